Source: an optimization exercise on an open RTL-to-GDS flow (aim: small area). Production flows keep margins and buffers that such runs may drop.
At most, simulation tests tie the RTL to the original design; equivalence was not proved.
Order is by start time. A run may have started before the one above it ended, and the first run may already hold edits.
Some runs may be left out. An edit can pass the tests and still lose a function that they never use.
Only the layout flow was run in run 4; the RTL was not checked for function there.
Power figures rest on the tool's default switching activity, not on a simulated workload.

`flow/constraint.sdc`:
```
create_clock -name core_clock -period 5.0 [get_ports {HCLK}]
set_input_delay 1.0000 -clock core_clock [delete_from_list [all_inputs] [get_ports {HCLK}]]
set_output_delay 1.0000 -clock core_clock [all_outputs]
set_load 0.01 [all_outputs]
```
`flow/run.sh`:
```
#!/bin/bash
# synth_recipe.tcl (not shown) runs the flow's synth.tcl, then flattens the netlist and writes it again
# the make line also repeats each setting of config.mk as NAME=value (left out here)
make -C /OpenROAD-flow-scripts/flow DESIGN_CONFIG=/design/flow/config.mk WORK_HOME=/design/flow/orfs CLKGATE_MAP_FILE= SYNTH_SCRIPT=/design/flow/synth_recipe.tcl finish
```
`flow/design.v`:
```
`timescale 1ns / 1ps
module AHB_master#(
    parameter ADDR_WIDTH=32,
    parameter DATA_WIDTH=32)
(
    input wire HRESETn,
    input wire HCLK,
    input wire HREADY,
    input wire HRESP,                         
    input wire [DATA_WIDTH-1:0] HRDATA,
    output reg [ADDR_WIDTH-1:0] HADDR,
    output reg HWRITE,
    output reg [2:0] HSIZE,
    output reg [2:0] HBURST,
    output reg [3:0] HPROT,
    output reg [1:0] HTRANS,
    output reg HMASTLOCK,
    output reg [DATA_WIDTH-1:0] HWDATA,
    input wire cmd_valid,
    input wire cmd_write,
    input wire [ADDR_WIDTH-1:0] cmd_addr,
    input wire [DATA_WIDTH-1:0] cmd_wdata,
    input wire [7:0] cmd_len, 
    input wire [2:0] cmd_size,
    output reg cmd_ready,
    output reg resp_valid,
    output reg [DATA_WIDTH-1:0] resp_rdata,
    output reg resp_err
);
    localparam HTRANS_IDLE   = 2'b00;
    localparam HTRANS_BUSY   = 2'b01;
    localparam HTRANS_NONSEQ = 2'b10;
    localparam HTRANS_SEQ    = 2'b11;
    localparam S_IDLE = 3'd0;
    localparam S_ADDR = 3'd1;
    localparam S_DATA = 3'd2;
    reg [2:0] state, next_state;
    reg [7:0] beat_count;
    reg [ADDR_WIDTH-1:0] addr_reg;
    reg [DATA_WIDTH-1:0] wdata_reg;
    reg write_reg;
    reg [2:0] size_reg;
    always @(posedge HCLK or negedge HRESETn) begin
        if (!HRESETn) begin
            HADDR       <= {ADDR_WIDTH{1'b0}};
            HWRITE      <= 1'b0;
            HSIZE       <= 3'd2;
            HBURST      <= 3'd0;
            HPROT       <= 4'b0011;  
            HTRANS      <= HTRANS_IDLE;
            HMASTLOCK   <= 1'b0;
            HWDATA      <= {DATA_WIDTH{1'b0}};
            cmd_ready   <= 1'b1;
            resp_valid  <= 1'b0;
            resp_rdata  <= {DATA_WIDTH{1'b0}};
            resp_err    <= 1'b0;
            state       <= S_IDLE;
            beat_count  <= 8'd0;
            addr_reg    <= {ADDR_WIDTH{1'b0}};
            wdata_reg   <= {DATA_WIDTH{1'b0}};
            write_reg   <= 1'b0;
            size_reg    <= 3'd2;
        end else begin
            state <= next_state;
            case (state)
                S_IDLE: begin
                    HTRANS <= HTRANS_IDLE;
                    resp_valid <= 1'b0;
                    if (cmd_valid && cmd_ready) begin
                        addr_reg   <= cmd_addr;
                        wdata_reg  <= cmd_wdata;
                        write_reg  <= cmd_write;
                        size_reg   <= cmd_size;
                        beat_count <= (cmd_len == 0) ? 8'd1 : cmd_len;
                        HADDR      <= cmd_addr;
                        HSIZE      <= cmd_size;
                        HBURST     <= (cmd_len > 1) ? 3'b001 : 3'b000;  
                        HWRITE     <= cmd_write;
                        HPROT      <= 4'b0011;
                        HMASTLOCK  <= 1'b0;
                        HTRANS     <= HTRANS_NONSEQ;
                        cmd_ready  <= 1'b0;  
                    end else begin
                        cmd_ready  <= 1'b1;
                    end
                end
                S_ADDR: begin
                    if (HREADY) begin
                        if (write_reg)
                            HWDATA <= wdata_reg;
                    end
                end
                S_DATA: begin
                    if (HREADY) begin
                        if (write_reg) begin
                            if (beat_count > 1) begin
                                beat_count <= beat_count - 1;
                                addr_reg   <= addr_reg + (1 << size_reg);
                                HADDR      <= addr_reg + (1 << size_reg);
                                HTRANS     <= HTRANS_SEQ;
                                HWDATA     <= wdata_reg;  
                            end else begin
                                HTRANS     <= HTRANS_IDLE;
                                cmd_ready  <= 1'b1;
                                resp_valid <= 1'b1;
                                resp_err   <= HRESP;  
                            end
                        end else begin
                            resp_rdata <= HRDATA;
                            if (beat_count > 1) begin
                                beat_count <= beat_count - 1;
                                addr_reg   <= addr_reg + (1 << size_reg);
                                HADDR      <= addr_reg + (1 << size_reg);
                                HTRANS     <= HTRANS_SEQ;
                            end else begin
                                HTRANS     <= HTRANS_IDLE;
                                cmd_ready  <= 1'b1;
                                resp_valid <= 1'b1;
                                resp_err   <= HRESP;
                            end
                        end
                    end else begin
                        HTRANS <= HTRANS_BUSY;  
                    end
                end
                default: ;
            endcase
            if (resp_valid && cmd_valid == 0)
                resp_valid <= 1'b0;
        end
    end
    always @(*) begin
        next_state = state;
        case (state)
            S_IDLE: begin
                if (cmd_valid && cmd_ready)
                    next_state = S_ADDR;
            end
            S_ADDR: begin
                if (HREADY)
                    next_state = S_DATA;
            end
            S_DATA: begin
                if (HREADY && (beat_count == 1))
                    next_state = S_IDLE;
            end
            default: next_state = S_IDLE;
        endcase
    end
endmodule
```
`flow/config.mk`:
```
export PLATFORM = sky130hd
export DESIGN_NAME = AHB_master
export DESIGN_NICKNAME = AHB_master
export VERILOG_FILES = /design/flow/design.v
export SDC_FILE = /design/flow/constraint.sdc
export NUM_CORES = 4
export LEC_CHECK = 0
export CAP_MARGIN = 20
export CORE_MARGIN = 2
export CORE_UTILIZATION = 40
export SLEW_MARGIN = 20
```
==> results of run 1 <==
per-stage QoR:
step / instances / utilization [%] / setup slack (ps)
floorplan: 679 / - / 2292
CTS: 1116 / 57.56 / 1952
finish: 1117 / 57.58 / 1914
detailed placement: 1084 / 54.17 / 1515
global placement: 1084 / 54.17 / 1595
global route: 1116 / 57.56 / 1755
placed cells by master (no fill, tap or decap), types with 8 or more instances in the layout:
cell / netlist / layout
o22ai_1: 11 / 11
nand2_1: 151 / 150
o21ai_0: 20 / 20
dfrtp_1: 146 / 146
mux2_2: 35 / 35
and3_1: 15 / 14
buf_4: 9 / 8
a211oi_1: 8 / 8
clkbuf_16: 0 / 17
nor2_1: 35 / 34
o211ai_1: 9 / 9
mux2_4: 30 / 30
nand4_1: 8 / 8
ha_1: 10 / 10
a21oi_1: 31 / 31
nor3_1: 9 / 9
clkdlybuf4s50_1: 0 / 217
nand3_1: 13 / 13
critical path: stages:
cell	delay [ps]
clkdlybuf4s50_1	610
nand2_1	140
a21oi_4	330
a21boi_4	530
buf_4	290
nand4_1	130
o211ai_1	170
o311ai_0	160
synthesized netlist by cell type, drive strengths merged (3+ instances only):
| cell type | instances |
|---|---|
| a211oi | 8 |
| a21o | 5 |
| a21oi | 32 |
| a2bb2oi | 3 |
| a311oi | 5 |
| a31oi | 7 |
| and3 | 15 |
| buf | 34 |
| clkbuf | 12 |
| dfrtp | 146 |
| ha | 10 |
| inv | 6 |
| mux2 | 66 |
| nand2 | 151 |
| nand3 | 13 |
| nand4 | 8 |
| nor2 | 37 |
| nor3 | 9 |
| nor3b | 3 |
| nor4 | 4 |
| o211ai | 9 |
| o21a | 3 |
| o21ai | 24 |
| o22ai | 11 |
| or3 | 6 |
| xor2 | 3 |
layer usage:
layer  vias up  share of wire, %
li1       2783                 -
met4         0               1.8
met5         -                 0
met3        23               6.3
met1      2904                45
met2       218                47
worst min-delay path by stage:
stage | endpoint | slack, ps | cells past startpoint
after floorplan | wdata_reg[0]$_DFFE_PN0P_ | 440 | 2
after global placement | wdata_reg[16]$_DFFE_PN0P_ | 460 | 2
after detailed placement | wdata_reg[0]$_DFFE_PN0P_ | 460 | 2
after CTS | wdata_reg[0]$_DFFE_PN0P_ | 480 | 2
after global routing | wdata_reg[1]$_DFFE_PN0P_ | 500 | 2
final | wdata_reg[5]$_DFFE_PN0P_ | 480 | 2
layout make-up:
| cell class | instances | area, sq um |
|---|---|---|
| antenna | 1 | 2.502 |
| clock inverter | 12 | 121.4 |
| clock buffer | 20 | 466.7 |
| timing repair buffer | 226 | 2243 |
| fill | 1436 | 7363 |
| sequential | 148 | 3706 |
| tap | 225 | 281.5 |
| inverter | 6 | 22.52 |
| multi-input combinational | 479 | 3149 |
power by group:
part / switching [mW] / internal (mW) / total (mW)
clock network: 0.535 / 0.733 / 1.27
logic: 1.39 / 1.54 / 2.94
registers: 0.477 / 1.78 / 2.26
total: 2.41 / 4.06 / 6.46
cell families after synthesis:
logic type,Yosys count
compound gates,126
xor+xnor,5
fa+ha+maj,11
buf+inv,52
flops,148
mux,67
other cells,2
simple gates,263
==> results.cfg, run 1 <==
[logic_synthesis]
syn-cell-area_sq_um = 7117
yosysTopAreaCellShare_pct = 51.34
synth_ff_type = dfrtp_1
yosysSeqAreaShare_pct = 52.07
synthXorXnorAreaFrac_pct = 0.6153
synth_fa_ha_area_share_pct = 2.039
synth_top_family_by_area = simple AND/OR/NAND/NOR gates
synth_largest_area_cell = dfrtp_1
async_reset_ff_share_pct = 100.0
synth_edf_count = 0
yosys.area_share.simple_pct = 16.75
synth.area.mux_share_pct = 12.17
ys_seq_elements = 148
synth_area_leaders = dfrtp_1 (51%), nand2_1 (8.0%), mux2_4 (6.3%)
yosysWarnings = 1
synth_area_per_cell_sq_um = 10.56
synth_compound_area_share_pct = 11.94
yosys.cell_types.count = 67
synthCells = 674

[sta]
grt_setup_unrepaired = false
fmax_mhz = 324.1
drv_slew = 0
worst_pin_slew_ps = 1091
setup_violations = 0
final.setup.tns_ps = 0
period_share_pct = 61.72
min_period_ps = 3086
slew_headroom_pct = 27.29
finalClockSkew_ps = 13.85
finalHoldViolations = 0
fin_hold_ws_ps = 477.7

[grt]
grtUsageMet2_pct = 32.31
grt_antenna_before_repair = 0
grt_pass1_vias = 5771
grt-ovfl-total = 0
grt_max_degree = 58
grt.busiest_layer = met2
grt_util_met1_pct = 30.25
use_met3_pct = 4.857
grt_first_pass_wirelength_mm = 30.90
grtUsageTotal_pct = 21.32

[cts]
numCtsBuffers = 17
clk_latency_ps = 420
clock-root-buffer = clkbuf_16
clockBufferDepth = 2
ctsHtreeMaxLevel = 4
clock_sinks = 148
cts_tree = yes
clkTransAtPathRegs_ps = 70
ctsResizeCount = 0
hold_buffers = 0
post_cts_buffers = 0

[finish]
drive_gt1_share_pct = 13.92
fin_area_sq_um = 9993
area_delta_synth_final_pct = 40.42
fin_nets = 1002

[drt]
route.vias.total = 5928
drt_iter0_drc = 414
dr.pass1.iters = 5
wire_per_inst_um = 18.24
drc = 0
routed_wl_mm = 20.38
antenna_left = 0
via_per_inst = 5.307

[worst_setup_path]
cp.required_ps = 5260
r2r_slack_ps = 1990
rr_endpoint = HADDR[28]$_DFFE_PN0P_
crit_end = HADDR[31]$_DFFE_PN0P_
regToRegStartpoint = HSIZE[1]$_DFFE_PN1P_
crit_type = in2reg
start_kind = primary input
reg2regPathDepth = 9
path_max_fanout = 16
cp.arrival_ps = 3350
cp-end-kind = flip-flop
crit_path_start = HREADY

[status]
outcome = finished clean

[floorplanning]
ios = 226
core-area_sq_um = 17360
die_w_um = 137.4
die-area_sq_um = 18870
rows = 48
die-height_um = 137.4
start_util_pct = 41.00

[pwr]
power_density_nw_per_um2 = 646.6
p_total_mw = 6.461
peakVddDrop_v = 0.0003250
leakage_nw = 4.351

[place]
hpwl_mm = 14.26
gp_routability_congestion = 0.8201
dpl_cell_area_sq_um = 9403
portBuffers = 218

[hold_path]
hold_class = reg2reg
min_from = wdata_reg[5]$_DFFE_PN0P_

[flow_run]
cap_violations = 0
==> run 2: changes to the inputs <==
==> flow/design.v (replaced) <==
`timescale 1ns / 1ps
module AHB_master#(
    parameter ADDR_WIDTH=32,
    parameter DATA_WIDTH=32)
(
    input wire HRESETn,
    input wire HCLK,
    input wire HREADY,
    input wire HRESP,                         
    input wire [DATA_WIDTH-1:0] HRDATA,
    output reg [ADDR_WIDTH-1:0] HADDR,
    output reg HWRITE,
    output reg [2:0] HSIZE,
    output wire [2:0] HBURST,
    output wire [3:0] HPROT,
    output reg [1:0] HTRANS,
    output wire HMASTLOCK,
    output reg [DATA_WIDTH-1:0] HWDATA,
    input wire cmd_valid,
    input wire cmd_write,
    input wire [ADDR_WIDTH-1:0] cmd_addr,
    input wire [DATA_WIDTH-1:0] cmd_wdata,
    input wire [7:0] cmd_len,
    input wire [2:0] cmd_size,
    output wire cmd_ready,
    output wire resp_valid,
    output reg [DATA_WIDTH-1:0] resp_rdata,
    output reg resp_err
);
    reg ph;                          
    reg burst;                       
    reg [7:0] beat_count;            
    reg [DATA_WIDTH-1:0] wdata_reg;  
    wire idle    = ~(HTRANS[1] | HTRANS[0]);
    wire accept  = idle & cmd_valid;
    wire data_st = ~idle & ph;
    wire last    = ~|beat_count[7:1];
    wire step    = data_st & HREADY & ~last;
    assign cmd_ready  = idle;
    assign resp_valid = idle & ph;
    assign HBURST     = {2'b00, burst};
    assign HPROT      = 4'b0011;
    assign HMASTLOCK  = 1'b0;
    always @(posedge HCLK or negedge HRESETn) begin
        if (!HRESETn) begin
            HADDR      <= {ADDR_WIDTH{1'b0}};
            HWRITE     <= 1'b0;
            HSIZE      <= 3'd2;
            burst      <= 1'b0;
            HTRANS     <= 2'b00;
            HWDATA     <= {DATA_WIDTH{1'b0}};
            resp_rdata <= {DATA_WIDTH{1'b0}};
            resp_err   <= 1'b0;
            ph         <= 1'b0;
        end else begin
            ph        <= ~idle & (ph | HREADY);
            HTRANS[1] <= idle ? cmd_valid : (~ph | (HREADY & ~last));
            HTRANS[0] <= data_st & ~(HREADY & last);
            if (accept) begin
                HADDR  <= cmd_addr;
                HSIZE  <= cmd_size;
                HWRITE <= cmd_write;
                burst  <= |cmd_len[7:1];
            end else if (step) begin
                HADDR  <= HADDR + ({{(ADDR_WIDTH-8){1'b0}}, 8'd1} << HSIZE);
            end
            if (HREADY & HWRITE)
                HWDATA <= wdata_reg;
            if (data_st & HREADY & ~HWRITE)
                resp_rdata <= HRDATA;
            if (data_st & HREADY & last)
                resp_err <= HRESP;
        end
    end
    always @(posedge HCLK) begin
        if (accept) begin
            wdata_reg  <= cmd_wdata;
            beat_count <= cmd_len;
        end else if (step) begin
            beat_count <= beat_count - 8'd1;
        end
    end
endmodule
--- a/flow/config.mk
+++ b/flow/config.mk
@@ -6,4 +6,5 @@
 export NUM_CORES = 4
 export LEC_CHECK = 0
+export ABC_AREA = 1
 export CAP_MARGIN = 20
 export CORE_MARGIN = 2
==> run 2 against run 1 <==
Clock-buffer cell count is 1 lower; wire length is 6.7% lower; worst setup slack better by 180 ps; core utilization is 0.32 points higher; clock power is 4% higher; synthesized cell count is 8.5% higher; global-route usage is 1.0 points lower; worst hold slack worse by 8.7 ps; die area is 0.17% lower.
==> results.cfg, run 2 <==
[floorplanning]
start_util_pct = 40.93
ios = 226
die_w_um = 137.3
die-area_sq_um = 18840
core-area_sq_um = 17360
die-height_um = 137.3
rows = 48

[sta]
finalHoldViolations = 0
drv_slew = 0
fmax_mhz = 344.6
min_period_ps = 2902
grt_setup_unrepaired = false
final.setup.tns_ps = 0
finalClockSkew_ps = 10.22
setup_violations = 0
worst_pin_slew_ps = 932.8
period_share_pct = 58.04
layout_setup_ws_ps = 2098
slew_headroom_pct = 37.67

[pwr]
power_density_nw_per_um2 = 603.6
swShare_pct = 35.32
leakage_nw = 4.345
p_int_mw = 3.923
switching_power_mw = 2.142
comb_power_share_pct = 43.6
clkPwrFrac_pct = 21.8
p_seq_share_pct = 34.7
peakVddDrop_v = 0.0002845

[hold_path]
min_path_cells = 1
hold_class = reg2reg
min_to = HWDATA[21]$_DFFE_PN0P_
min_from = wdata_reg[21]$_DFFE_PP_

[drt]
route.vias.total = 5819
drc = 0
wire_per_inst_um = 16.01
routed_wl_mm = 19.02
antenna_left = 0
drt_iter0_drc = 326
dr.pass1.iters = 5
via_per_inst = 4.898

[cts]
hold_buffers = 0
ctsHtreeMaxLevel = 4
clockBufferDepth = 2
clk_latency_ps = 420
numCtsBuffers = 17
ctsResizeCount = 0
clock_sinks = 145
cts_tree = yes
clkTransAtPathRegs_ps = 60
post_cts_buffers = 0
clock-root-buffer = clkbuf_16

[logic_synthesis]
ys_top_cells_by_count = nand2_1 (182), dfrtp_1 (104), mux2_2 (65), nor2_1 (61), inv_1 (59)
yosys.cell_types.count = 40
syn-cell-area_sq_um = 7104
async_reset_ff_share_pct = 72.41
yosysWarnings = 1
synth_ff_type = dfrtp_1
synthCells = 731
synth_largest_area_cell = dfrtp_1
yosysSeqAreaShare_pct = 53.91
yosysTopAreaCellShare_pct = 36.63
synth_area_per_cell_sq_um = 9.719
synth.most_common_cell = nand2_1
ys_seq_elements = 145
synth_edf_count = 40
synth_area_leaders = dfrtp_1 (37%), edfxtp_1 (17%), mux2_2 (10%)

[grt]
grt_max_degree = 75
grtUsageTotal_pct = 20.28
grt_first_pass_wirelength_mm = 29.24
grt_pass1_vias = 5690
grt_antenna_before_repair = 1
grt-ovfl-total = 0

[worst_setup_path]
cp.required_ps = 4000
regToRegStartpoint = HSIZE[1]$_DFFE_PN1P_
cp.arrival_ps = 1900
r2r_slack_ps = 2600
path_max_fanout = 9
reg2regPathDepth = 13
start_kind = flip-flop
crit_type = reg2out
cp-end-kind = primary output
rr_endpoint = HADDR[19]$_DFFE_PN0P_

[status]
outcome = finished clean

[place]
hpwl_mm = 13.75
pre_cts_slack_ps = 1759
gp_routability_congestion = 0.9199
portBuffers = 218

[finish]
area_delta_synth_final_pct = 41.44
fin_nets = 1073
final_common_cell = clkdlybuf4s50_1
antennaDiodeCount = 0
final_cell_mix = clkdlybuf4s50_1 (217), nand2_1 (182), dfrtp_1 (104), mux2_2 (65), nor2_1 (61)
drive_gt1_share_pct = 14.12

[flow_run]
cap_violations = 0
==> run 2: cell types whose count changed after synthesis, sizes merged, moves of 8 or more <==
cell	delta
nand2	+34
nor2	+39
a21oi	-11
nand3	+44
dfrtp	-42
clkbuf	-12
inv	+56
and3	-15
a211oi	-8
edfxtp	+40
nor3	+8
o22ai	-11
==> run 2: final cells by class <==
class / instances / area [sq um]
fill: 1479 / 7308
sequential: 145 / 3830
multi-input combinational: 499 / 2841
timing repair buffer: 225 / 2252
clock buffer: 19 / 432.9
tap: 225 / 281.5
inverter: 62 / 232.7
clock inverter: 13 / 177.7
==> run 2: metrics by stage <==
step / utilization, % / cell area (sq um) / std cells / hold WS (ps) / total power [mW]
6_report: 57.89 / 10050 / 1188 / 469.0 / 6.065
5_1_grt: 57.89 / 10050 / 1188 / 485.5 / 6.473
4_1_cts: 57.74 / 10020 / 1187 / 474.6 / 6.123
3_5_place_dp: 54.22 / 9410 / 1155 / 465.2 / 4.777
3_3_place_gp: 54.22 / 9410 / 1155 / 457.7 / 4.714
2_1_floorplan: - / 7123 / 736 / 455.3 / 3.505
==> run 2: worst max path at each step <==
| stage | start | endpoint | slack (ps) | cells after the start |
|---|---|---|---|---|
| 2_1_floorplan | cmd_valid | beat_count[0]$_DFFE_PP_ | 2700 | 5 |
| 3_3_place_gp | cmd_valid | beat_count[4]$_DFFE_PP_ | 1790 | 5 |
| 3_5_place_dp | cmd_valid | beat_count[4]$_DFFE_PP_ | 1760 | 5 |
| 4_1_cts | HTRANS[0]$_DFF_PN0_ | resp_valid | 2080 | 4 |
| 5_1_grt | HTRANS[0]$_DFF_PN0_ | resp_valid | 2000 | 4 |
| 6_report | HTRANS[0]$_DFF_PN0_ | resp_valid | 2100 | 4 |
==> run 2: cells by family after synthesis <==
family	after synthesis	synth area share (%)
DFF	145	53.91
AOI/OAI and AO/OA	60	5.037
adders and majority gates	10	1.867
muxes	65	10.30
buffers and inverters	92	6.358
xor gates and xnor gates	9	1.110
and+or+nand+nor	348	21.31
other	2	0.1057
==> run 2: power by group through the flow <==
stage          logic, mW  registers [mW]  clock network (mW)
2_1_floorplan       1.28            2.22                   0
3_3_place_gp        2.62            2.10                   0
3_5_place_dp        2.66            2.12                   0
4_1_cts             2.67            2.11                1.35
5_1_grt             2.90            2.18                1.40
6_report            2.64            2.10                1.32
==> run 2: routing by layer <==
metal  routed length, um  up-vias  GRT usage, %
met1                8264     2742         26.21
met5                  10        -             0
li1                    -     2845             -
met3                1379       21         4.857
met4                 285        2         6.586
met2                9077      209         33.58
==> run 2: critical path, stage by stage, from the launching register on <==
cell             delay, ps
dfrtp_1                410
nor2_4                 270
inv_2                  100
nor2_1                 110
clkdlybuf4s50_1        600
==> run 3: changes to the inputs <==
--- a/flow/config.mk
+++ b/flow/config.mk
@@ -6,5 +6,4 @@
 export NUM_CORES = 4
 export LEC_CHECK = 0
-export ABC_AREA = 1
 export CAP_MARGIN = 20
 export CORE_MARGIN = 2
==> run 3 against run 2 <==
Global-route usage grew 0.60 points; final area shrank 3.5%; synthesized cell count shrank 21%; non-clock buffer count shrank 1; worst hold slack gained 8.4 ps; clock skew shrank 3.2 ps; combinational power shrank 11%; area after synthesis shrank 4.7%; power shrank 6.2%; clock-buffer cell count shrank 2; clock power is essentially flat; sequential share of layout area grew 1.4 points; largest power group unchanged.
==> results.cfg, run 3 <==
[hold_path]
min_from = wdata_reg[25]$_DFFE_PP_
min_to = HWDATA[25]$_DFFE_PN0P_
hold_class = reg2reg
min_path_cells = 1

[place]
gp_routability_congestion = 0.9087
portBuffers = 218
dp_cells = 986
dpl_cell_area_sq_um = 9095
hpwl_mm = 13.55

[worst_setup_path]
max_stage_delay_ps = 880
r2r_slack_ps = 1860
path_max_fanout = 49
start_kind = primary input
rr_endpoint = HADDR[27]$_DFFE_PN0P_
cp.required_ps = 5300
path_cells = clkdlybuf4s50_1 -> or3b_2 -> clkinv_2 -> buf_4 -> nand2_1 -> o21ai_0 -> a31oi_1 -> nand3_1
crit_type = in2reg
cp.arrival_ps = 4020
regToRegStartpoint = HTRANS[1]$_DFF_PN0_
crit_slowest_cell = or3b_2
reg2regPathDepth = 7
cp-end-kind = flip-flop

[logic_synthesis]
synthCells = 574
synth_area_leaders = dfrtp_1 (38%), edfxtp_1 (18%), mux2_2 (11%)
synth_largest_area_cell = dfrtp_1
synth.most_common_cell = dfrtp_1
synth_area_per_cell_sq_um = 11.80
synth_edf_count = 40
yosys.cell_types.count = 60
syn-cell-area_sq_um = 6771
ys_top_cells_by_count = dfrtp_1 (104), nand2_1 (67), mux2_2 (66), edfxtp_1 (40), nor2_1 (36)
async_reset_ff_share_pct = 72.41
synth_ff_type = dfrtp_1
yosysSeqAreaShare_pct = 56.56
ys_seq_elements = 145
yosysTopAreaCellShare_pct = 38.43
yosysWarnings = 1

[finish]
final_cell_count_no_fill = 1019
layout.area.seq_sq_um = 3830
fin_area_sq_um = 9701
fillCellCount = 1402
drive_gt1_share_pct = 15.91
area_delta_synth_final_pct = 43.26
final_cell_mix = clkdlybuf4s50_1 (217), dfrtp_1 (104), nand2_1 (67), mux2_2 (66), edfxtp_1 (40)
final_common_cell = clkdlybuf4s50_1
fin_nets = 908
multi_input_area_sq_um = 2719

[cts]
ctsResizeCount = 0
ctsHtreeMaxLevel = 4
numCtsBuffers = 17
clkTransAtPathRegs_ps = 60
hold_buffers = 0
clock_sinks = 145
clk_latency_ps = 420
cts_tree = yes
clock-root-buffer = clkbuf_16
post_cts_buffers = 0
clockBufferDepth = 2

[sta]
worst_pin_slew_ps = 1052
finalHoldViolations = 0
drv_slew = 0
finalClockSkew_ps = 7.027
fmax_mhz = 268.8
final.setup.tns_ps = 0
setup_violations = 0
min_period_ps = 3721
period_share_pct = 74.41
slew_headroom_pct = 29.85
fin_hold_ws_ps = 477.4
grt_setup_unrepaired = false

[grt]
grt_antenna_before_repair = 2
grt_max_degree = 77
grt-ovfl-total = 0
grt_first_pass_wirelength_mm = 28.90
grt_pass1_vias = 5274
grtUsageTotal_pct = 20.87

[pwr]
peakVddDrop_v = 0.0002899
power_density_nw_per_um2 = 586.5
leakage_nw = 3.883

[floorplanning]
die-area_sq_um = 17990
die_w_um = 134.1
ios = 226
rows = 47
die-height_um = 134.1
core-area_sq_um = 16580
start_util_pct = 40.83

[status]
outcome = finished clean

[drt]
routed_wl_mm = 18.69
route.vias.total = 5337
antenna_left = 0
drt_iter0_drc = 228
wire_per_inst_um = 18.34
drc = 0
dr.pass1.iters = 6
via_per_inst = 5.237

[flow_run]
cap_violations = 0
[run 3: changes by cell type after synthesis, moves of 6 or more]
cell	before	now
and2_1	1	8
nor2_1	61	36
nor2_2	11	0
nor3b_1	0	6
a31oi_1	7	14
clkbuf_1	0	7
nand4_1	2	13
xnor2_1	3	9
nand2_1	182	67
nand3_1	57	26
o211ai_1	0	7
and3_1	0	6
inv_1	59	11
[run 3: area by class of cell]
class                   instances  share of cell area [%]
inverters                      12                  0.4772
clock buffers                  17                   4.385
repair buffers                224                   22.97
flip-flops and latches        145                   39.48
multi-input cells             385                   28.03
diodes                          1                 0.02580
well taps                     220                   2.838
clock inverters                15                   1.793
[run 3: layer usage]
| layer | track usage, % | up-vias | wire, um | share of wire [%] |
|---|---|---|---|---|
| met2 | 32.93 | 235 | 8708 | 47 |
| met4 | 6.316 | 2 | 245 | 1.3 |
| met1 | 28.39 | 2584 | 8269 | 44 |
| met3 | 5.556 | 23 | 1458 | 7.8 |
| li1 | - | 2493 | - | - |
| met5 | 0 | - | 8 | 0.043 |
[run 3: metrics by stage]
| step | worst slack, ps | util, % | total power, mW |
|---|---|---|---|
| global route | 969.4 | 58.48 | 6.021 |
| CTS | 1228 | 58.46 | 5.745 |
| finish | 1279 | 58.50 | 5.690 |
| detailed placement | 795.9 | 54.84 | 4.438 |
| floorplan | 2299 | - | 3.249 |
| global placement | 924.7 | 54.84 | 4.375 |
[run 3: cell families after synthesis]
kind of cell / after synthesis / share of synthesized area (%)
AO/OA/AOI/OAI: 87 / 9.978
XOR/XNOR: 17 / 2.199
adder cells (fa/ha/maj): 10 / 1.959
buffers and inverters: 49 / 3.603
flip-flops: 145 / 56.56
multiplexers: 67 / 11.12
other: 2 / 0.1109
AND/OR/NAND/NOR: 197 / 14.47
[run 3: how the worst max path moves through the flow]
stage	from	endpoint	slack [ps]	depth (start not counted)
finish	cmd_valid	HADDR[27]$_DFFE_PN0P_	1280	8
global route	cmd_valid	HADDR[29]$_DFFE_PN0P_	970	8
CTS	cmd_valid	HADDR[27]$_DFFE_PN0P_	1230	8
detailed placement	cmd_valid	HADDR[27]$_DFFE_PN0P_	800	8
global placement	cmd_valid	HADDR[28]$_DFFE_PN0P_	920	6
floorplan	HSIZE[1]$_DFFE_PN1P_	HADDR[18]$_DFFE_PN0P_	2300	10
[run 3: report_power, final]
| part | internal, mW | switching, mW | total, mW |
|---|---|---|---|
| Clock | 0.754 | 0.535 | 1.29 |
| Combinational | 1.30 | 1.06 | 2.36 |
| Sequential | 1.70 | 0.349 | 2.05 |
| Total | 3.75 | 1.94 | 5.69 |
[run 3: worst max-delay path, delay by kind of cell]
family                 cells  cell delay, ps
buffers and inverters      3            1700
and+or+nand+nor            3            1080
AOI/OAI and AO/OA          2             220
==> run 4: changes to the inputs <==
--- a/flow/design.v
+++ b/flow/design.v
@@ -37,4 +37,16 @@
     wire last    = ~|beat_count[7:1];
     wire step    = data_st & HREADY & ~last;
+    wire [7:0] inc = step ? (8'd1 << HSIZE) : 8'd0;
+    wire [32:0] cy;
+    assign cy[0] = inc[0];
+    genvar gi;
+    generate for (gi = 1; gi < 32; gi = gi + 1) begin : g_cy
+        if (gi < 8) begin : g_lo
+            assign cy[gi] = inc[gi] | (cy[gi-1] & HADDR[gi-1]);
+        end else begin : g_hi
+            assign cy[gi] = cy[gi-1] & HADDR[gi-1];
+        end
+    end endgenerate
+    assign cy[32] = 1'b0;
     assign cmd_ready  = idle;
     assign resp_valid = idle & ph;
@@ -62,6 +74,6 @@
                 HWRITE <= cmd_write;
                 burst  <= |cmd_len[7:1];
-            end else if (step) begin
-                HADDR  <= HADDR + ({{(ADDR_WIDTH-8){1'b0}}, 8'd1} << HSIZE);
+            end else begin
+                HADDR  <= HADDR ^ cy[31:0];
             end
             if (HREADY & HWRITE)
--- a/flow/config.mk
+++ b/flow/config.mk
@@ -9,3 +9,4 @@
 export CORE_MARGIN = 2
 export CORE_UTILIZATION = 40
+export CTS_BUF_LIST = sky130_fd_sc_hd__clkbuf_4
 export SLEW_MARGIN = 20
==> run 4 against run 3 <==
Final cell count shrank 12%; global-route usage shrank 2.8 points; clock-buffer cell count grew 4; die area shrank 12%; the layout now fails its checks (negative setup slack); critical endpoint is now HADDR[31]$_DFF_PN0_; first-iteration DRC count shrank 23%; via count shrank 21%.
==> results.cfg, run 4 <==
[cts]
clockBufferDepth = 2
hold_buffers = 0
clock-root-buffer = clkbuf_4
numCtsBuffers = 17
clock_sinks = 145
cts_tree = yes
clk_latency_ps = 550
ctsHtreeMaxLevel = 4
clkTransAtPathRegs_ps = 120

[sta]
finalHoldViolations = 0
layout_setup_ws_ps = -2537
drv_slew = 0
fin_hold_ws_ps = 478.8
min_period_ps = 7537
worst_pin_slew_ps = 1011
slew_headroom_pct = 32.60
setup_violations = 18
period_share_pct = 150.7
grt_setup_unrepaired = true
fmax_mhz = 132.7
finalClockSkew_ps = 16.81

[grt]
grt_pass1_vias = 4408
grt-ovfl-total = 0
grt_antenna_before_repair = 0
grt_first_pass_wirelength_mm = 22.29
grt_max_degree = 77
grtUsageTotal_pct = 18.07

[worst_setup_path]
cp.required_ps = 5430
r2r_slack_ps = -2530
cp_common_cell = ha_4
start_kind = primary input
cp.arrival_ps = 7970
cp-end-kind = flip-flop
crit_slowest_cell = dlygate4sd2_1
max_stage_delay_ps = 250
path_max_fanout = 2
crit_type = in2reg

[floorplanning]
rows = 44
die-area_sq_um = 15800
start_util_pct = 40.91
core-area_sq_um = 14480
die_w_um = 125.7
die-height_um = 125.7
ios = 226

[pwr]
swShare_pct = 31.80
clkPwrFrac_pct = 15.8
leakage_nw = 3.827
p_seq_share_pct = 39.3
comb_power_share_pct = 44.9
p_total_mw = 5.205
peakVddDrop_v = 0.0002356
p_int_mw = 3.550
power_density_nw_per_um2 = 565.4
switching_power_mw = 1.655

[finish]
fillCellCount = 1125
antennaDiodeCount = 0
final_cell_mix = clkdlybuf4s50_1 (216), nand2_1 (106), dfrtp_1 (104), mux2_2 (65), edfxtp_1 (40)
final_common_cell = clkdlybuf4s50_1
fin_nets = 840
area_delta_synth_final_pct = 55.43
drive_gt1_share_pct = 25.56

[drt]
drt_iter0_drc = 176
dr.pass1.iters = 6
antenna_left = 0
drc = 0
routed_wl_mm = 14.15
wire_per_inst_um = 15.87
via_per_inst = 4.726
route.vias.total = 4216

[logic_synthesis]
syn-cell-area_sq_um = 5923
yosysSeqAreaShare_pct = 64.66
synth_ff_type = dfrtp_1
synth_area_leaders = dfrtp_1 (44%), edfxtp_1 (20%), mux2_2 (12%)
ys_top_cells_by_count = nand2_1 (110), dfrtp_1 (104), mux2_2 (65), edfxtp_1 (40), ha_1 (32)
synthCells = 442
synth_area_per_cell_sq_um = 13.40
synth.most_common_cell = nand2_1
async_reset_ff_share_pct = 72.41
yosysWarnings = 1
synth_edf_count = 40
yosys.cell_types.count = 38
synth_largest_area_cell = dfrtp_1
yosysTopAreaCellShare_pct = 43.94
ys_seq_elements = 145

[status]
outcome = finished with violations
violations = negative setup slack

[flow_run]
cap_violations = 0

[place]
hpwl_mm = 10.22
portBuffers = 218
gp_routability_congestion = 0.7869

[hold_path]
hold_class = reg2reg
==> run 4: cell types whose count changed after synthesis, sizes merged, moves of 15 or more <==
cell	change
a21oi	-16
nand2	+43
nor2	-25
nand3	-26
ha	+23
nor3	-15
==> run 4: final timing paths <==
| check | depth (start not counted) | start | endpoint |
|---|---|---|---|
| worst max-delay path | 44 | HREADY | HADDR[31]$_DFF_PN0_ |
| worst min-delay path | 1 | wdata_reg[19]$_DFFE_PP_ | HWDATA[19]$_DFFE_PN0P_ |
| worst max register to register | 44 | beat_count[5]$_DFFE_PP_ | HADDR[31]$_DFF_PN0_ |
| worst min register to register | 1 | wdata_reg[19]$_DFFE_PP_ | HWDATA[19]$_DFFE_PN0P_ |
| max in group asynchronous | 2 | HRESETn | HSIZE[1]$_DFFE_PN1P_ |
| min in group asynchronous | 1 | HRESETn | HWDATA[7]$_DFFE_PN0P_ |
==> run 4: per-stage QoR <==
step	instance area, sq um	setup slack [ps]	utilization (%)	setup TNS (ps)	cells
6_report	9206	-2537	63.58	-24640	892
5_1_grt	9206	-2795	63.58	-28980	892
4_1_cts	9110	-2553	62.92	-24940	891
3_5_place_dp	8768	-3373	60.56	-41230	858
3_3_place_gp	8768	-3277	60.56	-39390	858
2_1_floorplan	6255	-2758	-	-28330	447
==> run 4: layout make-up <==
| class | instances | area, sq um | share of cell area (%) |
|---|---|---|---|
| Clock buffer | 21 | 157.7 | 1.712 |
| Clock inverter | 11 | 162.7 | 1.767 |
| Inverter | 4 | 15.01 | 0.1631 |
| Multi-Input combinational cell | 274 | 2370 | 25.74 |
| Sequential cell | 145 | 3830 | 41.60 |
| Tap cell | 184 | 230.2 | 2.501 |
| Timing Repair Buffer | 253 | 2441 | 26.52 |
==> run 4: logic make-up after synthesis <==
| kind of cell | Yosys count | synth area share [%] |
|---|---|---|
| adder cells (fa/ha/maj) | 32 | 6.760 |
| XOR/XNOR | 3 | 0.4437 |
| other | 2 | 0.1268 |
| multiplexers | 65 | 12.36 |
| AO/OA/AOI/OAI | 27 | 3.105 |
| buffers and inverters | 28 | 2.725 |
| AND/OR/NAND/NOR | 140 | 9.823 |
| flip-flops | 145 | 64.66 |
==> run 4: power groups by stage <==
| stage | clock [mW] | combinational, mW | sequential (mW) |
|---|---|---|---|
| 3_5_place_dp | 0 | 2.31 | 2.07 |
| 4_1_cts | 0.849 | 2.33 | 2.04 |
| 5_1_grt | 0.895 | 2.54 | 2.11 |
| 2_1_floorplan | 0 | 0.783 | 2.25 |
| 3_3_place_gp | 0 | 2.28 | 2.04 |
| 6_report | 0.821 | 2.34 | 2.05 |
==> run 4: metal layers <==
layer	part of all wire, %	track usage (%)	up-vias
met4	2.1	7.059	0
li1	-	-	2022
met5	0	0	-
met2	48	30.11	147
met1	43	21.60	2025
met3	7.4	6.330	22
==> run 4: critical path: cells and delay by family <==
| family | cells | cell delay [ps] |
|---|---|---|
| fa+ha+maj | 31 | 4760 |
| buf+inv | 1 | 250 |
| xor+xnor | 1 | 110 |
| compound gates | 10 | 1640 |
| simple gates | 1 | 170 |
==> run 4: repair_timing <==
item | CTS | global route
gates cloned | 0 | 0
gates resized for setup | 5 | 11
pin swaps | 5 | 5
buffers inserted | 1 | 1
setup endpoints to repair | 19 | 20
==> run 5: changes to the inputs <==
--- a/flow/design.v
+++ b/flow/design.v
@@ -37,16 +37,29 @@
     wire last    = ~|beat_count[7:1];
     wire step    = data_st & HREADY & ~last;
-    wire [7:0] inc = step ? (8'd1 << HSIZE) : 8'd0;
-    wire [32:0] cy;
+    wire [7:0] onehot = 8'd1 << HSIZE;
+    wire [7:0] inc = step ? onehot : 8'd0;
+    wire [31:0] cy;
+    wire [8:0] tl;
+    assign tl[0] = 1'b0;
+    genvar gi;
+    generate for (gi = 0; gi < 8; gi = gi + 1) begin : g_tl
+        assign tl[gi+1] = (onehot[gi] | tl[gi]) & HADDR[gi];
+    end endgenerate
+    wire p1 = &HADDR[15:8];
+    wire p2 = &HADDR[23:16];
+    wire [3:1] cin;
+    assign cin[1] = step & tl[8];
+    assign cin[2] = step & tl[8] & p1;
+    assign cin[3] = step & tl[8] & p1 & p2;
     assign cy[0] = inc[0];
-    genvar gi;
     generate for (gi = 1; gi < 32; gi = gi + 1) begin : g_cy
         if (gi < 8) begin : g_lo
             assign cy[gi] = inc[gi] | (cy[gi-1] & HADDR[gi-1]);
+        end else if (gi % 8 == 0) begin : g_blk
+            assign cy[gi] = cin[gi/8];
         end else begin : g_hi
             assign cy[gi] = cy[gi-1] & HADDR[gi-1];
         end
     end endgenerate
-    assign cy[32] = 1'b0;
     assign cmd_ready  = idle;
     assign resp_valid = idle & ph;
==> flow/flow/run.sh (new file) <==
#!/bin/bash
# The standard layout, with smaller port buffers (buf_1) and a clock tree
# without dummy loads.
set -euo pipefail
export BUFFER_PORTS_ARGS="-buffer_cell sky130_fd_sc_hd__buf_1"
export CTS_ARGS="-sink_clustering_enable -repair_clock_nets -dont_use_dummy_load -buf_list {sky130_fd_sc_hd__clkbuf_4 sky130_fd_sc_hd__clkbuf_8}"
bash standard.sh > standard_flow.log 2>&1
==> flow/standard.sh (new file) <==
#!/bin/bash
# synth_recipe.tcl (not shown) runs the flow's synth.tcl, then flattens the netlist and writes it again
# the make line also repeats each setting of config.mk as NAME=value (left out here)
make -C /OpenROAD-flow-scripts/flow DESIGN_CONFIG=/design/flow/config.mk WORK_HOME=/design/flow/orfs CLKGATE_MAP_FILE= SYNTH_SCRIPT=/design/flow/synth_recipe.tcl "${@:-finish}"
--- a/flow/config.mk
+++ b/flow/config.mk
@@ -9,4 +9,3 @@
 export CORE_MARGIN = 2
 export CORE_UTILIZATION = 40
-export CTS_BUF_LIST = sky130_fd_sc_hd__clkbuf_4
 export SLEW_MARGIN = 20
removed: flow/run.sh
==> run 5 against run 4 <==
The run now finishes clean; clock power is 19% lower; critical path type is now reg2reg; highest routed layer is now met5; worst hold slack worse by 17 ps; global-route usage shrank 1.2 points.
==> results.cfg, run 5 <==
[finish]
final_cell_mix = buf_1 (217), nand2_1 (111), dfrtp_1 (104), mux2_2 (63), edfxtp_1 (40)
fin_nets = 825
area_delta_synth_final_pct = 19.92
antennaDiodeCount = 0
fillCellCount = 1353
final_common_cell = buf_1
drive_gt1_share_pct = 14.54

[floorplanning]
rows = 44
die-height_um = 126.8
die_w_um = 126.8
die-area_sq_um = 16070
core-area_sq_um = 14640
ios = 226
start_util_pct = 41.17

[cts]
clkTransAtPathRegs_ps = 70
clk_latency_ps = 450
numCtsBuffers = 17
post_cts_buffers = 0
clockBufferDepth = 2
hold_buffers = 0
clock_sinks = 145
ctsResizeCount = 0
ctsHtreeMaxLevel = 4
clock-root-buffer = clkbuf_8
cts_tree = yes

[worst_setup_path]
regToRegStartpoint = beat_count[5]$_DFFE_PP_
cp.required_ps = 5320
cp-end-kind = flip-flop
r2r_slack_ps = 800
rr_endpoint = HADDR[7]$_DFF_PN0_
cp.arrival_ps = 4520
path_max_fanout = 7
start_kind = flip-flop
crit_type = reg2reg
reg2regPathDepth = 18

[drt]
highest_layer = met5
wire_per_inst_um = 15.38
drt_iter0_drc = 142
routed_wl_mm = 13.31
wl_met3_um = 952
antenna_left = 0
via_per_inst = 4.854
wl_met1_mm = 5.729
wl_met2_mm = 6.288
route.vias.total = 4199
dr.pass1.iters = 4
drc = 0

[logic_synthesis]
syn-cell-area_sq_um = 6030
yosysWarnings = 1
yosysSeqAreaShare_pct = 63.52
synth.most_common_cell = nand2_1
yosys.cell_types.count = 38
synth_edf_count = 40
yosysTopAreaCellShare_pct = 43.16
synthCells = 461
synth_ff_type = dfrtp_1
synth_area_per_cell_sq_um = 13.08
async_reset_ff_share_pct = 72.41
ys_top_cells_by_count = nand2_1 (111), dfrtp_1 (104), mux2_2 (63), edfxtp_1 (40), ha_1 (29)
synth_area_leaders = dfrtp_1 (43%), edfxtp_1 (20%), mux2_2 (12%)
ys_seq_elements = 145
synth_largest_area_cell = dfrtp_1

[sta]
min_period_ps = 4204
finalHoldViolations = 0
period_share_pct = 84.08
worst_pin_slew_ps = 842.9
final.setup.tns_ps = 0
grt_setup_unrepaired = false
fmax_mhz = 237.9
setup_violations = 0
slew_headroom_pct = 43.74
drv_slew = 0
finalClockSkew_ps = 27.44

[grt]
grt_pass1_vias = 4202
grt_max_degree = 63
grtUsageTotal_pct = 16.89
grt_antenna_before_repair = 1
grt-ovfl-total = 0
grt_first_pass_wirelength_mm = 21.00

[pwr]
power_density_nw_per_um2 = 590.2
leakage_nw = 3.064
peakVddDrop_v = 0.0002516
p_total_mw = 4.268

[hold_path]
min_from = wdata_reg[24]$_DFFE_PP_
min_path_cells = 1
min_to = HWDATA[24]$_DFFE_PN0P_
hold_class = reg2reg

[place]
portBuffers = 218
hpwl_mm = 9.852
gp_routability_congestion = 0.7779

[status]
outcome = finished clean

[flow_run]
cap_violations = 0
## run 5: how the worst max path moves through the flow
stage / startpoint / to / slack (ps) / cells after the start
2_1_floorplan: HREADY / HADDR[7]$_DFF_PN0_ / 890 / 18
3_3_place_gp: HREADY / HADDR[7]$_DFF_PN0_ / 630 / 19
3_5_place_dp: HREADY / HADDR[7]$_DFF_PN0_ / 470 / 19
4_1_cts: beat_count[5]$_DFFE_PP_ / HADDR[7]$_DFF_PN0_ / 780 / 18
5_1_grt: beat_count[4]$_DFFE_PP_ / HADDR[7]$_DFF_PN0_ / 530 / 18
6_report: beat_count[5]$_DFFE_PP_ / HADDR[7]$_DFF_PN0_ / 800 / 18
## run 5: metrics by stage
stage          hold WS [ps]  area [sq um]  setup WS, ps  cells  utilization, %
6_report              461.8          7231         795.9    865           49.38
5_1_grt               481.4          7231         526.4    865           49.38
4_1_cts               459.1          7229         776.9    865           49.37
3_5_place_dp          464.9          6995         470.0    848           47.77
3_3_place_gp          458.1          6995         629.6    848           47.77
2_1_floorplan         455.3          6048         889.5    466               -
## run 5: cell families (layout without fill, tap and decap cells)
logic type | count (synthesis) | count (layout) | share of synthesized area [%]
AOI/OAI and AO/OA | 35 | 35 | 3.901
xor gates and xnor gates | 9 | 9 | 1.307
adders and majority gates | 29 | 29 | 6.018
buffers and inverters | 30 | 245 | 2.739
DFF | 145 | 145 | 63.52
muxes | 65 | 65 | 12.14
other | 2 | 7 | 0.1246
and+or+nand+nor | 146 | 146 | 10.25
## run 5: final cells by class
| cell class | instances | area, sq um | area share [%] |
|---|---|---|---|
| clock buffer | 17 | 234.0 | 3.236 |
| inverter | 4 | 16.27 | 0.2250 |
| multi-input combinational | 291 | 2053 | 28.40 |
| sequential | 145 | 3830 | 52.97 |
| tap | 184 | 230.2 | 3.184 |
| timing repair buffer | 224 | 867.1 | 11.99 |
## run 5: power breakdown
part / internal [mW] / switching, mW
clock: 0.299 / 0.365
sequential: 1.75 / 0.335
combinational: 0.652 / 0.865
## run 5: metal layers
layer | global-route usage (%) | vias up
li1 | - | 2010
met1 | 20.49 | 1993
met2 | 27.44 | 168
met3 | 5.947 | 26
met4 | 7.304 | 2
met5 | 0 | -
## run 5: worst max-delay path, cell delays in order, from the launching register on
cell and delay, ps:
edfxtp_1 440, nor4_4 510, a21o_2 230, nor4_1 50, ha_1 190, a31o_2 210, ha_1 170, a31o_2 210
ha_1 180, a41o_1 210, ha_1 170, a21o_1 150, ha_1 170, a31o_2 210, ha_1 170, a31o_2 210
ha_1 190, o21a_1 190, o31ai_1 220
==> run 6: changes to the inputs <==
==> flow/flow/run.sh (replaced) <==
#!/bin/bash
# The standard layout, with smaller port buffers (buf_1), a clock tree of
# small clock buffers without dummy loads, and the tie cells left as synthesis
# made them.
set -euo pipefail
export BUFFER_PORTS_ARGS="-buffer_cell sky130_fd_sc_hd__buf_1"
export CTS_ARGS="-sink_clustering_enable -repair_clock_nets -dont_use_dummy_load -buf_list sky130_fd_sc_hd__clkbuf_4 -sink_clustering_size 8"
export SKIP_REPAIR_TIE_FANOUT=1
bash standard.sh > standard_flow.log 2>&1
--- a/flow/config.mk
+++ b/flow/config.mk
@@ -8,4 +8,4 @@
 export CAP_MARGIN = 20
 export CORE_MARGIN = 2
-export CORE_UTILIZATION = 40
+export CORE_UTILIZATION = 60
 export SLEW_MARGIN = 20
==> run 6 against run 5 <==
Non-clock buffer count is 1 lower; area after synthesis stayed put; worst hold slack better by 20 ps; synthesized cell count unchanged; combinational power about the same; critical path depth stayed put; clock skew down 6.9 ps; global-route usage rose by 7.2 points; worst setup slack improved by 23 ps; register-to-register slack improved by 20 ps; via count decreased by 1.2%; largest power group unchanged.
==> results.cfg, run 6 <==
[status]
outcome = finished clean

[logic_synthesis]
ys_top_cells_by_count = nand2_1 (111), dfrtp_1 (104), mux2_2 (63), edfxtp_1 (40), ha_1 (29)
synthCells = 461
yosysTopAreaCellShare_pct = 43.16
synth_edf_count = 40
synth_largest_area_cell = dfrtp_1
yosysWarnings = 1
yosysSeqAreaShare_pct = 63.52
synth_area_per_cell_sq_um = 13.08
synth_area_leaders = dfrtp_1 (43%), edfxtp_1 (20%), mux2_2 (12%)
synth.most_common_cell = nand2_1
async_reset_ff_share_pct = 72.41
ys_seq_elements = 145
syn-cell-area_sq_um = 6030
synth_ff_type = dfrtp_1
yosys.cell_types.count = 38

[sta]
finalClockSkew_ps = 20.52
min_period_ps = 4181
setup_violations = 0
fmax_mhz = 239.1
drv_slew = 0
period_share_pct = 83.63
grt_setup_unrepaired = false
worst_pin_slew_ps = 930.5
finalHoldViolations = 0
slew_headroom_pct = 37.97
final.setup.tns_ps = 0

[drt]
dr.pass1.iters = 4
antenna_left = 0
wire_per_inst_um = 15.29
via_per_inst = 5.132
routed_wl_mm = 12.35
drt_iter0_drc = 140
drc = 0
route.vias.total = 4147

[finish]
fillCellCount = 745
fin_nets = 819
multi_input_area_sq_um = 2034
drive_gt1_share_pct = 14.52
final_cell_mix = buf_1 (217), nand2_1 (111), dfrtp_1 (104), mux2_2 (63), edfxtp_1 (40)
utilization_pct = 71.95
final_common_cell = buf_1
area_delta_synth_final_pct = 16.64
layout.area.seq_sq_um = 3830
antennaDiodeCount = 0

[worst_setup_path]
reg2regPathDepth = 18
cp-end-kind = flip-flop
crit_path_start = beat_count[4]$_DFFE_PP_
start_kind = flip-flop
regToRegStartpoint = beat_count[4]$_DFFE_PP_
path_max_fanout = 7
cp.arrival_ps = 4590
cp.required_ps = 5410
crit_type = reg2reg

[cts]
ctsHtreeMaxLevel = 4
clockBufferDepth = 2
hold_buffers = 0
post_cts_buffers = 0
numCtsBuffers = 17
clock_sinks = 145
clkTransAtPathRegs_ps = 100
ctsResizeCount = 0
clock-root-buffer = clkbuf_4
cts_tree = yes
clk_latency_ps = 510

[grt]
grt-ovfl-total = 0
grt_max_degree = 75
grt_antenna_before_repair = 0
grt_first_pass_wirelength_mm = 20.33
grt_pass1_vias = 4147
grtUsageTotal_pct = 24.04

[floorplanning]
ios = 226
die-height_um = 104.2
die-area_sq_um = 10870
core-area_sq_um = 9774
die_w_um = 104.2
start_util_pct = 61.69
rows = 36

[place]
hpwl_mm = 9.076
gp_routability_congestion = 0.7914
portBuffers = 218

[flow_run]
cap_violations = 0

[pwr]
power_density_nw_per_um2 = 578.0
p_total_mw = 4.065
peakVddDrop_v = 0.0002981
leakage_nw = 2.999

[hold_path]
hold_class = reg2reg
min_from = wdata_reg[27]$_DFFE_PP_
min_path_cells = 1
run 6: cell type report:
cell class | instances | share of cell area [%]
inverters | 4 | 0.2135
flip-flops and latches | 145 | 54.46
multi-input cells | 286 | 28.93
repair buffers | 223 | 12.22
well taps | 133 | 2.366
clock buffers | 17 | 1.815
run 6: critical path: stages (launching register included):
cell and delay, ps:
edfxtp_1 470, nor4_4 470, a21o_2 230, nor4_1 60
ha_1 190, a31o_2 210, ha_1 180, a31o_2 220
ha_1 180, a41o_1 200, ha_1 170, a21o_1 150
ha_1 170, a31o_2 220, ha_1 180, a31o_2 210
ha_1 190, o21a_1 180, o31ai_1 220
run 6: logic make-up after synthesis:
group	after synthesis	synth area share (%)
mux	65	12.14
fa+ha+maj	29	6.018
simple gates	146	10.25
compound gates	35	3.901
other cells	2	0.1246
buf+inv	30	2.739
flops	145	63.52
xor+xnor	9	1.307
run 6: stage by stage:
step | hold WS (ps) | std cells | setup WS [ps] | cell area (sq um)
3_5_place_dp | 464.8 | 791 | 469.1 | 6905
6_report | 482.3 | 808 | 818.5 | 7033
3_3_place_gp | 455.4 | 791 | 647.3 | 6905
2_1_floorplan | 455.3 | 461 | 889.5 | 6030
4_1_cts | 490.8 | 808 | 794.2 | 7033
5_1_grt | 499.7 | 808 | 569.5 | 7033
run 6: path summary, 6_finish.rpt:
kind / to / slack (ps)
min in group asynchronous: HWDATA[18]$_DFFE_PN0P_ / 630
max in group asynchronous: HSIZE[1]$_DFFE_PN1P_ / 3360
hold / removal: HWDATA[27]$_DFFE_PN0P_ / 480
setup / recovery: HADDR[7]$_DFF_PN0_ / 820
setup reg to reg: HADDR[7]$_DFF_PN0_ / 820
hold reg to reg: HWDATA[27]$_DFFE_PN0P_ / 480
run 6: per-layer routing:
layer	share of wire [%]	wire, um	track usage, %	vias to the layer above
met2	47	5854	37.08	158
met4	2.4	296	10.04	0
met3	7.1	873	8.083	21
li1	-	-	-	2008
met5	0	0	0	-
met1	43	5327	31.52	1960
run 6: report_power, final:
group          switching (mW)  internal, mW  total, mW
clock network           0.326         0.156      0.481
registers               0.331          1.75       2.08
logic                   0.853         0.653       1.51
==> run 7: changes to the inputs <==
==> flow/flow/run.sh (replaced) <==
#!/bin/bash
# Layout flow: the standard synthesis; then the combinational logic between
# the registers re-mapped by ABC for area (flow/resynth.ys: registers, half
# adders and tie cells kept as synthesis made them, with their names); then
# the standard layout, with buf_1 port buffers, a clock tree of small clock
# buffers without dummy loads, and the tie cells left as synthesis made them.
set -euo pipefail
here=$(pwd)
res=$here/orfs/results/$FLOW_PLATFORM/AHB_master/base
platform=$FLOW_HOME/platforms/$FLOW_PLATFORM
lib=$platform/lib/sky130_fd_sc_hd__tt_025C_1v80.lib

bash standard.sh synth > synth_flow.log 2>&1

cp "$res/1_2_yosys.v" "$here/std_synth.v"
dont_use=$(sed -n '/DONT_USE_CELLS += /,/^#/p' "$platform/config.mk" \
  | grep -o 'sky130_fd_sc_hd__[a-z0-9_]*' | sed 's/^/-dont_use /' | tr '\n' ' ')
sed -e "s#@LIB@#$lib#g" -e "s#@DONT_USE@#$dont_use#" \
    -e "s#@IN@#$here/std_synth.v#" -e "s#@OUT@#$here/resynth.v#" \
    flow/resynth.ys > resynth_run.ys
yosys -s resynth_run.ys > resynth.log 2>&1
cp "$here/resynth.v" "$res/1_2_yosys.v"
rm -f "$res/1_synth.odb" "$res/1_synth.sdc"

export BUFFER_PORTS_ARGS="-buffer_cell sky130_fd_sc_hd__buf_1"
export CTS_ARGS="-sink_clustering_enable -repair_clock_nets -dont_use_dummy_load -buf_list sky130_fd_sc_hd__clkbuf_4"
export SKIP_REPAIR_TIE_FANOUT=1
bash standard.sh > standard_flow.log 2>&1
==> flow/flow/resynth.ys (new file) <==
# Re-map the combinational logic of the standard synthesis for area.
# Registers, half adders and tie cells stay the cells synthesis made, with
# their names; only the logic between them is mapped again by ABC.
read_liberty -ignore_miss_func @LIB@
read_verilog @IN@
hierarchy -top AHB_master
blackbox sky130_fd_sc_hd__df* sky130_fd_sc_hd__edf* sky130_fd_sc_hd__ha_* sky130_fd_sc_hd__fa_* sky130_fd_sc_hd__conb_1
flatten
opt_clean
abc -liberty @LIB@ @DONT_USE@ -script "+strash;dch -f;amap;topo"
opt_clean -purge
setundef -zero
splitnets
insbuf -buf sky130_fd_sc_hd__buf_4 A X
opt_clean -purge
stat -liberty @LIB@
write_verilog -noattr -nohex -nodec @OUT@
==> run 7 against run 6 <==
Still clean; non-clock buffer count increased by 1; final cell count decreased by 5.9%; area after synthesis increased by 5.4%; die area increased by 5.2%; sequential power about the same; clock-buffer cell count unchanged; worst setup slack got worse by 320 ps; wire length increased by 2.3%; clock power increased by 1%; core utilization decreased by 6.4 points; global-route usage decreased by 1.1 points; via count increased by 0.41%; critical path type unchanged; largest power group unchanged; highest routed layer unchanged.
==> results.cfg, run 7 <==
[worst_setup_path]
cp_common_cell = ha_1
crit_buf_inv = 3
crit_type = reg2reg
crit_slowest_cell = or4_1
cp.arrival_ps = 4880
path_delay_family = compound AO/OA/AOI/OAI gates
path_cells = or4_1 -> nor4_1 -> buf_4 -> nor2_1 -> clkinv_1 -> nor2_1 -> clkinv_1 -> nor2_1 -> ha_1 -> o21bai_1 -> ha_1 -> o21bai_1 -> ha_1 -> o21bai_1 -> ha_1 -> a31o_1 -> ha_1 -> a31o_1 -> ha_1 -> a31o_1 -> ha_1 -> a31oi_1 -> xnor2_1 -> o22a_1
start_kind = flip-flop
path_max_fanout = 4
cp.required_ps = 5370
max_stage_delay_ps = 580
cp-end-kind = flip-flop

[cts]
cts_tree = yes
clockBufferDepth = 2
clock-root-buffer = clkbuf_4
clock_sinks = 145
post_cts_buffers = 0
numCtsBuffers = 17
clkTransAtPathRegs_ps = 120
hold_buffers = 0
clk_latency_ps = 510
ctsResizeCount = 0
ctsHtreeMaxLevel = 4

[logic_synthesis]
synthCells = 484
synth_area_per_cell_sq_um = 13.13
syn-cell-area_sq_um = 6356
yosysWarnings = 1

[drt]
wire_per_inst_um = 16.63
via_per_inst = 5.479
route.vias.total = 4164
drt_iter0_drc = 182
drc = 0
dr.pass1.iters = 4
antenna_left = 0
routed_wl_mm = 12.64

[place]
portBuffers = 218
hpwl_mm = 9.080
dpl_cell_area_sq_um = 6638
gp_routability_congestion = 0.8166

[floorplanning]
start_util_pct = 61.57
ios = 226
core-area_sq_um = 10320
rows = 37
die_w_um = 106.9
die-area_sq_um = 11430
die-height_um = 106.9

[grt]
grt_pass1_vias = 4246
grt-ovfl-total = 0
grt_max_degree = 73
grt_first_pass_wirelength_mm = 20.02
grt_antenna_before_repair = 0
grtUsageTotal_pct = 22.90

[sta]
slew_headroom_pct = 33.59
drv_slew = 0
finalClockSkew_ps = 30.16
min_period_ps = 4505
fmax_mhz = 222.0
period_share_pct = 90.10
grt_setup_unrepaired = false
final.setup.tns_ps = 0
worst_pin_slew_ps = 994.7
finalHoldViolations = 0
setup_violations = 0

[pwr]
power_density_nw_per_um2 = 610.9
peakVddDrop_v = 0.0003131
leakage_nw = 2.607

[finish]
drive_gt1_share_pct = 4.327
final_common_cell = buf_1
final_cell_mix = buf_1 (217), dfrtp_1 (104), o22a_1 (100), edfxtp_1 (40), ha_1 (29)
area_delta_synth_final_pct = 6.437
antennaDiodeCount = 0
fin_nets = 768
fin_area_sq_um = 6765

[status]
outcome = finished clean

[hold_path]
hold_class = reg2reg

[flow_run]
cap_violations = 0
[run 7: cell count changes in the layout (fill, tap and decap cells not counted), sizes merged, moves of 3 or more]
| cell | delta |
|---|---|
| xnor2 | -5 |
| mux2 | -65 |
| nand2 | -98 |
| inv | -3 |
| o22a | +100 |
| a21oi | +9 |
| xor2 | -3 |
| nor2 | +8 |
| o21bai | +3 |
| o21a | -3 |
| clkinv | +17 |
[run 7: final cells by class]
type / instances / area [sq um]
inverter: 18 / 67.56
fill: 852 / 3558
sequential: 145 / 3830
multi-input combinational: 220 / 1703
clock buffer: 17 / 127.6
timing repair buffer: 224 / 867.1
tap: 136 / 170.2
[run 7: stage by stage]
stage / setup slack [ps] / cells / hold slack [ps] / utilization [%] / power (mW)
6_report: 495.1 / 760 / 451.6 / 65.53 / 4.133
2_1_floorplan: 683.4 / 484 / 449.5 / - / 3.581
4_1_cts: 478.3 / 760 / 454.8 / 65.53 / 4.185
3_5_place_dp: 509.4 / 743 / 459.2 / 64.30 / 3.704
5_1_grt: 175.8 / 760 / 483.0 / 65.53 / 4.442
3_3_place_gp: 661.4 / 743 / 452.4 / 64.30 / 3.629
[run 7: final timing paths]
kind	slack (ps)	startpoint	depth (start not counted)	end
setup / recovery	500	beat_count[4]$_DFFE_PP_	24	HADDR[7]$_DFF_PN0_
hold / removal	450	wdata_reg[5]$_DFFE_PP_	1	HWDATA[5]$_DFFE_PN0P_
max in group asynchronous	3390	HRESETn	2	resp_rdata[28]$_DFFE_PN0P_
min in group asynchronous	600	HRESETn	1	HWDATA[18]$_DFFE_PN0P_
hold reg to reg	450	wdata_reg[5]$_DFFE_PP_	1	HWDATA[5]$_DFFE_PN0P_
setup reg to reg	500	beat_count[4]$_DFFE_PP_	24	HADDR[7]$_DFF_PN0_
[run 7: worst reg2reg max path, stage by stage, from the launching register on]
cell and delay, ps:
edfxtp_1 440, or4_1 580, nor4_1 220, buf_4 180, nor2_1 50, clkinv_1 90, nor2_1 70, clkinv_1 60
nor2_1 40, ha_1 160, o21bai_1 150, ha_1 170, o21bai_1 150, ha_1 170, o21bai_1 150, ha_1 180
a31o_1 180, ha_1 180, a31o_1 190, ha_1 180, a31o_1 180, ha_1 180, a31oi_1 170, xnor2_1 80
o22a_1 150
[run 7: metal layers]
layer	vias to the layer above	part of all wire, %	GRT usage [%]
met3	23	7.4	7.356
li1	1968	-	-
met2	166	49	37.35
met5	-	0	0
met4	0	2.7	10.20
met1	2007	41	28.02
[run 7: power by group]
part           switching, mW  internal (mW)
registers              0.318           1.74
clock network          0.331          0.156
logic                  0.884          0.703
total                   1.53           2.60
==> run 8: changes to the inputs <==
--- a/flow/flow/run.sh
+++ b/flow/flow/run.sh
@@ -4,5 +4,6 @@
 # adders and tie cells kept as synthesis made them, with their names); then
 # the standard layout, with buf_1 port buffers, a clock tree of small clock
-# buffers without dummy loads, and the tie cells left as synthesis made them.
+# buffers without dummy loads, and the tie-high and tie-low cells merged into
+# one cell (flow/merge_ties.py) and left where synthesis put them.
 set -euo pipefail
 here=$(pwd)
@@ -20,4 +21,5 @@
     flow/resynth.ys > resynth_run.ys
 yosys -s resynth_run.ys > resynth.log 2>&1
+python3 flow/merge_ties.py "$here/resynth.v" > merge_ties.log 2>&1
 cp "$here/resynth.v" "$res/1_2_yosys.v"
 rm -f "$res/1_synth.odb" "$res/1_synth.sdc"
==> flow/flow/merge_ties.py (new file) <==
"""Merge the tie-high and tie-low cells of a netlist into one conb_1 cell,
which drives its HI and LO outputs at once. Leaves the netlist as it is unless
it has exactly one tie-high-only and one tie-low-only conb_1 cell."""
import re
import sys

path = sys.argv[1]
text = open(path).read()
pat = re.compile(r"  sky130_fd_sc_hd__conb_1 (\S+) \(\n\s*\.(HI|LO)\(([^()]*)\)\n  \);\n")
ties = list(pat.finditer(text))
hi = [m for m in ties if m.group(2) == "HI"]
lo = [m for m in ties if m.group(2) == "LO"]
if len(ties) == 2 and len(hi) == 1 and len(lo) == 1:
    h, l = hi[0], lo[0]
    merged = (f"  sky130_fd_sc_hd__conb_1 {h.group(1)} (\n"
              f"    .HI({h.group(3)}),\n    .LO({l.group(3)})\n  );\n")
    parts = sorted([(h.start(), h.end(), merged), (l.start(), l.end(), "")], reverse=True)
    for start, end, new in parts:
        text = text[:start] + new + text[end:]
    open(path, "w").write(text)
    print("merged tie cells", h.group(1), "and", l.group(1))
else:
    print("tie cells left as they are:", len(ties))
--- a/flow/flow/resynth.ys
+++ b/flow/flow/resynth.ys
@@ -8,5 +8,5 @@
 flatten
 opt_clean
-abc -liberty @LIB@ @DONT_USE@ -script "+strash;dch -f;amap;topo"
+abc -liberty @LIB@ @DONT_USE@ -script "+strash;dch -f;amap -m;topo"
 opt_clean -purge
 setundef -zero
==> run 8 against run 7 <==
First-iteration DRC count is 7.1% lower; clock power hardly changed; highest routed layer unchanged; clock skew hardly changed; final area hardly changed; largest power group unchanged; fmax is 2.7% lower; final cell count is 0.26% lower; die area is 0.11% lower.
==> results.cfg, run 8 <==
[pwr]
swShare_pct = 36.87
leakage_nw = 2.553
clkPwrFrac_pct = 11.9
peakVddDrop_v = 0.0003452
p_int_mw = 2.569
switching_power_mw = 1.501
comb_power_share_pct = 38.0
p_total_mw = 4.069
power_density_nw_per_um2 = 601.1
p_seq_share_pct = 50.1

[floorplanning]
start_util_pct = 61.77
rows = 37
die-height_um = 106.9
die-area_sq_um = 11420
core-area_sq_um = 10280
die_w_um = 106.9
ios = 226

[status]
outcome = finished clean

[cts]
numCtsBuffers = 17
post_cts_buffers = 0
ctsHtreeMaxLevel = 4
ctsResizeCount = 0
clkTransAtPathRegs_ps = 110
hold_buffers = 0
clk_latency_ps = 490
clock-root-buffer = clkbuf_4
cts_tree = yes
clockBufferDepth = 2
clock_sinks = 145

[hold_path]
min_path_cells = 1
hold_class = reg2reg
min_to = HWDATA[1]$_DFFE_PN0P_
min_from = wdata_reg[1]$_DFFE_PP_

[logic_synthesis]
synthCells = 482
synth_area_per_cell_sq_um = 13.17
syn-cell-area_sq_um = 6349
yosysWarnings = 1

[finish]
drive_gt1_share_pct = 4.341
antennaDiodeCount = 0
area_delta_synth_final_pct = 6.642
final_common_cell = buf_1
fin_nets = 767
final_cell_count_no_fill = 758
fin_area_sq_um = 6770
final_cell_mix = buf_1 (217), dfrtp_1 (104), o22a_1 (100), edfxtp_1 (40), ha_1 (29)

[drt]
wire_per_inst_um = 16.73
route.vias.total = 4148
drt_iter0_drc = 169
via_per_inst = 5.472
dr.pass1.iters = 5
antenna_left = 0
routed_wl_mm = 12.68
drc = 0

[worst_setup_path]
regToRegStartpoint = beat_count[4]$_DFFE_PP_
start_kind = flip-flop
path_delay_family = compound AO/OA/AOI/OAI gates
crit_slowest_cell = or4_1
cp_common_cell = ha_1
crit_buf_inv = 2
cp-end-kind = flip-flop
crit_type = reg2reg
r2r_slack_ps = 370
path_max_fanout = 4
max_stage_delay_ps = 590
reg2regPathDepth = 23
cp.required_ps = 5360
rr_endpoint = HADDR[7]$_DFF_PN0_
cp.arrival_ps = 4980
path_cells = or4_1 -> nor4_1 -> nor2_1 -> clkinv_1 -> nor2_1 -> clkinv_1 -> nor2_1 -> ha_1 -> o21bai_1 -> ha_1 -> o21bai_1 -> ha_1 -> o21bai_1 -> ha_1 -> a31o_1 -> ha_1 -> a31o_1 -> ha_1 -> a31o_1 -> ha_1 -> a31oi_1 -> xnor2_1 -> o22a_1

[place]
dp_cells = 740
gp_routability_congestion = 0.8273
dpl_cell_area_sq_um = 6623
hpwl_mm = 8.994
pre_cts_slack_ps = 408.0
portBuffers = 218

[sta]
layout_setup_ws_ps = 372.4
fmax_mhz = 216.1
slew_headroom_pct = 36.46
finalClockSkew_ps = 29.80
drv_slew = 0
min_period_ps = 4628
finalHoldViolations = 0
worst_pin_slew_ps = 947.2
final.setup.tns_ps = 0
grt_setup_unrepaired = false
period_share_pct = 92.55
setup_violations = 0

[grt]
grtUsageTotal_pct = 22.64
use_met3_pct = 7.660
grt_max_degree = 73
grt.busiest_layer = met2
grt-ovfl-total = 0
grtUsageMet2_pct = 36.35
grt_first_pass_wirelength_mm = 19.80
grt_pass1_vias = 4101
grt_util_met1_pct = 28.61
grt_antenna_before_repair = 0

[flow_run]
cap_violations = 0
run 8: worst reg2reg max path: stages (launching register included):
cell and delay (ps):
edfxtp_1 440, or4_1 590, nor4_1 410, nor2_1 130, clkinv_1 110, nor2_1 70
clkinv_1 60, nor2_1 40, ha_1 160, o21bai_1 150, ha_1 170, o21bai_1 160
ha_1 170, o21bai_1 150, ha_1 170, a31o_1 180, ha_1 170, a31o_1 180
ha_1 180, a31o_1 190, ha_1 180, a31oi_1 190, xnor2_1 90, o22a_1 160
run 8: final cells by class:
type / count / area [sq um]
tap: 136 / 170.2
fill: 871 / 3507
timing repair buffer: 224 / 879.6
clock buffer: 17 / 127.6
inverter: 17 / 63.81
multi-input combinational: 219 / 1699
sequential: 145 / 3830
run 8: worst max path at each step:
stage                                 start            endpoint  cells after the start
floorplan           beat_count[4]$_DFFE_PP_  HADDR[7]$_DFF_PN0_                     23
global placement    beat_count[4]$_DFFE_PP_  HADDR[7]$_DFF_PN0_                     23
detailed placement  beat_count[4]$_DFFE_PP_  HADDR[7]$_DFF_PN0_                     23
CTS                 beat_count[4]$_DFFE_PP_  HADDR[7]$_DFF_PN0_                     23
global route        beat_count[4]$_DFFE_PP_  HADDR[7]$_DFF_PN0_                     23
finish              beat_count[4]$_DFFE_PP_  HADDR[7]$_DFF_PN0_                     23
run 8: routing by layer:
| layer | wire length (um) | part of all wire, % |
|---|---|---|
| met1 | 5362 | 42 |
| met2 | 6051 | 48 |
| met3 | 963 | 7.6 |
| met4 | 307 | 2.4 |
| met5 | 0 | 0 |
run 8: power groups by stage:
stage / Sequential [mW] / Clock (mW) / Combinational, mW
3_5_place_dp: 2.06 / 0 / 1.57
5_1_grt: 2.10 / 0.553 / 1.72
6_report: 2.04 / 0.484 / 1.54
2_1_floorplan: 2.00 / 0 / 1.51
3_3_place_gp: 2.04 / 0 / 1.52
4_1_cts: 2.04 / 0.504 / 1.57
run 8: per-stage QoR:
step           utilization [%]  hold slack [ps]
2_1_floorplan                -            449.5
3_3_place_gp             64.44            450.5
3_5_place_dp             64.44            458.7
4_1_cts                  65.68            454.6
5_1_grt                  65.88            477.1
6_report                 65.88            455.0
==> run 9: changes to the inputs <==
--- a/flow/config.mk
+++ b/flow/config.mk
@@ -6,6 +6,6 @@
 export NUM_CORES = 4
 export LEC_CHECK = 0
-export CAP_MARGIN = 20
+export CAP_MARGIN = 0
 export CORE_MARGIN = 2
 export CORE_UTILIZATION = 60
-export SLEW_MARGIN = 20
+export SLEW_MARGIN = 0
==> run 9 against run 8 <==
Clock skew hardly changed; global-route usage stayed put; still clean on timing, DRC and antenna; die area stayed put; power is 0.14% lower; final cell count is 0.13% lower; first-iteration DRC count is 5.3% higher; register-to-register slack hardly changed; clock-buffer cell count stayed put.
==> results.cfg, run 9 <==
[status]
outcome = finished clean

[drt]
drc = 0
via_per_inst = 5.457
wire_per_inst_um = 16.62
drt_iter0_drc = 178
antenna_left = 0
dr.pass1.iters = 5
route.vias.total = 4131
routed_wl_mm = 12.58

[pwr]
p_total_mw = 4.064
leakage_nw = 2.544
peakVddDrop_v = 0.0003451
power_density_nw_per_um2 = 602.0

[logic_synthesis]
yosysWarnings = 1
synth_area_per_cell_sq_um = 13.17
synthCells = 482
syn-cell-area_sq_um = 6349

[sta]
setup_violations = 0
fmax_mhz = 216.2
drv_slew = 0
grt_setup_unrepaired = false
worst_pin_slew_ps = 979.5
period_share_pct = 92.49
finalHoldViolations = 0
min_period_ps = 4625
fin_hold_ws_ps = 456.1
finalClockSkew_ps = 29.81
final.setup.tns_ps = 0
slew_headroom_pct = 34.70
layout_setup_ws_ps = 375.5

[grt]
grt_antenna_before_repair = 0
grt_pass1_vias = 4101
grtUsageTotal_pct = 22.64
grt-ovfl-total = 0
grt_first_pass_wirelength_mm = 19.80
grt_max_degree = 73

[place]
gp_routability_congestion = 0.8273
hpwl_mm = 8.994
portBuffers = 218
pre_cts_slack_ps = 408.0

[floorplanning]
rows = 37
die-area_sq_um = 11420
start_util_pct = 61.77
die-height_um = 106.9
die_w_um = 106.9
ios = 226
core-area_sq_um = 10280

[cts]
clock-root-buffer = clkbuf_4
post_cts_buffers = 0
ctsHtreeMaxLevel = 4
clkTransAtPathRegs_ps = 110
clockBufferDepth = 2
clk_latency_ps = 490
cts_tree = yes
hold_buffers = 0
ctsResizeCount = 0
clock_sinks = 145
numCtsBuffers = 17

[flow_run]
cap_violations = 0

[finish]
area_delta_synth_final_pct = 6.326
fin_nets = 766
utilization_pct = 65.68
drive_gt1_share_pct = 4.187
final_cell_mix = buf_1 (217), dfrtp_1 (104), o22a_1 (100), edfxtp_1 (40), ha_1 (29)
final_common_cell = buf_1
antennaDiodeCount = 0

[worst_setup_path]
rr_endpoint = HADDR[7]$_DFF_PN0_
regToRegStartpoint = beat_count[4]$_DFFE_PP_
reg2regPathDepth = 23
crit_end = HADDR[7]$_DFF_PN0_
cp.arrival_ps = 4980
crit_slowest_cell = or4_1
cp.depth = 23
max_stage_delay_ps = 580
cp-end-kind = flip-flop
crit_buf_inv = 2
path_delay_family = compound AO/OA/AOI/OAI gates
cp.required_ps = 5350
crit_path_start = beat_count[4]$_DFFE_PP_
cp_common_cell = ha_1
path_max_fanout = 4
r2r_slack_ps = 380
path_cells = or4_1 -> nor4_1 -> nor2_1 -> clkinv_1 -> nor2_1 -> clkinv_1 -> nor2_1 -> ha_1 -> o21bai_1 -> ha_1 -> o21bai_1 -> ha_1 -> o21bai_1 -> ha_1 -> a31o_1 -> ha_1 -> a31o_1 -> ha_1 -> a31o_1 -> ha_1 -> a31oi_1 -> xnor2_1 -> o22a_1
start_kind = flip-flop
crit_type = reg2reg

[hold_path]
hold_class = reg2reg
min_path_cells = 1
-- run 9: worst min-delay path by stage --
stage,to,start,slack (ps)
5_1_grt,HWDATA[1]$_DFFE_PN0P_,wdata_reg[1]$_DFFE_PP_,480
3_5_place_dp,HWDATA[19]$_DFFE_PN0P_,wdata_reg[19]$_DFFE_PP_,460
2_1_floorplan,HWDATA[0]$_DFFE_PN0P_,wdata_reg[0]$_DFFE_PP_,450
4_1_cts,HWDATA[1]$_DFFE_PN0P_,wdata_reg[1]$_DFFE_PP_,450
6_report,HWDATA[1]$_DFFE_PN0P_,wdata_reg[1]$_DFFE_PP_,460
3_3_place_gp,HWDATA[21]$_DFFE_PN0P_,wdata_reg[21]$_DFFE_PP_,450
-- run 9: layout make-up --
cell class	instances	area (sq um)
sequential	145	3830
timing repair buffer	223	859.6
tap	136	170.2
clock buffer	17	127.6
fill	876	3527
multi-input combinational	219	1699
inverter	17	63.81
-- run 9: metal layers --
metal	wire length (um)	vias to the layer above	track usage, %
met5	0	-	0
met4	307	0	8.627
met3	959	22	7.660
met2	6037	157	36.35
met1	5276	1978	28.61
li1	-	1974	-
-- run 9: metrics by stage --
step	instances	instance area, sq um
3_3_place_gp	740	6623
3_5_place_dp	740	6623
2_1_floorplan	482	6349
6_report	757	6750
5_1_grt	757	6750
4_1_cts	757	6750
-- run 9: where the power goes --
part | leakage [nW] | switching [mW] | internal, mW
sequential | 1.53 | 0.306 | 1.73
combinational | 0.938 | 0.862 | 0.678
clock | 0.0782 | 0.328 | 0.156
==> run 10: changes to the inputs <==
--- a/flow/config.mk
+++ b/flow/config.mk
@@ -8,4 +8,4 @@
 export CAP_MARGIN = 0
 export CORE_MARGIN = 2
-export CORE_UTILIZATION = 60
+export CORE_UTILIZATION = 50
 export SLEW_MARGIN = 0
==> run 10 against run 9 <==
Still clean; core utilization fell by 11 points; area after synthesis did not move; worst hold slack got worse by 5.4 ps; fmax rose by 0.24%; critical path type unchanged; critical endpoint unchanged.
==> results.cfg, run 10 <==
[status]
outcome = finished clean

[logic_synthesis]
synthCells = 482
syn-cell-area_sq_um = 6349
synth_area_per_cell_sq_um = 13.17
yosysWarnings = 1

[floorplanning]
rows = 41
die_w_um = 116.7
start_util_pct = 50.72
core-area_sq_um = 12520
die-area_sq_um = 13610
ios = 226
die-height_um = 116.7

[worst_setup_path]
cp-end-kind = flip-flop
start_kind = flip-flop
cp.arrival_ps = 5020
cp_common_cell = ha_1
path_cells = or4_1 -> nor4_1 -> nor2_1 -> clkinv_1 -> nor2_1 -> clkinv_1 -> nor2_1 -> ha_1 -> o21bai_1 -> ha_1 -> o21bai_1 -> ha_1 -> o21bai_1 -> ha_1 -> a31o_1 -> ha_1 -> a31o_1 -> ha_1 -> a31o_1 -> ha_1 -> a31oi_1 -> xnor2_1 -> o22a_1
path_max_fanout = 4
crit_slowest_cell = or4_1
crit_type = reg2reg
max_stage_delay_ps = 580
cp.required_ps = 5400

[grt]
grt-ovfl-total = 0
grt_pass1_vias = 4028
grtUsageTotal_pct = 19.26
grt_first_pass_wirelength_mm = 19.75
grt_antenna_before_repair = 0
grt_max_degree = 79

[sta]
fmax_mhz = 216.8
grt_setup_unrepaired = false
finalClockSkew_ps = 24.88
worst_pin_slew_ps = 1107
slew_headroom_pct = 26.20
drv_slew = 0
layout_setup_ws_ps = 386.7
setup_violations = 0
period_share_pct = 92.27
final.setup.tns_ps = 0
min_period_ps = 4613
finalHoldViolations = 0

[drt]
via_per_inst = 5.206
routed_wl_mm = 12.82
antenna_left = 0
drt_iter0_drc = 259
route.vias.total = 4128
wire_per_inst_um = 16.16
drc = 0
dr.pass1.iters = 4

[finish]
fin_area_sq_um = 6795
area_delta_synth_final_pct = 7.036
final_common_cell = buf_1
antennaDiodeCount = 0
fillCellCount = 1154
final_cell_mix = buf_1 (217), dfrtp_1 (104), o22a_1 (100), edfxtp_1 (40), ha_1 (29)
fin_nets = 766
drive_gt1_share_pct = 4.187

[cts]
clkTransAtPathRegs_ps = 120
ctsHtreeMaxLevel = 4
cts_tree = yes
numCtsBuffers = 17
post_cts_buffers = 0
clockBufferDepth = 2
clock_sinks = 145
ctsResizeCount = 0
clock-root-buffer = clkbuf_4
hold_buffers = 0
clk_latency_ps = 510

[pwr]
peakVddDrop_v = 0.0002871
leakage_nw = 2.544
power_density_nw_per_um2 = 598.4

[hold_path]
hold_class = reg2reg

[place]
gp_routability_congestion = 0.7961
pre_cts_slack_ps = 372.3
dpl_cell_area_sq_um = 6668
portBuffers = 218
hpwl_mm = 8.995

[flow_run]
cap_violations = 0
-- run 10: critical path: cells and delay by family, from the launching register on --
kind            cells  cell delay, ps
simple gates        5            1260
flops               1             430
compound gates      8            1340
fa+ha+maj           7            1210
buf+inv             2             170
xor+xnor            1              80
-- run 10: final timing paths --
path | slack, ps | from | endpoint | cells past startpoint
min | 450 | wdata_reg[23]$_DFFE_PP_ | HWDATA[23]$_DFFE_PN0P_ | 1
max in group asynchronous | 3210 | HRESETn | HSIZE[1]$_DFFE_PN1P_ | 2
max reg2reg | 390 | beat_count[4]$_DFFE_PP_ | HADDR[7]$_DFF_PN0_ | 23
min reg2reg | 450 | wdata_reg[23]$_DFFE_PP_ | HWDATA[23]$_DFFE_PN0P_ | 1
min in group asynchronous | 710 | HRESETn | resp_rdata[9]$_DFFE_PN0P_ | 1
max | 390 | beat_count[4]$_DFFE_PP_ | HADDR[7]$_DFF_PN0_ | 23
-- run 10: through the flow --
step | hold WS [ps] | cells | power [mW] | util [%]
6_report | 450.7 | 793 | 4.066 | 54.29
5_1_grt | 448.2 | 793 | 4.402 | 54.29
4_1_cts | 453.5 | 793 | 4.124 | 54.29
3_5_place_dp | 457.8 | 776 | 3.629 | 53.27
3_3_place_gp | 451.4 | 776 | 3.582 | 53.27
2_1_floorplan | 449.5 | 482 | 3.517 | -
-- run 10: power breakdown --
part           total [mW]  internal (mW)  switching (mW)  leakage [nW]
combinational        1.53          0.678           0.857         0.938
sequential           2.04           1.73           0.305          1.53
clock               0.493          0.156           0.338        0.0782
total                4.07           2.57            1.50          2.54
-- run 10: per-layer routing --
metal	track usage, %	part of all wire, %	vias up
li1	-	-	1962
met1	23.32	42	2024
met2	31.18	48	124
met3	6.850	7.4	18
met4	8.471	2.0	0
met5	0	0	-
-- run 10: cell type report --
cell class	count	area (sq um)	area share, %
inverter	17	63.81	0.9391
tap	172	215.2	3.167
clock buffer	17	127.6	1.878
sequential	145	3830	56.36
multi-input combinational	219	1699	25.00
timing repair buffer	223	859.6	12.65

[afterwards: timing with drivers on the ports]
In the flow no input, the clock included, has a driving cell. The finished layouts below were timed again as built, in two steps.
Step 1 assumes that a clkbuf_16 drives the clock port and a buf_2 every other input.
Step 2, shift: input delay + t, output delay - t, t = (earliest + latest rising clock arrival at the registers) / 2. This alone moves slack from input paths to output paths.
a / b / c = ideal / step 1 / step 2; a / b = the first two.
| run | shift t [ns] | setup WS [ns] | worst setup path after step 2 | slew at the worst register clock pin (ns) |
|---|---|---|---|---|
| run 1 | 0.462 | 1.914 / 1.914 / 1.452 | input to register | 0.07 / 0.07 |
| run 2 | 0.453 | 2.098 / 2.059 / 1.786 | input to register | 0.07 / 0.07 |
| run 3 | 0.456 | 1.279 / 1.268 / 0.812 | input to register | 0.06 / 0.06 |
| run 4 | 0.573 | -2.537 / -2.533 / -3.105 | input to register | 0.12 / 0.12 |
| run 5 | 0.468 | 0.796 / 0.796 / 0.483 | input to register | 0.08 / 0.08 |
| run 6 | 0.530 | 0.819 / 0.819 / 0.505 | input to register | 0.11 / 0.11 |
| run 7 | 0.530 | 0.495 / 0.495 / 0.495 | register to register | 0.12 / 0.12 |
| run 8 | 0.508 | 0.372 / 0.372 / 0.372 | register to register | 0.11 / 0.11 |
| run 9 | 0.506 | 0.375 / 0.375 / 0.375 | register to register | 0.11 / 0.11 |
| run 10 | 0.537 | 0.387 / 0.387 / 0.387 | register to register | 0.12 / 0.12 |
The setup slack of run 4, which loses most, moves by +0.004 ns with the drivers and by -0.568 ns with both steps.
